This is an optimization exercise on Yosys and OpenROAD, whose aim is small area, not a production implementation. Where RTL was checked, it was by simulation tests only, not by an equivalence proof against the original. Order is by start time. A run may have started before the one above it ended, and the first run may already hold edits. Not every run is shown, and edits may drop behaviour that the tests do not exercise. Only the layout flow was run in runs 1 and 2; the RTL was not checked for function there. In runs 9 to 14 the design's own scripts or RTL, not TritonCTS, make the clock network. The flow treats the clock pin as an ideal source. Dropping or thinning the clock tree relies on that and would not hold on a real chip.

**design.v**
```verilog
module firv2(
           o_data,
           i_data,
           i_enable,
           clock
           );
   parameter NB_DATA   = 8;
   parameter NBF_DATA  = 7;
   parameter NB_COEFF  = 8;
   parameter NBF_COEFF = 7;
   parameter N_COEFFS  = 15;
   localparam NB_DOT       = NB_DATA + NB_COEFF;
   localparam NBF_DOT      = NBF_DATA + NBF_COEFF;
   localparam NB_ADD       = NB_DOT + 4;
   localparam NBF_ADD      = NBF_DOT;
   localparam NB_DATA_OUT  = NB_DATA;
   localparam NBF_DATA_OUT = NBF_DATA;
   localparam NBI_ADD      = NB_ADD-NBF_ADD;
   localparam NBI_DATA_OUT = NB_DATA_OUT-NBF_DATA_OUT;
   localparam NB_SAT       = NBI_ADD-NBI_DATA_OUT;
   output reg signed [NB_DATA_OUT - 1 : 0] o_data;
   input [NB_DATA                 - 1 : 0] i_data;
   input                                   i_enable;
   input                                   clock;
   reg signed  [NB_DATA - 1 : 0] data_r;
   reg signed [NB_COEFF  - 1 : 0] coeff[N_COEFFS - 1 : 0];
   wire signed [NB_DATA  - 1 : 0] datam[N_COEFFS - 1 : 0];
      wire signed [NB_DOT   - 1 : 0] dots[N_COEFFS - 1 : 0];
   (* srl_style = "srl_register" *)reg [NB_DATA*N_COEFFS - 1 : 0] shift_data;
   reg signed [NB_ADD           - 1 : 0] tmp_add_data;
   wire signed [NB_DATA_OUT-1:0] add_trunc;
   integer                        ptr;
   always@(posedge clock) begin
     coeff[0]  <= 8'd0;
     coeff[1]  <= 8'd0;
     coeff[2]  <= 8'd1;
     coeff[3]  <= 8'd4;
     coeff[4]  <= 8'd10;
     coeff[5]  <= 8'd16;
     coeff[6]  <= 8'd21;
     coeff[7]  <= 8'd24;
     coeff[8]  <= 8'd21;
     coeff[9]  <= 8'd16;
     coeff[10]  <= 8'd10;
     coeff[11]  <= 8'd4;
     coeff[12]  <= 8'd1;
     coeff[13]  <= 8'd0;
     coeff[14]  <= 8'd0;
   end
   always@(posedge clock)
     data_r <= i_data;
   always@(posedge clock) begin
      if(i_enable)
        shift_data <= {{shift_data[(N_COEFFS-1)*NB_DATA - 1 -: (N_COEFFS-1)*NB_DATA]},data_r};
      else
        shift_data <= shift_data;
   end
   generate
      genvar                     ptr_dot;
      for(ptr_dot=0;ptr_dot<N_COEFFS;ptr_dot=ptr_dot+1) begin:dots_prod
         assign datam[ptr_dot] = shift_data[(ptr_dot+1)*NB_DATA - 1 -: NB_DATA];
            assign dots[ptr_dot]  = datam[ptr_dot]*coeff[ptr_dot];
      end
   endgenerate
   always@(*) begin
      tmp_add_data = $signed({NB_ADD{1'b0}});
      for(ptr=0;ptr<N_COEFFS;ptr=ptr+1) begin
         tmp_add_data = tmp_add_data + $signed({{NB_ADD-NB_DOT{dots[ptr][NB_DOT-1]}},dots[ptr]});
      end
   end
   assign add_trunc = (~|tmp_add_data[NB_ADD-1 -: NB_SAT+1] || &tmp_add_data[NB_ADD-1 -: NB_SAT+1]) ? 
                      tmp_add_data[NB_ADD-NB_SAT-1 -: NB_DATA_OUT] : (tmp_add_data[NB_ADD-1]) ? {{1'b1},{NB_DATA_OUT-1{1'b0}}}:{{1'b0},{NB_DATA_OUT-1{1'b1}}};
   always@(posedge clock) begin
      if(i_enable)      
        o_data <= add_trunc;
      else
        o_data <= o_data;
   end
endmodule  
```
**run.sh**
```bash
#!/bin/bash
# synth_recipe.tcl (not shown) runs the flow's synth.tcl, then flattens the netlist and writes it again
# the make line also repeats each setting of config.mk as NAME=value (left out here)
make -C /OpenROAD-flow-scripts/flow DESIGN_CONFIG=/design/flow/config.mk WORK_HOME=/design/flow/orfs CLKGATE_MAP_FILE= SYNTH_SCRIPT=/design/flow/synth_recipe.tcl finish
```
**config.mk**
```make
export PLATFORM = sky130hd
export DESIGN_NAME = firv2
export DESIGN_NICKNAME = firv2
export VERILOG_FILES = /design/flow/design.v
export SDC_FILE = /design/flow/constraint.sdc
export NUM_CORES = 4
export LEC_CHECK = 0
export CAP_MARGIN = 20
export CORE_MARGIN = 2
export CORE_UTILIZATION = 40
export SLEW_MARGIN = 20
```
**constraint.sdc**
```tcl
create_clock -name core_clock -period 10.0 [get_ports {clock}]
set_input_delay 2.0000 -clock core_clock [delete_from_list [all_inputs] [get_ports {clock}]]
set_output_delay 2.0000 -clock core_clock [all_outputs]
set_load 0.01 [all_outputs]
```
==> impl_metrics.py, run 1 <==
metrics = {
    "yosys": {
        "synth_top_family_by_area": "adder cells",
        "avgSynthCellArea_um2": 12.3,
        "synthFlopType": "edfxtp_1",
        "yosys.area_share.adder": 0.412,
        "synthCells": 774,
        "synth_async_sr_flop_share": 0,
        "synth_compound_area_frac": 0.0567,
        "yosysWarnings": 2,
        "synth_xor_area_frac": 0.0322,
        "ys_types": 39,
        "ys_seq_area_frac": 0.370,
        "synth_mux_area_frac": 0.00118,
        "yosys.area_share.simple": 0.0193,
        "synth_seq_cells": 120,
        "synth_edf_count": 112,
        "synth_area_um2": 9510,
        "syn_nets": 1019,
    },
    "die": {
        "ios": 18,
        "die_area_um2": 25000,
        "die_w_um": 158,
        "die_y_um": 158,
        "coreArea_um2": 23400,
        "rows": 56,
        "start_util": 0.407,
    },
    "clock_tree": {
        "root_buffer": "clkbuf_16",
        "cts_buffers": 17,
        "ctsHoldBuffers": 0,
        "cts.htree.levels": 4,
        "clkTransAtPathRegs_ns": 0.06,
        "post_cts_buffers": 0,
        "postCtsResizedCells": 0,
        "cts_tree": "yes",
        "clock_latency_ns": 0.42,
        "clock_path_buffers": 2,
        "cts.sinks": 120,
    },
    "min_path": {
        "holdPathEnd": "shift_data[7]$_DFFE_PP_",
        "hold_start": "data_r[7]$_DFF_P_",
        "hold_class": "reg -> reg",
        "hold_depth": 0,
    },
    "routing": {
        "ant_nets": 0,
        "route.detailed.drc": 0,
        "dr.pass1.iters": 4,
        "vias": 5083,
        "wl_per_cell_um": 14.7,
        "viasPerCell": 4.46,
        "first_iter_violations": 273,
        "routed_wl_um": 16800,
    },
    "worst_setup_path": {
        "max_stage_delay_ns": 0.56,
        "crit_top_cell": "fa_1",
        "path_max_fanout": 7,
        "critPathKind": "reg -> reg",
        "reg2reg_depth": 27,
        "critPathSlowestCell": "fa_1",
        "reg2reg_slack_ns": 2.11,
        "r2r_end": "o_data[4]$_DFFE_PP_",
        "cp.required_ns": 10.14,
        "crit_buf_inv": 4,
        "r2r-start": "shift_data[35]$_DFFE_PP_",
        "crit_family": "adder cells",
        "start_kind": "flip-flop",
        "endpoint_kind": "flip-flop",
        "worstPathArrival_ns": 8.03,
    },
    "grt": {
        "grt_pass1_vias": 5441,
        "grt_max_degree": 70,
        "track_usage": 0.152,
        "grt_pass1_wl_um": 28300,
        "overflow": 0,
        "grt_antenna_before_repair": 0,
    },
    "sta": {
        "fmax_mhz": 127,
        "finalSetupViolations": 0,
        "skew_ns": 0.00624,
        "hold_viol_final": 0,
        "relSlewSlack": 0.397,
        "rsz0062_at_grt": "false",
        "tightest_slew_ns": 0.904,
        "layout_min_cycle_time_ns": 7.89,
        "period_share": 0.789,
        "maxSlewViolCount": 0,
        "fin_ws_ns": 2.11,
        "final.setup.tns_ns": 0,
    },
    "place": {
        "place_congestion": 0.791,
        "place.port_buffers": 17,
        "post-place-ws_ns": 2.08,
        "hpwl_um": 13600,
        "dpl_cell_area_um2": 10100,
    },
    "layout": {
        "antennaDiodeCount": 0,
        "drive_above_1_share": 0.0487,
        "final_area_um2": 10700,
        "fin_util": 0.457,
        "syn2layout_area_growth_pct": 12.3,
        "nets": 1053,
    },
    "run_status": {
        "status": "no timing/DRC/antenna violations",
    },
    "job": {
        "max-cap-violations": 0,
    },
}
==> final cells by class <==
class	count	area [um2]
tap	319	399
fill	2151	12700
timing repair buffer	18	175
inverter	268	1010
multi-input combinational	383	4960
clock buffer	22	474
clock inverter	10	141
sequential	120	3520
==> placed cells by master, fill, tap and decap left out, types with 4 or more instances in the layout <==
cell	Yosys	routed
nand2_1	5	5
ha_1	104	104
a21oi_1	32	32
clkdlybuf4s50_1	0	16
fa_1	131	131
o21ai_0	13	13
edfxtp_1	112	112
o21bai_1	6	6
inv_1	268	268
nor3_1	4	4
nor2_1	4	4
a21o_1	14	14
clkbuf_16	0	17
dfxtp_1	8	8
xor2_1	12	12
xnor2_1	23	23
==> cell families (layout without fill, tap and decap cells) <==
group / after synthesis / after routing
buf+inv: 271 / 318
fa+ha+maj: 235 / 235
flops: 120 / 120
compound gates: 80 / 80
xor+xnor: 35 / 35
simple gates: 32 / 32
mux: 1 / 1
==> registers in the layout (all words and copies together) (netlist names) <==
register    flops
data_r          8
o_data          8
shift_data    104
==> through the flow <==
step	std cells	hold WS, ns
4_1_cts	1140	0.404
3_3_place_gp	1108	0.387
3_5_place_dp	1108	0.391
2_1_floorplan	774	0.386
5_1_grt	1140	0.409
6_report	1140	0.402
==> cell usage after synthesis (all sizes together), types with 3 or more instances <==
master,count,area share
a21o,14,0.011
a21oi,32,0.017
and2,3,0.0020
dfxtp,8,0.017
edfxtp,112,0.35
fa,131,0.28
ha,104,0.14
inv,268,0.11
nand2,5,0.0020
nand2b,3,0.0020
nand4,4,0.0033
nor2,4,0.0016
nor2b,3,0.0020
nor3,4,0.0021
o21a,3,0.0024
o21ai,15,0.0079
o21bai,6,0.0047
or3,3,0.0025
xnor2,23,0.021
xor2,12,0.011
==> per-layer routing <==
layer | track usage | routed length [um]
met1 | 0.218 | 8490
met3 | 0.0320 | 502
met4 | 0.0390 | 190
met5 | 0 | 0
met2 | 0.236 | 7590
==> how the worst max path moves through the flow <==
stage | from | end | slack [ns] | cells past startpoint
floorplan | shift_data[35]$_DFFE_PP_ | o_data[0]$_DFFE_PP_ | 2.57 | 31
global route | shift_data[83]$_DFFE_PP_ | o_data[1]$_DFFE_PP_ | 1.63 | 27
finish | shift_data[35]$_DFFE_PP_ | o_data[4]$_DFFE_PP_ | 2.11 | 27
CTS | shift_data[35]$_DFFE_PP_ | o_data[4]$_DFFE_PP_ | 2.08 | 27
global placement | shift_data[35]$_DFFE_PP_ | o_data[1]$_DFFE_PP_ | 2.24 | 29
detailed placement | shift_data[35]$_DFFE_PP_ | o_data[4]$_DFFE_PP_ | 2.08 | 27
Power of run 1 is left out: the tool's default activity adds up to more than one toggle a clock period on the data nets, which glitch-free logic cannot reach.
==> inputs of run 2 (changes only) <==
==> design.v (replaced) <==
module firv2(
           o_data,
           i_data,
           i_enable,
           clock
           );
   output reg [7:0] o_data;
   input      [7:0] i_data;
   input            i_enable;
   input            clock;
   reg [7:0] data_r;
   reg [7:0] tap0;
   reg [7:0] tap1;
   reg [7:0] tap2;
   reg [7:0] tap3;
   reg [7:0] tap4;
   reg [7:0] tap5;
   reg [7:0] tap6;
   reg [7:0] tap7;
   reg [7:0] tap8;
   reg [7:0] tap9;
   reg [7:0] tap10;
   reg [7:0] tap11;
   reg [7:0] tap12;
   always @(posedge clock)
     data_r <= {~i_data[7], i_data[6:0]};
   always @(posedge clock)
     if (i_enable) begin
        tap0 <= data_r;
        tap1 <= tap0;
        tap2 <= tap1;
        tap3 <= tap2;
        tap4 <= tap3;
        tap5 <= tap4;
        tap6 <= tap5;
        tap7 <= tap6;
        tap8 <= tap7;
        tap9 <= tap8;
        tap10 <= tap9;
        tap11 <= tap10;
        tap12 <= tap11;
     end
   wire s1 = tap6[0] ^ tap8[0];
   wire c2 = tap6[0] & tap8[0];
   wire s4 = tap6[1] ^ tap8[1] ^ c2;
   wire c3 = (tap6[1] & tap8[1]) | (tap6[1] & c2) | (tap8[1] & c2);
   wire s6 = tap6[2] ^ tap8[2] ^ c3;
   wire c5 = (tap6[2] & tap8[2]) | (tap6[2] & c3) | (tap8[2] & c3);
   wire s8 = tap6[3] ^ tap8[3] ^ c5;
   wire c7 = (tap6[3] & tap8[3]) | (tap6[3] & c5) | (tap8[3] & c5);
   wire s10 = tap6[4] ^ tap8[4] ^ c7;
   wire c9 = (tap6[4] & tap8[4]) | (tap6[4] & c7) | (tap8[4] & c7);
   wire s12 = tap6[5] ^ tap8[5] ^ c9;
   wire c11 = (tap6[5] & tap8[5]) | (tap6[5] & c9) | (tap8[5] & c9);
   wire s14 = tap6[6] ^ tap8[6] ^ c11;
   wire c13 = (tap6[6] & tap8[6]) | (tap6[6] & c11) | (tap8[6] & c11);
   wire s16 = tap6[7] ^ tap8[7] ^ c13;
   wire c15 = (tap6[7] & tap8[7]) | (tap6[7] & c13) | (tap8[7] & c13);
   wire s17 = tap4[0] ^ tap10[0];
   wire c18 = tap4[0] & tap10[0];
   wire s20 = tap4[1] ^ tap10[1] ^ c18;
   wire c19 = (tap4[1] & tap10[1]) | (tap4[1] & c18) | (tap10[1] & c18);
   wire s21 = s1 ^ s20;
   wire c22 = s1 & s20;
   wire s24 = tap4[2] ^ tap10[2] ^ c19;
   wire c23 = (tap4[2] & tap10[2]) | (tap4[2] & c19) | (tap10[2] & c19);
   wire s26 = s4 ^ c22 ^ s24;
   wire c25 = (s4 & c22) | (s4 & s24) | (c22 & s24);
   wire s28 = tap4[3] ^ tap10[3] ^ c23;
   wire c27 = (tap4[3] & tap10[3]) | (tap4[3] & c23) | (tap10[3] & c23);
   wire s30 = s6 ^ c25 ^ s28;
   wire c29 = (s6 & c25) | (s6 & s28) | (c25 & s28);
   wire s32 = tap4[4] ^ tap10[4] ^ c27;
   wire c31 = (tap4[4] & tap10[4]) | (tap4[4] & c27) | (tap10[4] & c27);
   wire s34 = s8 ^ c29 ^ s32;
   wire c33 = (s8 & c29) | (s8 & s32) | (c29 & s32);
   wire s36 = tap4[5] ^ tap10[5] ^ c31;
   wire c35 = (tap4[5] & tap10[5]) | (tap4[5] & c31) | (tap10[5] & c31);
   wire s38 = s10 ^ c33 ^ s36;
   wire c37 = (s10 & c33) | (s10 & s36) | (c33 & s36);
   wire s40 = tap4[6] ^ tap10[6] ^ c35;
   wire c39 = (tap4[6] & tap10[6]) | (tap4[6] & c35) | (tap10[6] & c35);
   wire s42 = s12 ^ c37 ^ s40;
   wire c41 = (s12 & c37) | (s12 & s40) | (c37 & s40);
   wire s44 = tap4[7] ^ tap10[7] ^ c39;
   wire c43 = (tap4[7] & tap10[7]) | (tap4[7] & c39) | (tap10[7] & c39);
   wire s46 = s14 ^ c41 ^ s44;
   wire c45 = (s14 & c41) | (s14 & s44) | (c41 & s44);
   wire s48 = c43 ^ s16 ^ c45;
   wire c47 = (c43 & s16) | (c43 & c45) | (s16 & c45);
   wire s49 = c15 ^ c47;
   wire c50 = c15 & c47;
   wire c51 = (tap2[0] & tap12[0]) | (tap2[0] & s1) | (tap12[0] & s1);
   wire s53 = tap2[1] ^ tap12[1] ^ s17;
   wire c52 = (tap2[1] & tap12[1]) | (tap2[1] & s17) | (tap12[1] & s17);
   wire c54 = (c51 & s4) | (c51 & s53) | (s4 & s53);
   wire s56 = tap2[2] ^ tap12[2] ^ tap3[0];
   wire c55 = (tap2[2] & tap12[2]) | (tap2[2] & tap3[0]) | (tap12[2] & tap3[0]);
   wire s58 = tap11[0] ^ s56 ^ c52;
   wire c57 = (tap11[0] & s56) | (tap11[0] & c52) | (s56 & c52);
   wire s60 = s21 ^ s6 ^ c54;
   wire c59 = (s21 & s6) | (s21 & c54) | (s6 & c54);
   wire c61 = s58 & s60;
   wire s63 = tap2[3] ^ tap12[3] ^ tap3[1];
   wire c62 = (tap2[3] & tap12[3]) | (tap2[3] & tap3[1]) | (tap12[3] & tap3[1]);
   wire s65 = tap11[1] ^ tap7[0] ^ s17;
   wire c64 = (tap11[1] & tap7[0]) | (tap11[1] & s17) | (tap7[0] & s17);
   wire s67 = c55 ^ s63 ^ s65;
   wire c66 = (c55 & s63) | (c55 & s65) | (s63 & s65);
   wire s69 = c57 ^ s67 ^ s8;
   wire c68 = (c57 & s67) | (c57 & s8) | (s67 & s8);
   wire s71 = c59 ^ s26 ^ c61;
   wire c70 = (c59 & s26) | (c59 & c61) | (s26 & c61);
   wire c72 = s69 & s71;
   wire s74 = tap2[4] ^ tap12[4] ^ tap3[2];
   wire c73 = (tap2[4] & tap12[4]) | (tap2[4] & tap3[2]) | (tap12[4] & tap3[2]);
   wire s76 = tap11[2] ^ tap7[1] ^ tap5[0];
   wire c75 = (tap11[2] & tap7[1]) | (tap11[2] & tap5[0]) | (tap7[1] & tap5[0]);
   wire s78 = tap9[0] ^ tap7[0] ^ c62;
   wire c77 = (tap9[0] & tap7[0]) | (tap9[0] & c62) | (tap7[0] & c62);
   wire s80 = s74 ^ s76 ^ c64;
   wire c79 = (s74 & s76) | (s74 & c64) | (s76 & c64);
   wire s82 = s78 ^ s21 ^ c66;
   wire c81 = (s78 & s21) | (s78 & c66) | (s21 & c66);
   wire s84 = s80 ^ s82 ^ s10;
   wire c83 = (s80 & s82) | (s80 & s10) | (s82 & s10);
   wire s86 = c68 ^ s30 ^ c70;
   wire c85 = (c68 & s30) | (c68 & c70) | (s30 & c70);
   wire c87 = (s84 & c72) | (s84 & s86) | (c72 & s86);
   wire s89 = tap2[5] ^ tap12[5] ^ tap3[3];
   wire c88 = (tap2[5] & tap12[5]) | (tap2[5] & tap3[3]) | (tap12[5] & tap3[3]);
   wire s91 = tap11[3] ^ tap7[2] ^ tap5[1];
   wire c90 = (tap11[3] & tap7[2]) | (tap11[3] & tap5[1]) | (tap7[2] & tap5[1]);
   wire s93 = tap9[1] ^ tap7[1] ^ c73;
   wire c92 = (tap9[1] & tap7[1]) | (tap9[1] & c73) | (tap7[1] & c73);
   wire s95 = c75 ^ s89 ^ s91;
   wire c94 = (c75 & s89) | (c75 & s91) | (s89 & s91);
   wire s97 = c77 ^ s93 ^ s95;
   wire c96 = (c77 & s93) | (c77 & s95) | (s93 & s95);
   wire s99 = c79 ^ s97 ^ c81;
   wire c98 = (c79 & s97) | (c79 & c81) | (s97 & c81);
   wire s101 = s26 ^ s99 ^ s12;
   wire c100 = (s26 & s99) | (s26 & s12) | (s99 & s12);
   wire s103 = c83 ^ s34 ^ c85;
   wire c102 = (c83 & s34) | (c83 & c85) | (s34 & c85);
   wire c104 = (s101 & c87) | (s101 & s103) | (c87 & s103);
   wire s106 = tap2[6] ^ tap12[6] ^ tap3[4];
   wire c105 = (tap2[6] & tap12[6]) | (tap2[6] & tap3[4]) | (tap12[6] & tap3[4]);
   wire s108 = tap11[4] ^ tap7[3] ^ tap5[2];
   wire c107 = (tap11[4] & tap7[3]) | (tap11[4] & tap5[2]) | (tap7[3] & tap5[2]);
   wire s110 = tap9[2] ^ tap7[2] ^ c88;
   wire c109 = (tap9[2] & tap7[2]) | (tap9[2] & c88) | (tap7[2] & c88);
   wire s112 = c90 ^ s106 ^ s108;
   wire c111 = (c90 & s106) | (c90 & s108) | (s106 & s108);
   wire s114 = c92 ^ c94 ^ s110;
   wire c113 = (c92 & c94) | (c92 & s110) | (c94 & s110);
   wire s116 = s112 ^ c96 ^ s114;
   wire c115 = (s112 & c96) | (s112 & s114) | (c96 & s114);
   wire s118 = s116 ^ c98 ^ s30;
   wire c117 = (s116 & c98) | (s116 & s30) | (c98 & s30);
   wire s120 = s118 ^ s14 ^ c100;
   wire c119 = (s118 & s14) | (s118 & c100) | (s14 & c100);
   wire s122 = s38 ^ c102 ^ s120;
   wire c121 = (s38 & c102) | (s38 & s120) | (c102 & s120);
   wire c123 = c104 & s122;
   wire s125 = tap2[7] ^ tap12[7] ^ tap3[5];
   wire c124 = (tap2[7] & tap12[7]) | (tap2[7] & tap3[5]) | (tap12[7] & tap3[5]);
   wire s127 = tap11[5] ^ tap7[4] ^ tap5[3];
   wire c126 = (tap11[5] & tap7[4]) | (tap11[5] & tap5[3]) | (tap7[4] & tap5[3]);
   wire s129 = tap9[3] ^ tap7[3] ^ c105;
   wire c128 = (tap9[3] & tap7[3]) | (tap9[3] & c105) | (tap7[3] & c105);
   wire s131 = c107 ^ s125 ^ s127;
   wire c130 = (c107 & s125) | (c107 & s127) | (s125 & s127);
   wire s133 = c109 ^ c111 ^ s129;
   wire c132 = (c109 & c111) | (c109 & s129) | (c111 & s129);
   wire s135 = s131 ^ c113 ^ s133;
   wire c134 = (s131 & c113) | (s131 & s133) | (c113 & s133);
   wire s137 = c115 ^ s135 ^ s34;
   wire c136 = (c115 & s135) | (c115 & s34) | (s135 & s34);
   wire s139 = c117 ^ s137 ^ s16;
   wire c138 = (c117 & s137) | (c117 & s16) | (s137 & s16);
   wire s141 = c119 ^ s42 ^ c121;
   wire c140 = (c119 & s42) | (c119 & c121) | (s42 & c121);
   wire s143 = s139 ^ c123 ^ s141;
   wire c142 = (s139 & c123) | (s139 & s141) | (c123 & s141);
   wire s145 = tap3[6] ^ tap11[6] ^ tap7[5];
   wire c144 = (tap3[6] & tap11[6]) | (tap3[6] & tap7[5]) | (tap11[6] & tap7[5]);
   wire s147 = tap5[4] ^ tap9[4] ^ tap7[4];
   wire c146 = (tap5[4] & tap9[4]) | (tap5[4] & tap7[4]) | (tap9[4] & tap7[4]);
   wire s149 = c124 ^ c126 ^ s145;
   wire c148 = (c124 & c126) | (c124 & s145) | (c126 & s145);
   wire s151 = s147 ^ c128 ^ c130;
   wire c150 = (s147 & c128) | (s147 & c130) | (c128 & c130);
   wire s153 = s149 ^ c132 ^ s151;
   wire c152 = (s149 & c132) | (s149 & s151) | (c132 & s151);
   wire s155 = c134 ^ s153 ^ s38;
   wire c154 = (c134 & s153) | (c134 & s38) | (s153 & s38);
   wire s157 = c136 ^ c15 ^ s155;
   wire c156 = (c136 & c15) | (c136 & s155) | (c15 & s155);
   wire s159 = c138 ^ s46 ^ s157;
   wire c158 = (c138 & s46) | (c138 & s157) | (s46 & s157);
   wire s161 = c140 ^ s159 ^ c142;
   wire c160 = (c140 & s159) | (c140 & c142) | (s159 & c142);
   wire s163 = tap3[7] ^ tap11[7] ^ tap7[6];
   wire c162 = (tap3[7] & tap11[7]) | (tap3[7] & tap7[6]) | (tap11[7] & tap7[6]);
   wire s165 = tap5[5] ^ tap9[5] ^ tap7[5];
   wire c164 = (tap5[5] & tap9[5]) | (tap5[5] & tap7[5]) | (tap9[5] & tap7[5]);
   wire s167 = c144 ^ c146 ^ s163;
   wire c166 = (c144 & c146) | (c144 & s163) | (c146 & s163);
   wire s169 = s165 ^ c148 ^ s167;
   wire c168 = (s165 & c148) | (s165 & s167) | (c148 & s167);
   wire s171 = c150 ^ s169 ^ c152;
   wire c170 = (c150 & s169) | (c150 & c152) | (s169 & c152);
   wire s173 = s171 ^ s42 ^ c154;
   wire c172 = (s171 & s42) | (s171 & c154) | (s42 & c154);
   wire s175 = c156 ^ s173 ^ s48;
   wire c174 = (c156 & s173) | (c156 & s48) | (s173 & s48);
   wire s177 = c158 ^ s175 ^ c160;
   wire c176 = (c158 & s175) | (c158 & c160) | (s175 & c160);
   wire s179 = tap7[7] ^ tap5[6] ^ tap9[6];
   wire c178 = (tap7[7] & tap5[6]) | (tap7[7] & tap9[6]) | (tap5[6] & tap9[6]);
   wire s181 = tap7[6] ^ c162 ^ c164;
   wire c180 = (tap7[6] & c162) | (tap7[6] & c164) | (c162 & c164);
   wire s183 = s179 ^ c166 ^ s181;
   wire c182 = (s179 & c166) | (s179 & s181) | (c166 & s181);
   wire s185 = c168 ^ s183 ^ c170;
   wire c184 = (c168 & s183) | (c168 & c170) | (s183 & c170);
   wire s187 = s185 ^ s46 ^ c172;
   wire c186 = (s185 & s46) | (s185 & c172) | (s46 & c172);
   wire s189 = s187 ^ s49 ^ c174;
   wire c188 = (s187 & s49) | (s187 & c174) | (s49 & c174);
   wire s190 = c176 ^ s189;
   wire c191 = c176 & s189;
   wire s193 = tap5[7] ^ tap9[7] ^ tap7[7];
   wire c192 = (tap5[7] & tap9[7]) | (tap5[7] & tap7[7]) | (tap9[7] & tap7[7]);
   wire s195 = c178 ^ s193 ^ c180;
   wire c194 = (c178 & s193) | (c178 & c180) | (s193 & c180);
   wire s197 = c182 ^ s195 ^ c184;
   wire c196 = (c182 & s195) | (c182 & c184) | (s195 & c184);
   wire s199 = s197 ^ s48 ^ c186;
   wire c198 = (s197 & s48) | (s197 & c186) | (s48 & c186);
   wire s201 = c50 ^ s199 ^ c188;
   wire c200 = (c50 & s199) | (c50 & c188) | (s199 & c188);
   wire s202 = c191 ^ s201;
   wire c203 = c191 & s201;
   wire s205 = c192 ^ c194 ^ c196;
   wire c204 = (c192 & c194) | (c192 & c196) | (c194 & c196);
   wire s207 = s205 ^ s49 ^ c198;
   wire c206 = (s205 & s49) | (s205 & c198) | (s49 & c198);
   wire s209 = s207 ^ c200 ^ c203;
   wire c208 = (s207 & c200) | (s207 & c203) | (c200 & c203);
   wire s211 = c204 ^ c50 ^ c206;
   wire c210 = (c204 & c50) | (c204 & c206) | (c50 & c206);
   wire s212 = c208 ^ s211;
   wire c213 = c208 & s211;
   wire s214 = c210 ^ c213;
   always @(posedge clock)
     if (i_enable)
       o_data <= {~s214, s212, s209, s202, s190, s177, s161, s143};
endmodule
==> run 2 against run 1 <==
  * Still clean
  * Setup slack better by 0.84 ns
  * Non-clock buffer count is the same
  * Sequential share of layout area is 17 points higher
  * Critical path type unchanged
==> impl_metrics.py, run 2 <==
metrics = {
    "yosys": {
        "ys_types": 12,
        "synth_area_leaders": "edfxtp_1 55%, fa_1 31%, inv_1 8.2%",
        "synthCells": 368,
        "synthFlopType": "edfxtp_1",
        "synth_seq_cells": 120,
        "yosysWarnings": 1,
        "syn_nets": 481,
        "ys_seq_area_frac": 0.577,
        "synth_async_sr_flop_share": 0,
        "synth_top_area_cell": "edfxtp_1",
        "synth_common_cells": "134 x inv_1, 112 x edfxtp_1, 96 x fa_1",
        "avgSynthCellArea_um2": 16.6,
        "yosysMostFrequentCell": "inv_1",
        "synth_edf_count": 112,
        "netlist.area_leader.share": 0.551,
        "synth_area_um2": 6100,
    },
    "routing": {
        "viasPerCell": 4.31,
        "ant_nets": 0,
        "wl_per_cell_um": 15.6,
        "dr.pass1.iters": 4,
        "vias": 2609,
        "route.detailed.drc": 0,
        "routed_wl_um": 9460,
        "first_iter_violations": 144,
    },
    "clock_tree": {
        "cts_buffers": 17,
        "clock_path_buffers": 2,
        "postCtsResizedCells": 0,
        "cts.sinks": 120,
        "ctsHoldBuffers": 0,
        "clkTransAtPathRegs_ns": 0.06,
        "post_cts_buffers": 0,
        "root_buffer": "clkbuf_16",
        "cts.htree.levels": 4,
        "cts_tree": "yes",
        "clock_latency_ns": 0.41,
    },
    "worst_setup_path": {
        "worstPathArrival_ns": 7.21,
        "critPathKind": "reg -> reg",
        "reg2reg_slack_ns": 2.95,
        "path_max_fanout": 2,
        "startpoint": "tap4[0]$_DFFE_PP_",
        "start_kind": "flip-flop",
        "r2r-start": "tap4[0]$_DFFE_PP_",
        "endpoint_kind": "flip-flop",
        "r2r_end": "o_data[6]$_DFFE_PP_",
        "setup.worst_path.end": "o_data[6]$_DFFE_PP_",
        "reg2reg_depth": 20,
        "cp.required_ns": 10.16,
    },
    "layout": {
        "nets": 518,
        "mostFrequentLayoutCells": "134 x inv_1, 112 x edfxtp_1, 96 x fa_1",
        "syn2layout_area_growth_pct": 16.6,
        "drive_above_1_share": 0.0861,
        "antennaDiodeCount": 0,
        "final_common_cell": "inv_1",
    },
    "min_path": {
        "hold_class": "reg -> reg",
    },
    "sta": {
        "period_share": 0.705,
        "fmax_mhz": 142,
        "skew_ns": 0.00651,
        "rsz0062_at_grt": "false",
        "relSlewSlack": 0.341,
        "final.setup.tns_ns": 0,
        "finalSetupViolations": 0,
        "maxSlewViolCount": 0,
        "hold_viol_final": 0,
        "layout_min_cycle_time_ns": 7.05,
        "tightest_slew_ns": 0.989,
    },
    "die": {
        "die_w_um": 128,
        "coreArea_um2": 15000,
        "die_area_um2": 16300,
        "rows": 45,
        "start_util": 0.406,
        "die_y_um": 128,
        "ios": 18,
    },
    "grt": {
        "grt_pass1_wl_um": 16000,
        "grt_pass1_vias": 3058,
        "overflow": 0,
        "grt_max_degree": 82,
        "use_met3": 0.0503,
        "track_usage": 0.137,
        "grt_util_met2": 0.214,
        "grt_use_met1": 0.177,
        "grt_antenna_before_repair": 0,
        "busiest_layer": "met2",
    },
    "run_status": {
        "status": "no timing/DRC/antenna violations",
    },
    "place": {
        "hpwl_um": 6920,
        "place_congestion": 0.784,
        "place.port_buffers": 17,
    },
    "job": {
        "max-cap-violations": 0,
    },
}
run 2: cell families after synthesis:
| logic type | count (synthesis) | share of synthesized area |
|---|---|---|
| XOR/XNOR | 1 | 0.00144 |
| buffers and inverters | 134 | 0.0824 |
| AND/OR/NAND/NOR | 5 | 0.00349 |
| adder cells (fa/ha/maj) | 105 | 0.333 |
| flip-flops | 120 | 0.577 |
| AO/OA/AOI/OAI | 3 | 0.00246 |
run 2: final cells by class:
class                   instances  area (um2)
well taps                     188         235
clock buffers                  18         439
clock inverters                14         165
multi-input cells             114        2080
inverters                     134         503
fillers                      1295        7920
flip-flops and latches        120        3520
repair buffers                 18         175
run 2: how the worst min path moves through the flow:
stage | end | depth (start not counted) | start | slack [ns]
finish | tap0[5]$_DFFE_PP_ | 0 | data_r[5]$_DFF_P_ | 0.40
global route | tap0[3]$_DFFE_PP_ | 0 | data_r[3]$_DFF_P_ | 0.41
CTS | tap0[5]$_DFFE_PP_ | 0 | data_r[5]$_DFF_P_ | 0.40
detailed placement | tap0[5]$_DFFE_PP_ | 0 | data_r[5]$_DFF_P_ | 0.39
global placement | tap0[4]$_DFFE_PP_ | 0 | data_r[4]$_DFF_P_ | 0.39
floorplan | tap0[0]$_DFFE_PP_ | 0 | data_r[0]$_DFF_P_ | 0.39
run 2: critical path, cell delays in order (launching register included):
cell	delay, ns
edfxtp_1	0.36
ha_1	0.16
inv_1	0.05
fa_1	0.37
fa_1	0.38
fa_1	0.38
fa_1	0.38
fa_1	0.48
inv_1	0.05
fa_1	0.44
fa_1	0.44
fa_1	0.45
fa_1	0.54
fa_1	0.42
fa_1	0.46
fa_1	0.54
ha_1	0.14
inv_1	0.05
fa_1	0.40
inv_1	0.07
ha_1	0.22
run 2: per-layer routing:
metal,part of all wire,vias up,wire [um]
met5,0,-,0
met4,0.017,0,161
met3,0.037,13,354
met2,0.50,43,4700
met1,0.45,1368,4250
li1,-,1185,-
run 2: metrics by stage:
stage / worst slack (ns) / cell area [um2] / utilization / hold slack [ns] / cells
final: 2.95 / 7120 / 0.473 / 0.402 / 606
after CTS: 2.89 / 7120 / 0.473 / 0.403 / 606
after global routing: 2.62 / 7120 / 0.473 / 0.412 / 606
after global placement: 3.01 / 6510 / 0.433 / 0.389 / 574
after detailed placement: 2.91 / 6510 / 0.433 / 0.389 / 574
after floorplan: 3.18 / 6100 / - / 0.386 / 368
Power of run 2 is not shown: the default activity estimate is doubtful for this run.
==> inputs of run 3 (changes only) <==
==> design.v (replaced) <==
module firv2(
           o_data,
           i_data,
           i_enable,
           clock
           );
   output reg [7:0] o_data;
   input      [7:0] i_data;
   input            i_enable;
   input            clock;
   reg [7:0] data_r;
   reg [7:0] tap0;
   reg [7:0] tap1;
   reg [7:0] tap2;
   reg [7:0] tap3;
   reg [7:0] tap4;
   reg [7:0] tap5;
   reg [7:0] tap6;
   reg [7:0] tap7;
   reg [7:0] tap8;
   reg [7:0] tap9;
   reg [7:0] tap10;
   reg [7:0] tap11;
   reg [7:0] tap12;
   always @(posedge clock)
     data_r <= {~i_data[7], i_data[6:0]};
   always @(posedge clock)
     if (i_enable) begin
        tap0 <= data_r;
        tap1 <= tap0;
        tap2 <= tap1;
        tap3 <= tap2;
        tap4 <= tap3;
        tap5 <= tap4;
        tap6 <= tap5;
        tap7 <= tap6;
        tap8 <= tap7;
        tap9 <= tap8;
        tap10 <= tap9;
        tap11 <= tap10;
        tap12 <= tap11;
     end
   wire s1, c2;
   fir_ha u_s1 (.a(tap6[0]), .b(tap8[0]), .s(s1), .co(c2));
   wire s4, c3;
   fir_fa u_s4 (.a(tap6[1]), .b(tap8[1]), .c(c2), .s(s4), .co(c3));
   wire s6, c5;
   fir_fa u_s6 (.a(tap6[2]), .b(tap8[2]), .c(c3), .s(s6), .co(c5));
   wire s8, c7;
   fir_fa u_s8 (.a(tap6[3]), .b(tap8[3]), .c(c5), .s(s8), .co(c7));
   wire s10, c9;
   fir_fa u_s10 (.a(tap6[4]), .b(tap8[4]), .c(c7), .s(s10), .co(c9));
   wire s12, c11;
   fir_fa u_s12 (.a(tap6[5]), .b(tap8[5]), .c(c9), .s(s12), .co(c11));
   wire s14, c13;
   fir_fa u_s14 (.a(tap6[6]), .b(tap8[6]), .c(c11), .s(s14), .co(c13));
   wire s16, c15;
   fir_fa u_s16 (.a(tap6[7]), .b(tap8[7]), .c(c13), .s(s16), .co(c15));
   wire s17, c18;
   fir_ha u_s17 (.a(tap4[0]), .b(tap10[0]), .s(s17), .co(c18));
   wire s20, c19;
   fir_fa u_s20 (.a(tap4[1]), .b(tap10[1]), .c(c18), .s(s20), .co(c19));
   wire s21, c22;
   fir_ha u_s21 (.a(s1), .b(s20), .s(s21), .co(c22));
   wire s24, c23;
   fir_fa u_s24 (.a(tap4[2]), .b(tap10[2]), .c(c19), .s(s24), .co(c23));
   wire s26, c25;
   fir_fa u_s26 (.a(s4), .b(c22), .c(s24), .s(s26), .co(c25));
   wire s28, c27;
   fir_fa u_s28 (.a(tap4[3]), .b(tap10[3]), .c(c23), .s(s28), .co(c27));
   wire s30, c29;
   fir_fa u_s30 (.a(s6), .b(c25), .c(s28), .s(s30), .co(c29));
   wire s32, c31;
   fir_fa u_s32 (.a(tap4[4]), .b(tap10[4]), .c(c27), .s(s32), .co(c31));
   wire s34, c33;
   fir_fa u_s34 (.a(s8), .b(c29), .c(s32), .s(s34), .co(c33));
   wire s36, c35;
   fir_fa u_s36 (.a(tap4[5]), .b(tap10[5]), .c(c31), .s(s36), .co(c35));
   wire s38, c37;
   fir_fa u_s38 (.a(s10), .b(c33), .c(s36), .s(s38), .co(c37));
   wire s40, c39;
   fir_fa u_s40 (.a(tap4[6]), .b(tap10[6]), .c(c35), .s(s40), .co(c39));
   wire s42, c41;
   fir_fa u_s42 (.a(s12), .b(c37), .c(s40), .s(s42), .co(c41));
   wire s44, c43;
   fir_fa u_s44 (.a(tap4[7]), .b(tap10[7]), .c(c39), .s(s44), .co(c43));
   wire s46, c45;
   fir_fa u_s46 (.a(s14), .b(c41), .c(s44), .s(s46), .co(c45));
   wire s48, c47;
   fir_fa u_s48 (.a(c43), .b(s16), .c(c45), .s(s48), .co(c47));
   wire s49, c50;
   fir_ha u_s49 (.a(c15), .b(c47), .s(s49), .co(c50));
   wire c51 = (tap2[0] & tap12[0]) | (tap2[0] & s1) | (tap12[0] & s1);
   wire s53, c52;
   fir_fa u_s53 (.a(tap2[1]), .b(tap12[1]), .c(s17), .s(s53), .co(c52));
   wire c54 = (c51 & s4) | (c51 & s53) | (s4 & s53);
   wire s56, c55;
   fir_fa u_s56 (.a(tap2[2]), .b(tap12[2]), .c(tap3[0]), .s(s56), .co(c55));
   wire s58, c57;
   fir_fa u_s58 (.a(tap11[0]), .b(s56), .c(c52), .s(s58), .co(c57));
   wire s60, c59;
   fir_fa u_s60 (.a(s21), .b(s6), .c(c54), .s(s60), .co(c59));
   wire c61 = s58 & s60;
   wire s63, c62;
   fir_fa u_s63 (.a(tap2[3]), .b(tap12[3]), .c(tap3[1]), .s(s63), .co(c62));
   wire s65, c64;
   fir_fa u_s65 (.a(tap11[1]), .b(tap7[0]), .c(s17), .s(s65), .co(c64));
   wire s67, c66;
   fir_fa u_s67 (.a(c55), .b(s63), .c(s65), .s(s67), .co(c66));
   wire s69, c68;
   fir_fa u_s69 (.a(c57), .b(s67), .c(s8), .s(s69), .co(c68));
   wire s71, c70;
   fir_fa u_s71 (.a(c59), .b(s26), .c(c61), .s(s71), .co(c70));
   wire c72 = s69 & s71;
   wire s74, c73;
   fir_fa u_s74 (.a(tap2[4]), .b(tap12[4]), .c(tap3[2]), .s(s74), .co(c73));
   wire s76, c75;
   fir_fa u_s76 (.a(tap11[2]), .b(tap7[1]), .c(tap5[0]), .s(s76), .co(c75));
   wire s78, c77;
   fir_fa u_s78 (.a(tap9[0]), .b(tap7[0]), .c(c62), .s(s78), .co(c77));
   wire s80, c79;
   fir_fa u_s80 (.a(s74), .b(s76), .c(c64), .s(s80), .co(c79));
   wire s82, c81;
   fir_fa u_s82 (.a(s78), .b(s21), .c(c66), .s(s82), .co(c81));
   wire s84, c83;
   fir_fa u_s84 (.a(s80), .b(s82), .c(s10), .s(s84), .co(c83));
   wire s86, c85;
   fir_fa u_s86 (.a(c68), .b(s30), .c(c70), .s(s86), .co(c85));
   wire c87 = (s84 & c72) | (s84 & s86) | (c72 & s86);
   wire s89, c88;
   fir_fa u_s89 (.a(tap2[5]), .b(tap12[5]), .c(tap3[3]), .s(s89), .co(c88));
   wire s91, c90;
   fir_fa u_s91 (.a(tap11[3]), .b(tap7[2]), .c(tap5[1]), .s(s91), .co(c90));
   wire s93, c92;
   fir_fa u_s93 (.a(tap9[1]), .b(tap7[1]), .c(c73), .s(s93), .co(c92));
   wire s95, c94;
   fir_fa u_s95 (.a(c75), .b(s89), .c(s91), .s(s95), .co(c94));
   wire s97, c96;
   fir_fa u_s97 (.a(c77), .b(s93), .c(s95), .s(s97), .co(c96));
   wire s99, c98;
   fir_fa u_s99 (.a(c79), .b(s97), .c(c81), .s(s99), .co(c98));
   wire s101, c100;
   fir_fa u_s101 (.a(s26), .b(s99), .c(s12), .s(s101), .co(c100));
   wire s103, c102;
   fir_fa u_s103 (.a(c83), .b(s34), .c(c85), .s(s103), .co(c102));
   wire c104 = (s101 & c87) | (s101 & s103) | (c87 & s103);
   wire s106, c105;
   fir_fa u_s106 (.a(tap2[6]), .b(tap12[6]), .c(tap3[4]), .s(s106), .co(c105));
   wire s108, c107;
   fir_fa u_s108 (.a(tap11[4]), .b(tap7[3]), .c(tap5[2]), .s(s108), .co(c107));
   wire s110, c109;
   fir_fa u_s110 (.a(tap9[2]), .b(tap7[2]), .c(c88), .s(s110), .co(c109));
   wire s112, c111;
   fir_fa u_s112 (.a(c90), .b(s106), .c(s108), .s(s112), .co(c111));
   wire s114, c113;
   fir_fa u_s114 (.a(c92), .b(c94), .c(s110), .s(s114), .co(c113));
   wire s116, c115;
   fir_fa u_s116 (.a(s112), .b(c96), .c(s114), .s(s116), .co(c115));
   wire s118, c117;
   fir_fa u_s118 (.a(s116), .b(c98), .c(s30), .s(s118), .co(c117));
   wire s120, c119;
   fir_fa u_s120 (.a(s118), .b(s14), .c(c100), .s(s120), .co(c119));
   wire s122, c121;
   fir_fa u_s122 (.a(s38), .b(c102), .c(s120), .s(s122), .co(c121));
   wire c123 = c104 & s122;
   wire s125, c124;
   fir_fa u_s125 (.a(tap2[7]), .b(tap12[7]), .c(tap3[5]), .s(s125), .co(c124));
   wire s127, c126;
   fir_fa u_s127 (.a(tap11[5]), .b(tap7[4]), .c(tap5[3]), .s(s127), .co(c126));
   wire s129, c128;
   fir_fa u_s129 (.a(tap9[3]), .b(tap7[3]), .c(c105), .s(s129), .co(c128));
   wire s131, c130;
   fir_fa u_s131 (.a(c107), .b(s125), .c(s127), .s(s131), .co(c130));
   wire s133, c132;
   fir_fa u_s133 (.a(c109), .b(c111), .c(s129), .s(s133), .co(c132));
   wire s135, c134;
   fir_fa u_s135 (.a(s131), .b(c113), .c(s133), .s(s135), .co(c134));
   wire s137, c136;
   fir_fa u_s137 (.a(c115), .b(s135), .c(s34), .s(s137), .co(c136));
   wire s139, c138;
   fir_fa u_s139 (.a(c117), .b(s137), .c(s16), .s(s139), .co(c138));
   wire s141, c140;
   fir_fa u_s141 (.a(c119), .b(s42), .c(c121), .s(s141), .co(c140));
   wire s143, c142;
   fir_fa u_s143 (.a(s139), .b(c123), .c(s141), .s(s143), .co(c142));
   wire s145, c144;
   fir_fa u_s145 (.a(tap3[6]), .b(tap11[6]), .c(tap7[5]), .s(s145), .co(c144));
   wire s147, c146;
   fir_fa u_s147 (.a(tap5[4]), .b(tap9[4]), .c(tap7[4]), .s(s147), .co(c146));
   wire s149, c148;
   fir_fa u_s149 (.a(c124), .b(c126), .c(s145), .s(s149), .co(c148));
   wire s151, c150;
   fir_fa u_s151 (.a(s147), .b(c128), .c(c130), .s(s151), .co(c150));
   wire s153, c152;
   fir_fa u_s153 (.a(s149), .b(c132), .c(s151), .s(s153), .co(c152));
   wire s155, c154;
   fir_fa u_s155 (.a(c134), .b(s153), .c(s38), .s(s155), .co(c154));
   wire s157, c156;
   fir_fa u_s157 (.a(c136), .b(c15), .c(s155), .s(s157), .co(c156));
   wire s159, c158;
   fir_fa u_s159 (.a(c138), .b(s46), .c(s157), .s(s159), .co(c158));
   wire s161, c160;
   fir_fa u_s161 (.a(c140), .b(s159), .c(c142), .s(s161), .co(c160));
   wire s163, c162;
   fir_fa u_s163 (.a(tap3[7]), .b(tap11[7]), .c(tap7[6]), .s(s163), .co(c162));
   wire s165, c164;
   fir_fa u_s165 (.a(tap5[5]), .b(tap9[5]), .c(tap7[5]), .s(s165), .co(c164));
   wire s167, c166;
   fir_fa u_s167 (.a(c144), .b(c146), .c(s163), .s(s167), .co(c166));
   wire s169, c168;
   fir_fa u_s169 (.a(s165), .b(c148), .c(s167), .s(s169), .co(c168));
   wire s171, c170;
   fir_fa u_s171 (.a(c150), .b(s169), .c(c152), .s(s171), .co(c170));
   wire s173, c172;
   fir_fa u_s173 (.a(s171), .b(s42), .c(c154), .s(s173), .co(c172));
   wire s175, c174;
   fir_fa u_s175 (.a(c156), .b(s173), .c(s48), .s(s175), .co(c174));
   wire s177, c176;
   fir_fa u_s177 (.a(c158), .b(s175), .c(c160), .s(s177), .co(c176));
   wire s179, c178;
   fir_fa u_s179 (.a(tap7[7]), .b(tap5[6]), .c(tap9[6]), .s(s179), .co(c178));
   wire s181, c180;
   fir_fa u_s181 (.a(tap7[6]), .b(c162), .c(c164), .s(s181), .co(c180));
   wire s183, c182;
   fir_fa u_s183 (.a(s179), .b(c166), .c(s181), .s(s183), .co(c182));
   wire s185, c184;
   fir_fa u_s185 (.a(c168), .b(s183), .c(c170), .s(s185), .co(c184));
   wire s187, c186;
   fir_fa u_s187 (.a(s185), .b(s46), .c(c172), .s(s187), .co(c186));
   wire s189, c188;
   fir_fa u_s189 (.a(s187), .b(s49), .c(c174), .s(s189), .co(c188));
   wire s190, c191;
   fir_ha u_s190 (.a(c176), .b(s189), .s(s190), .co(c191));
   wire s193, c192;
   fir_fa u_s193 (.a(tap5[7]), .b(tap9[7]), .c(tap7[7]), .s(s193), .co(c192));
   wire s195, c194;
   fir_fa u_s195 (.a(c178), .b(s193), .c(c180), .s(s195), .co(c194));
   wire s197, c196;
   fir_fa u_s197 (.a(c182), .b(s195), .c(c184), .s(s197), .co(c196));
   wire s199, c198;
   fir_fa u_s199 (.a(s197), .b(s48), .c(c186), .s(s199), .co(c198));
   wire s201, c200;
   fir_fa u_s201 (.a(c50), .b(s199), .c(c188), .s(s201), .co(c200));
   wire s202, c203;
   fir_ha u_s202 (.a(c191), .b(s201), .s(s202), .co(c203));
   wire s205, c204;
   fir_fa u_s205 (.a(c192), .b(c194), .c(c196), .s(s205), .co(c204));
   wire s207, c206;
   fir_fa u_s207 (.a(s205), .b(s49), .c(c198), .s(s207), .co(c206));
   wire s209, c208;
   fir_fa u_s209 (.a(s207), .b(c200), .c(c203), .s(s209), .co(c208));
   wire s211, c210;
   fir_fa u_s211 (.a(c204), .b(c50), .c(c206), .s(s211), .co(c210));
   wire s212, c213;
   fir_ha u_s212 (.a(c208), .b(s211), .s(s212), .co(c213));
   wire s214 = c210 ^ c213;
   always @(posedge clock)
     if (i_enable)
       o_data <= {~s214, s212, s209, s202, s190, s177, s161, s143};
endmodule
module fir_fa(a, b, c, s, co);
   input  a, b, c;
   output s, co;
   assign s  = a ^ b ^ c;
   assign co = (a & b) | (a & c) | (b & c);
endmodule
module fir_ha(a, b, s, co);
   input  a, b;
   output s, co;
   assign s  = a ^ b;
   assign co = a & b;
endmodule
--- a/config.mk
+++ b/config.mk
@@ -9,3 +9,4 @@
 export CORE_MARGIN = 2
 export CORE_UTILIZATION = 40
 export SLEW_MARGIN = 20
+export SYNTH_HIERARCHICAL = 1
==> run 3 against run 2 <==
  * Setup slack worse by 0.18 ns
  * Cell area down 8.2%
  * Global-route usage up 0.41 points
  * First-iteration DRC count up 74%
  * Die area down 8.0%
  * Via count down 18%
  * Sequential share of layout area up 4.4 points
  * Count of clock-buffer cells in the layout up 10
  * Critical path depth down 2
  * Worst hold slack about the same
  * Non-clock buffer count unchanged
  * Register-to-register slack worse by 0.18 ns
  * Largest cell class unchanged
==> impl_metrics.py, run 3 <==
metrics = {
    "yosys": {
        "yosysWarnings": 7,
        "synth_common_cells": "112 x edfxtp_1, 96 x fa_1, 8 x dfxtp_1",
        "synth_area_um2": 5600,
        "avgSynthCellArea_um2": 24.0,
        "synth_async_sr_flop_share": 0,
        "ys_seq_area_frac": 0.629,
        "synth_top_area_cell": "edfxtp_1",
        "yosysMostFrequentCell": "edfxtp_1",
        "synth_area_leaders": "edfxtp_1 60%, fa_1 34%, dfxtp_1 2.9%",
        "synth_seq_cells": 120,
        "synthCells": 233,
        "synthFlopType": "edfxtp_1",
        "syn_nets": 346,
        "netlist.area_leader.share": 0.600,
        "synth_edf_count": 112,
        "ys_types": 11,
    },
    "min_path": {
        "hold_start": "data_r[3]$_DFF_P_",
        "hold_depth": 0,
        "hold_class": "reg -> reg",
    },
    "clock_tree": {
        "clock_path_buffers": 2,
        "clock_latency_ns": 0.41,
        "post_cts_buffers": 0,
        "cts.htree.levels": 4,
        "postCtsResizedCells": 0,
        "root_buffer": "clkbuf_16",
        "clkTransAtPathRegs_ns": 0.05,
        "cts.sinks": 120,
        "cts_buffers": 17,
        "ctsHoldBuffers": 0,
        "cts_tree": "yes",
    },
    "grt": {
        "grt_use_met1": 0.186,
        "grt_antenna_before_repair": 0,
        "busiest_layer": "met2",
        "grt_util_met2": 0.213,
        "grt_pass1_vias": 2524,
        "use_met3": 0.0516,
        "grt_pass1_wl_um": 14600,
        "track_usage": 0.141,
        "overflow": 0,
        "grt_max_degree": 75,
    },
    "sta": {
        "period_share": 0.723,
        "skew_ns": 0.00718,
        "relSlewSlack": 0.379,
        "hold_viol_final": 0,
        "finalSetupViolations": 0,
        "rsz0062_at_grt": "false",
        "tightest_slew_ns": 0.931,
        "final.setup.tns_ns": 0,
        "maxSlewViolCount": 0,
        "layout_min_cycle_time_ns": 7.23,
        "fmax_mhz": 138,
    },
    "worst_setup_path": {
        "r2r-start": "tap6[0]$_DFFE_PP_",
        "path_max_fanout": 2,
        "start_kind": "flip-flop",
        "endpoint_kind": "flip-flop",
        "startpoint": "tap6[0]$_DFFE_PP_",
        "cp.required_ns": 10.16,
        "crit_top_cell": "fa_1",
        "critPathSlowestCell": "fa_1",
        "critPathKind": "reg -> reg",
        "max_stage_delay_ns": 0.66,
        "crit_chain": "ha_1 > fa_1 > fa_1 > fa_1 > fa_1 > fa_1 > fa_1 > fa_1 > fa_1 > fa_1 > fa_1 > fa_1 > fa_1 > ha_1 > ha_1 > fa_1 > ha_1 > xnor2_1",
        "reg2reg_depth": 18,
        "worstPathArrival_ns": 7.40,
    },
    "die": {
        "die_area_um2": 15000,
        "die_w_um": 122,
        "die_y_um": 122,
        "start_util": 0.407,
        "coreArea_um2": 13800,
        "ios": 18,
        "rows": 43,
    },
    "layout": {
        "seq_area_um2": 3520,
        "antennaDiodeCount": 0,
        "drive_above_1_share": 0.102,
        "nets": 383,
        "final_common_cell": "edfxtp_1",
        "mostFrequentLayoutCells": "112 x edfxtp_1, 96 x fa_1, 17 x clkbuf_16",
        "multi_input_area_um2": 2080,
        "fillers": 1144,
        "syn2layout_area_growth_pct": 16.6,
    },
    "routing": {
        "vias": 2134,
        "routed_wl_um": 8740,
        "first_iter_violations": 251,
        "wl_per_cell_um": 18.9,
        "ant_nets": 0,
        "viasPerCell": 4.61,
        "dr.pass1.iters": 4,
        "route.detailed.drc": 0,
    },
    "place": {
        "hpwl_um": 6400,
        "place_congestion": 0.738,
        "place.port_buffers": 17,
    },
    "job": {
        "max-cap-violations": 0,
    },
    "run_status": {
        "status": "no timing/DRC/antenna violations",
    },
}
[run 3: cell count changes after synthesis]
cell and delta:
and2_1 +1, nor2_1 -2, nand2_1 -2, inv_1 -133
a22oi_1 +1
[run 3: final cells by class]
type,instances,area share
inverter,1,0.000575
sequential,120,0.539
clock inverter,4,0.00345
tap,180,0.0345
multi-input combinational,112,0.318
timing repair buffer,18,0.0268
clock buffer,28,0.0776
[run 3: layer usage]
metal	routed length [um]	part of all wire	up-vias
met5	0	0	-
met4	159	0.018	0
met3	278	0.032	13
met2	4440	0.51	31
met1	3860	0.44	1179
li1	-	-	911
[run 3: modules after synthesis, one instance, submodules excluded]
module / copies in the design / flip-flops and latches / cell area, um2 / cells
firv2: 1 / 120 / 3590 / 130
fir_fa: 96 / 0 / 20.0 / 1
fir_ha: 7 / 0 / 12.5 / 1
[run 3: kinds of logic after synthesis]
family                     after synthesis  synth area share
adders and majority gates              105             0.363
xor gates and xnor gates                 1           0.00156
and+or+nand+nor                          2           0.00223
AOI/OAI and AO/OA                        4           0.00402
buffers and inverters                    1          0.000669
DFF                                    120             0.629
[run 3: metrics by stage]
stage | area [um2] | hold slack (ns) | utilization | instances | setup WS (ns)
floorplan | 5600 | 0.386 | - | 233 | 3.25
global placement | 6000 | 0.387 | 0.436 | 431 | 2.75
detailed placement | 6000 | 0.389 | 0.436 | 431 | 2.68
CTS | 6530 | 0.402 | 0.474 | 463 | 2.66
global route | 6530 | 0.407 | 0.474 | 463 | 2.46
finish | 6530 | 0.402 | 0.474 | 463 | 2.77
[run 3: path summary, 6_finish.rpt]
check                                      endpoint  slack (ns)
worst min register to register    tap0[3]$_DFFE_PP_        0.40
worst max-delay path            o_data[7]$_DFFE_PP_        2.77
worst max register to register  o_data[7]$_DFFE_PP_        2.77
worst min-delay path              tap0[3]$_DFFE_PP_        0.40
[run 3: worst max-delay path: cells and delay by family, from the launching register on]
kind	cells	cell delay [ns]
xor+xnor	1	0.12
fa+ha+maj	17	6.49
flops	1	0.38
Power of run 3 is not shown: the default activity estimate is doubtful for this run.
==> inputs of run 4 (changes only) <==
--- a/config.mk
+++ b/config.mk
@@ -8,5 +8,8 @@
 export CAP_MARGIN = 20
 export CORE_MARGIN = 2
 export CORE_UTILIZATION = 40
+export CTS_BUF_LIST = sky130_fd_sc_hd__clkbuf_8
+export CTS_CLUSTER_DIAMETER = 100
+export CTS_CLUSTER_SIZE = 30
 export SLEW_MARGIN = 20
 export SYNTH_HIERARCHICAL = 1
==> run 4 against run 3 <==
  * Still clean
  * Final cell count stayed put
  * Maximum frequency is 0.53% higher
  * Sequential cell count stayed put
  * Sequential share of layout area is 1.6 points higher
  * Non-clock buffer count stayed put
  * Critical endpoint unchanged
==> impl_metrics.py, run 4 <==
metrics = {
    "routing": {
        "routed_wl_um": 8500,
        "vias": 2132,
        "viasPerCell": 4.60,
        "dr.pass1.iters": 4,
        "route.detailed.drc": 0,
        "wl_per_cell_um": 18.4,
        "ant_nets": 0,
        "first_iter_violations": 225,
    },
    "worst_setup_path": {
        "cp.required_ns": 10.19,
        "path_max_fanout": 2,
        "critPathKind": "reg -> reg",
        "critPathSlowestCell": "fa_1",
        "reg2reg_slack_ns": 2.80,
        "crit_top_cell": "fa_1",
        "r2r_end": "o_data[7]$_DFFE_PP_",
        "start_kind": "flip-flop",
        "endpoint_kind": "flip-flop",
        "crit_chain": "ha_1 > fa_1 > fa_1 > fa_1 > fa_1 > fa_1 > fa_1 > fa_1 > fa_1 > fa_1 > fa_1 > fa_1 > fa_1 > ha_1 > ha_1 > fa_1 > ha_1 > xnor2_1",
        "worstPathArrival_ns": 7.38,
        "reg2reg_depth": 18,
        "max_stage_delay_ns": 0.63,
        "r2r-start": "tap6[0]$_DFFE_PP_",
    },
    "clock_tree": {
        "cts.sinks": 120,
        "cts.htree.levels": 4,
        "cts_buffers": 17,
        "clock_latency_ns": 0.43,
        "clkTransAtPathRegs_ns": 0.07,
        "post_cts_buffers": 0,
        "root_buffer": "clkbuf_8",
        "clock_path_buffers": 2,
        "ctsHoldBuffers": 0,
        "postCtsResizedCells": 0,
        "cts_tree": "yes",
    },
    "die": {
        "start_util": 0.407,
        "rows": 43,
        "die_w_um": 122,
        "die_area_um2": 15000,
        "ios": 18,
        "die_y_um": 122,
        "coreArea_um2": 13800,
    },
    "yosys": {
        "yosysMostFrequentCell": "edfxtp_1",
        "synth_area_um2": 5600,
        "avgSynthCellArea_um2": 24.0,
        "synthCells": 233,
        "yosysWarnings": 7,
        "syn_nets": 346,
        "ys_seq_area_frac": 0.629,
        "synth_top_area_cell": "edfxtp_1",
        "synth_seq_cells": 120,
        "synth_area_leaders": "edfxtp_1 60%, fa_1 34%, dfxtp_1 2.9%",
        "synth_common_cells": "112 x edfxtp_1, 96 x fa_1, 8 x dfxtp_1",
        "synthFlopType": "edfxtp_1",
        "synth_async_sr_flop_share": 0,
        "ys_types": 11,
        "synth_edf_count": 112,
        "netlist.area_leader.share": 0.600,
    },
    "sta": {
        "skew_ns": 0.00786,
        "final.setup.tns_ns": 0,
        "tightest_slew_ns": 0.935,
        "worst_hold_slack_ns": 0.405,
        "finalSetupViolations": 0,
        "layout_min_cycle_time_ns": 7.20,
        "relSlewSlack": 0.376,
        "hold_viol_final": 0,
        "rsz0062_at_grt": "false",
        "period_share": 0.720,
        "maxSlewViolCount": 0,
        "fmax_mhz": 139,
    },
    "min_path": {
        "hold_depth": 0,
        "hold_start": "data_r[3]$_DFF_P_",
        "holdPathEnd": "tap0[3]$_DFFE_PP_",
        "hold_class": "reg -> reg",
    },
    "layout": {
        "nets": 383,
        "drive_above_1_share": 0.102,
        "syn2layout_area_growth_pct": 13.2,
        "final_cells": 463,
        "antennaDiodeCount": 0,
        "final_common_cell": "edfxtp_1",
        "mostFrequentLayoutCells": "112 x edfxtp_1, 96 x fa_1, 21 x clkbuf_8",
    },
    "run_status": {
        "status": "no timing/DRC/antenna violations",
    },
    "place": {
        "placed_cells": 431,
        "hpwl_um": 6400,
        "place_congestion": 0.738,
        "place.port_buffers": 17,
    },
    "grt": {
        "grt_max_degree": 75,
        "track_usage": 0.138,
        "grt_pass1_wl_um": 14200,
        "overflow": 0,
        "grt_pass1_vias": 2520,
        "grt_antenna_before_repair": 0,
    },
    "job": {
        "max-cap-violations": 0,
    },
}
-- run 4: cell counts after synthesis --
Identical to the previous run, type by type.
-- run 4: worst max-delay path, delay by kind of cell (launching register included) --
kind	cells	cell delay [ns]
flops	1	0.39
xor+xnor	1	0.12
fa+ha+maj	17	6.44
-- run 4: layout make-up --
cell class / count / area (um2)
tap: 180 / 225
multi-input combinational: 112 / 2080
clock buffer: 21 / 289
fill: 1160 / 7430
timing repair buffer: 18 / 175
sequential: 120 / 3520
inverter: 1 / 3.75
clock inverter: 11 / 48.8
-- run 4: per-stage QoR --
step                instance area (um2)   util  setup WS (ns)
floorplan                          5600      -           3.25
global placement                   6000  0.436           2.75
detailed placement                 6000  0.436           2.68
CTS                                6340  0.460           2.68
global route                       6340  0.460           2.47
finish                             6340  0.460           2.80
-- run 4: logic make-up (layout without fill, tap and decap cells) --
group | count (synthesis) | in the layout | share of synthesized area
AND/OR/NAND/NOR | 2 | 2 | 0.00223
adder cells (fa/ha/maj) | 105 | 105 | 0.363
AO/OA/AOI/OAI | 4 | 4 | 0.00402
XOR/XNOR | 1 | 1 | 0.00156
flip-flops | 120 | 120 | 0.629
buffers and inverters | 1 | 51 | 0.000669
-- run 4: Yosys stat by module, one instance, submodules excluded --
module | cells | times used | flops+latches | area [um2]
fir_fa | 1 | 96 | 0 | 20.0
fir_ha | 1 | 7 | 0 | 12.5
firv2 | 130 | 1 | 120 | 3590
-- run 4: worst max-delay path by stage --
stage / from / to / slack [ns]
floorplan: tap6[0]$_DFFE_PP_ / o_data[7]$_DFFE_PP_ / 3.25
global placement: tap6[0]$_DFFE_PP_ / o_data[7]$_DFFE_PP_ / 2.75
detailed placement: tap6[0]$_DFFE_PP_ / o_data[7]$_DFFE_PP_ / 2.68
CTS: tap6[0]$_DFFE_PP_ / o_data[7]$_DFFE_PP_ / 2.68
global route: tap6[0]$_DFFE_PP_ / o_data[7]$_DFFE_PP_ / 2.47
finish: tap6[0]$_DFFE_PP_ / o_data[7]$_DFFE_PP_ / 2.80
-- run 4: routing by layer --
layer	share of wire	track usage
met5	0	0
met4	0.015	0.0560
met3	0.032	0.0516
met2	0.51	0.209
met1	0.44	0.181
Power of run 4 is not shown: the default activity estimate is doubtful for this run.
==> inputs of run 5 (changes only) <==
==> flow/run.sh (new file) <==
#!/bin/bash
# Own flow: the standard layout (standard.sh), with plain buf_1 port
# buffers and a clock tree of small buffers without dummy loads.
export BUFFER_PORTS_ARGS="-buffer_cell sky130_fd_sc_hd__buf_1"
export CTS_ARGS="-sink_clustering_enable -repair_clock_nets -dont_use_dummy_load -buf_list sky130_fd_sc_hd__clkbuf_4"
bash standard.sh > standard.log 2>&1
==> standard.sh (new file) <==
#!/bin/bash
# synth_recipe.tcl (not shown) runs the flow's synth.tcl, then flattens the netlist and writes it again
# the make line also repeats each setting of config.mk as NAME=value (left out here)
make -C /OpenROAD-flow-scripts/flow DESIGN_CONFIG=/design/flow/config.mk WORK_HOME=/design/flow/orfs CLKGATE_MAP_FILE= SYNTH_SCRIPT=/design/flow/synth_recipe.tcl "${@:-finish}"
==> config.mk (replaced) <==
export PLATFORM = sky130hd
export DESIGN_NAME = firv2
export DESIGN_NICKNAME = firv2
export VERILOG_FILES = /design/flow/design.v
export SDC_FILE = /design/flow/constraint.sdc
export NUM_CORES = 4
export LEC_CHECK = 0
export CAP_MARGIN = 20
export CORE_MARGIN = 2
export CORE_UTILIZATION = 75
export PLACE_DENSITY = 0.85
export SLEW_MARGIN = 20
export SYNTH_HIERARCHICAL = 1
removed: run.sh
==> run 5 against run 4 <==
  * Register-to-register slack better by 0.06 ns
  * Via count down 0.14%
  * Final cell count down 21%
  * Setup slack better by 0.060 ns
  * Global-route usage up 10 points
  * Die area down 45%
  * Cell area down 6.4%
  * Worst hold slack worse by 0.0060 ns
  * Sequential share of layout area up 3.8 points
  * Utilization up 36 points
==> impl_metrics.py, run 5 <==
metrics = {
    "routing": {
        "route.detailed.drc": 0,
        "wl_per_cell_um": 21.6,
        "viasPerCell": 5.80,
        "first_iter_violations": 133,
        "routed_wl_um": 7940,
        "ant_nets": 0,
        "vias": 2129,
        "dr.pass1.iters": 4,
    },
    "die": {
        "die_y_um": 90.4,
        "coreArea_um2": 7250,
        "rows": 31,
        "die_area_um2": 8180,
        "ios": 18,
        "start_util": 0.772,
        "die_w_um": 90.4,
    },
    "worst_setup_path": {
        "critPathSlowestCell": "fa_1",
        "cp.required_ns": 10.24,
        "critPathKind": "reg -> reg",
        "crit_chain": "ha_1 > fa_1 > fa_1 > fa_1 > fa_1 > fa_1 > fa_1 > fa_1 > fa_1 > fa_1 > fa_1 > fa_1 > fa_1 > ha_1 > ha_1 > fa_1 > ha_1 > xnor2_1",
        "crit_top_cell": "fa_1",
        "endpoint_kind": "flip-flop",
        "max_stage_delay_ns": 0.60,
        "path_max_fanout": 2,
        "worstPathArrival_ns": 7.38,
        "start_kind": "flip-flop",
    },
    "run_status": {
        "status": "no timing/DRC/antenna violations",
    },
    "clock_tree": {
        "cts_buffers": 17,
        "clock_path_buffers": 2,
        "cts.sinks": 120,
        "clkTransAtPathRegs_ns": 0.08,
        "ctsHoldBuffers": 0,
        "root_buffer": "clkbuf_4",
        "cts.htree.levels": 4,
        "cts_tree": "yes",
        "postCtsResizedCells": 0,
        "clock_latency_ns": 0.52,
        "post_cts_buffers": 0,
    },
    "sta": {
        "maxSlewViolCount": 0,
        "tightest_slew_ns": 0.905,
        "hold_viol_final": 0,
        "finalSetupViolations": 0,
        "relSlewSlack": 0.397,
        "period_share": 0.714,
        "rsz0062_at_grt": "false",
        "final.setup.tns_ns": 0,
        "fmax_mhz": 140,
        "layout_min_cycle_time_ns": 7.14,
        "skew_ns": 0.0477,
    },
    "yosys": {
        "ys_seq_area_frac": 0.629,
        "yosys.area_share.simple": 0.00223,
        "synth_mux_area_frac": 0,
        "synthCells": 233,
        "synth_seq_cells": 120,
        "synth_area_leaders": "edfxtp_1 60%, fa_1 34%, dfxtp_1 2.9%",
        "synthFlopType": "edfxtp_1",
        "synth_compound_area_frac": 0.00402,
        "yosys.area_share.adder": 0.363,
        "netlist.area_leader.share": 0.600,
        "synth_edf_count": 112,
        "synth_common_cells": "112 x edfxtp_1, 96 x fa_1, 8 x dfxtp_1",
        "yosysWarnings": 7,
        "synth_top_family_by_area": "adder cells",
        "synth_area_um2": 5600,
        "yosysMostFrequentCell": "edfxtp_1",
        "ys_types": 11,
        "synth_async_sr_flop_share": 0,
        "synth_xor_area_frac": 0.00156,
        "syn_nets": 346,
        "synth_top_area_cell": "edfxtp_1",
        "avgSynthCellArea_um2": 24.0,
    },
    "grt": {
        "grt_max_degree": 103,
        "grt_antenna_before_repair": 0,
        "grt_pass1_vias": 2515,
        "overflow": 0,
        "track_usage": 0.237,
        "grt_pass1_wl_um": 13400,
    },
    "layout": {
        "drive_above_1_share": 0.0784,
        "final_cells": 367,
        "seq_area_um2": 3520,
        "final_area_um2": 5930,
        "mostFrequentLayoutCells": "112 x edfxtp_1, 96 x fa_1, 18 x clkbuf_4",
        "multi_input_area_um2": 2080,
        "fillers": 359,
        "nets": 383,
        "antennaDiodeCount": 0,
        "final_common_cell": "edfxtp_1",
        "syn2layout_area_growth_pct": 5.90,
    },
    "place": {
        "hpwl_um": 6080,
        "place.port_buffers": 17,
        "dpl_cell_area_um2": 5800,
        "placed_cells": 350,
        "place_congestion": 0.879,
    },
    "job": {
        "max-cap-violations": 0,
    },
    "min_path": {
        "hold_class": "reg -> reg",
    },
}
-- run 5: worst paths after layout --
check | from | endpoint | slack (ns) | cells past startpoint
setup / recovery | tap6[0]$_DFFE_PP_ | o_data[7]$_DFFE_PP_ | 2.86 | 18
setup reg to reg | tap6[0]$_DFFE_PP_ | o_data[7]$_DFFE_PP_ | 2.86 | 18
hold / removal | tap1[1]$_DFFE_PP_ | tap2[1]$_DFFE_PP_ | 0.40 | 0
hold reg to reg | tap1[1]$_DFFE_PP_ | tap2[1]$_DFFE_PP_ | 0.40 | 0
-- run 5: modules after synthesis (local to each module, per instance) --
| module | cells inside | cell area, um2 |
|---|---|---|
| firv2 | 130 | 3590 |
| fir_fa | 1 | 20.0 |
| fir_ha | 1 | 12.5 |
-- run 5: kinds of logic (layout without fill, tap and decap cells) --
logic type / after synthesis / in the layout
flip-flops: 120 / 120
adder cells (fa/ha/maj): 105 / 105
AO/OA/AOI/OAI: 4 / 4
AND/OR/NAND/NOR: 2 / 2
XOR/XNOR: 1 / 1
buffers and inverters: 1 / 36
-- run 5: area by class of cell --
cell class	instances	share of cell area
Multi-Input combinational cell	112	0.350
Sequential cell	120	0.594
Clock buffer	17	0.0215
Timing Repair Buffer	18	0.0133
Tap cell	99	0.0209
Inverter	1	0.000633
-- run 5: layer usage --
layer / track usage / wire length [um]
met3: 0.0718 / 294
met1: 0.317 / 3070
met2: 0.381 / 4480
met5: 0 / 0
met4: 0.0910 / 97
-- run 5: critical path: cells and delay by family, from the launching register on --
kind | cells | cell delay (ns)
xor+xnor | 1 | 0.12
fa+ha+maj | 17 | 6.37
flops | 1 | 0.40
-- run 5: per-stage QoR --
step	setup WS, ns	hold slack [ns]	utilization
3_3_place_gp	2.91	0.387	0.800
5_1_grt	2.61	0.416	0.818
4_1_cts	2.80	0.395	0.817
6_report	2.86	0.399	0.818
3_5_place_dp	2.82	0.396	0.800
2_1_floorplan	3.25	0.386	-
Power of run 5 is not shown: the default activity estimate is doubtful for this run.
==> inputs of run 6 (changes only) <==
==> flow/run.sh (replaced) <==
#!/bin/bash
# Own flow: the standard layout (standard.sh), with plain buf_1 port
# buffers and a clock tree of small buffers without dummy loads.
export BUFFER_PORTS_ARGS="-buffer_cell sky130_fd_sc_hd__buf_1"
export CTS_ARGS="-sink_clustering_enable -repair_clock_nets -dont_use_dummy_load -buf_list sky130_fd_sc_hd__clkbuf_8"
bash standard.sh > standard.log 2>&1
==> run 6 against run 5 <==
  * First-iteration DRC count down 14%
  * Clock skew shrank 0.020 ns
  * Die area unchanged
  * Synthesized area did not move
  * Cell area increased by 1.8%
  * Sequential cell count unchanged
  * Synthesized cell count unchanged
  * Register-to-register slack about the same
  * Maximum frequency decreased by 0.11%
  * Worst hold slack improved by 0.0025 ns
  * Largest cell class unchanged
==> impl_metrics.py, run 6 <==
metrics = {
    "run_status": {
        "status": "no timing/DRC/antenna violations",
    },
    "routing": {
        "route.detailed.drc": 0,
        "first_iter_violations": 114,
        "dr.pass1.iters": 4,
        "routed_wl_um": 7940,
        "vias": 2123,
        "viasPerCell": 5.78,
        "ant_nets": 0,
        "wl_per_cell_um": 21.6,
    },
    "layout": {
        "drive_above_1_share": 0.0784,
        "nets": 383,
        "final_area_um2": 6040,
        "antennaDiodeCount": 0,
        "multi_input_area_um2": 2080,
        "syn2layout_area_growth_pct": 7.79,
        "seq_area_um2": 3520,
        "fillers": 339,
        "fin_util": 0.833,
        "final_common_cell": "edfxtp_1",
        "mostFrequentLayoutCells": "112 x edfxtp_1, 96 x fa_1, 17 x clkbuf_8",
    },
    "worst_setup_path": {
        "endpoint_kind": "flip-flop",
        "start_kind": "flip-flop",
        "path_max_fanout": 2,
        "critPathKind": "reg -> reg",
        "cp.required_ns": 10.16,
        "reg2reg_depth": 18,
        "worstPathArrival_ns": 7.30,
    },
    "place": {
        "hpwl_um": 6080,
        "place_congestion": 0.879,
        "dpl_cell_area_um2": 5800,
        "place.port_buffers": 17,
    },
    "clock_tree": {
        "clock_path_buffers": 2,
        "clkTransAtPathRegs_ns": 0.06,
        "root_buffer": "clkbuf_8",
        "ctsHoldBuffers": 0,
        "post_cts_buffers": 0,
        "cts.htree.levels": 4,
        "cts.sinks": 120,
        "clock_latency_ns": 0.42,
        "cts_buffers": 17,
        "postCtsResizedCells": 0,
        "cts_tree": "yes",
    },
    "sta": {
        "hold_viol_final": 0,
        "skew_ns": 0.0279,
        "final.setup.tns_ns": 0,
        "maxSlewViolCount": 0,
        "period_share": 0.714,
        "tightest_slew_ns": 0.881,
        "layout_min_cycle_time_ns": 7.14,
        "rsz0062_at_grt": "false",
        "relSlewSlack": 0.412,
        "fmax_mhz": 140,
        "finalSetupViolations": 0,
    },
    "die": {
        "ios": 18,
        "die_area_um2": 8180,
        "coreArea_um2": 7250,
        "die_w_um": 90.4,
        "rows": 31,
        "die_y_um": 90.4,
        "start_util": 0.772,
    },
    "grt": {
        "grt_pass1_vias": 2515,
        "grt_max_degree": 103,
        "track_usage": 0.236,
        "grt_antenna_before_repair": 0,
        "grt_pass1_wl_um": 13400,
        "overflow": 0,
    },
    "yosys": {
        "syn_nets": 346,
        "ys_seq_area_frac": 0.629,
        "synth_async_sr_flop_share": 0,
        "synth_top_area_cell": "edfxtp_1",
        "yosysWarnings": 7,
        "avgSynthCellArea_um2": 24.0,
        "synth_edf_count": 112,
        "synthCells": 233,
        "synth_area_leaders": "edfxtp_1 60%, fa_1 34%, dfxtp_1 2.9%",
        "synth_area_um2": 5600,
        "yosysMostFrequentCell": "edfxtp_1",
        "synthFlopType": "edfxtp_1",
        "synth_common_cells": "112 x edfxtp_1, 96 x fa_1, 8 x dfxtp_1",
        "ys_types": 11,
        "netlist.area_leader.share": 0.600,
        "synth_seq_cells": 120,
    },
    "job": {
        "max-cap-violations": 0,
    },
    "min_path": {
        "hold_class": "reg -> reg",
        "hold_depth": 0,
    },
}
[run 6: kinds of logic after synthesis]
group,synth area share
flip-flops,0.629
AND/OR/NAND/NOR,0.00223
adder cells (fa/ha/maj),0.363
XOR/XNOR,0.00156
AO/OA/AOI/OAI,0.00402
buffers and inverters,0.000669
[run 6: worst paths after layout]
kind / start / endpoint / slack, ns
max reg2reg: tap6[0]$_DFFE_PP_ / o_data[7]$_DFFE_PP_ / 2.86
max: tap6[0]$_DFFE_PP_ / o_data[7]$_DFFE_PP_ / 2.86
min reg2reg: data_r[1]$_DFF_P_ / tap0[1]$_DFFE_PP_ / 0.40
min: data_r[1]$_DFF_P_ / tap0[1]$_DFFE_PP_ / 0.40
[run 6: worst max-delay path, stage by stage, from the launching register on]
cell and delay (ns):
edfxtp_1 0.39, ha_1 0.25, fa_1 0.39, fa_1 0.41, fa_1 0.41, fa_1 0.42, fa_1 0.40, fa_1 0.61
fa_1 0.47, fa_1 0.39, fa_1 0.47, fa_1 0.39, fa_1 0.38, fa_1 0.38, ha_1 0.21, ha_1 0.20
fa_1 0.37, ha_1 0.23, xnor2_1 0.12
[run 6: Yosys stat by module, one instance, submodules excluded]
module  times used  flip-flops and latches  cell area, um2  cells inside
fir_ha           7                       0            12.5             1
fir_fa          96                       0            20.0             1
firv2            1                     120            3590           130
[run 6: per-stage QoR]
| stage | hold slack, ns | worst slack [ns] | instances |
|---|---|---|---|
| 5_1_grt | 0.412 | 2.61 | 367 |
| 6_report | 0.401 | 2.86 | 367 |
| 2_1_floorplan | 0.386 | 3.25 | 233 |
| 4_1_cts | 0.405 | 2.79 | 367 |
| 3_5_place_dp | 0.396 | 2.82 | 350 |
| 3_3_place_gp | 0.387 | 2.91 | 350 |
[run 6: final cells by class]
type | count | share of cell area
sequential | 120 | 0.583
multi-input combinational | 112 | 0.344
clock buffer | 17 | 0.0387
tap | 99 | 0.0205
timing repair buffer | 18 | 0.0131
inverter | 1 | 0.000622
[run 6: layer usage]
| metal | GRT usage | vias to the layer above | share of wire |
|---|---|---|---|
| met5 | 0 | - | 0 |
| met4 | 0.0859 | 0 | 0.021 |
| met3 | 0.0676 | 15 | 0.032 |
| met2 | 0.378 | 47 | 0.56 |
| met1 | 0.321 | 1161 | 0.39 |
| li1 | - | 900 | - |
Power of run 6 is not shown: the default activity estimate is doubtful for this run.
==> inputs of run 7 (changes only) <==
--- a/design.v
+++ b/design.v
@@ -8,6 +8,8 @@
    input      [7:0] i_data;
    input            i_enable;
    input            clock;
+   wire       en   = i_enable;
+   wire       en_n = ~i_enable;
    reg [7:0] data_r;
    reg [7:0] tap0;
    reg [7:0] tap1;
@@ -24,22 +26,58 @@
    reg [7:0] tap12;
    always @(posedge clock)
      data_r <= {~i_data[7], i_data[6:0]};
-   always @(posedge clock)
-     if (i_enable) begin
-        tap0 <= data_r;
-        tap1 <= tap0;
-        tap2 <= tap1;
-        tap3 <= tap2;
-        tap4 <= tap3;
-        tap5 <= tap4;
-        tap6 <= tap5;
-        tap7 <= tap6;
-        tap8 <= tap7;
-        tap9 <= tap8;
-        tap10 <= tap9;
-        tap11 <= tap10;
-        tap12 <= tap11;
-     end
+   wire [7:0] tap0_next;
+   fir_hold8 u_hold_0 (.en(en), .en_n(en_n), .d(data_r), .q(tap0), .y(tap0_next));
+   always @(posedge clock)
+     tap0 <= tap0_next;
+   wire [7:0] tap1_next;
+   fir_hold8 u_hold_1 (.en(en), .en_n(en_n), .d(tap0), .q(tap1), .y(tap1_next));
+   always @(posedge clock)
+     tap1 <= tap1_next;
+   wire [7:0] tap2_next;
+   fir_hold8 u_hold_2 (.en(en), .en_n(en_n), .d(tap1), .q(tap2), .y(tap2_next));
+   always @(posedge clock)
+     tap2 <= tap2_next;
+   wire [7:0] tap3_next;
+   fir_hold8 u_hold_3 (.en(en), .en_n(en_n), .d(tap2), .q(tap3), .y(tap3_next));
+   always @(posedge clock)
+     tap3 <= tap3_next;
+   wire [7:0] tap4_next;
+   fir_hold8 u_hold_4 (.en(en), .en_n(en_n), .d(tap3), .q(tap4), .y(tap4_next));
+   always @(posedge clock)
+     tap4 <= tap4_next;
+   wire [7:0] tap5_next;
+   fir_hold8 u_hold_5 (.en(en), .en_n(en_n), .d(tap4), .q(tap5), .y(tap5_next));
+   always @(posedge clock)
+     tap5 <= tap5_next;
+   wire [7:0] tap6_next;
+   fir_hold8 u_hold_6 (.en(en), .en_n(en_n), .d(tap5), .q(tap6), .y(tap6_next));
+   always @(posedge clock)
+     tap6 <= tap6_next;
+   wire [7:0] tap7_next;
+   fir_hold8 u_hold_7 (.en(en), .en_n(en_n), .d(tap6), .q(tap7), .y(tap7_next));
+   always @(posedge clock)
+     tap7 <= tap7_next;
+   wire [7:0] tap8_next;
+   fir_hold8 u_hold_8 (.en(en), .en_n(en_n), .d(tap7), .q(tap8), .y(tap8_next));
+   always @(posedge clock)
+     tap8 <= tap8_next;
+   wire [7:0] tap9_next;
+   fir_hold8 u_hold_9 (.en(en), .en_n(en_n), .d(tap8), .q(tap9), .y(tap9_next));
+   always @(posedge clock)
+     tap9 <= tap9_next;
+   wire [7:0] tap10_next;
+   fir_hold8 u_hold_10 (.en(en), .en_n(en_n), .d(tap9), .q(tap10), .y(tap10_next));
+   always @(posedge clock)
+     tap10 <= tap10_next;
+   wire [7:0] tap11_next;
+   fir_hold8 u_hold_11 (.en(en), .en_n(en_n), .d(tap10), .q(tap11), .y(tap11_next));
+   always @(posedge clock)
+     tap11 <= tap11_next;
+   wire [7:0] tap12_next;
+   fir_hold8 u_hold_12 (.en(en), .en_n(en_n), .d(tap11), .q(tap12), .y(tap12_next));
+   always @(posedge clock)
+     tap12 <= tap12_next;
    wire s1, c2;
    fir_ha u_s1 (.a(tap6[0]), .b(tap8[0]), .s(s1), .co(c2));
    wire s4, c3;
@@ -254,9 +292,16 @@
    wire s212, c213;
    fir_ha u_s212 (.a(c208), .b(s211), .s(s212), .co(c213));
    wire s214 = c210 ^ c213;
-   always @(posedge clock)
-     if (i_enable)
-       o_data <= {~s214, s212, s209, s202, s190, s177, s161, s143};
+   wire [7:0] o_next;
+   fir_hold8 u_hold_o (.en(en), .en_n(en_n), .d({~s214, s212, s209, s202, s190, s177, s161, s143}), .q(o_data), .y(o_next));
+   always @(posedge clock)
+     o_data <= o_next;
+endmodule
+module fir_hold8(en, en_n, d, q, y);
+   input        en, en_n;
+   input  [7:0] d, q;
+   output [7:0] y;
+   assign y = (d & {8{en}}) | (q & {8{en_n}});
 endmodule
 module fir_fa(a, b, c, s, co);
    input  a, b, c;
--- a/config.mk
+++ b/config.mk
@@ -5,6 +5,7 @@
 export SDC_FILE = /design/flow/constraint.sdc
 export NUM_CORES = 4
 export LEC_CHECK = 0
+export ABC_AREA = 1
 export CAP_MARGIN = 20
 export CORE_MARGIN = 2
 export CORE_UTILIZATION = 75
==> run 7 against run 6 <==
  * Highest routed layer unchanged
  * Maximum frequency grew 1.3%
  * Clock skew shrank 0.0066 ns
  * Synthesized cell count grew to 2.6 times the previous value
  * Count of clock-buffer cells in the layout is the same
  * First-iteration DRC count grew 53%
  * Utilization shrank 2.2 points
  * Die area grew 5.5%
  * Critical path depth grew 2
  * Via count grew 81%
==> impl_metrics.py, run 7 <==
metrics = {
    "die": {
        "die_area_um2": 8630,
        "start_util": 0.771,
        "rows": 32,
        "coreArea_um2": 7690,
        "ios": 18,
        "die_w_um": 92.9,
        "die_y_um": 92.9,
    },
    "run_status": {
        "status": "no timing/DRC/antenna violations",
    },
    "layout": {
        "drive_above_1_share": 0.0371,
        "mostFrequentLayoutCells": "346 x nand2_1, 120 x dfxtp_1, 96 x fa_1",
        "syn2layout_area_growth_pct": 5.13,
        "nets": 735,
        "antennaDiodeCount": 0,
        "final_common_cell": "nand2_1",
    },
    "yosys": {
        "synth_async_sr_flop_share": 0,
        "synthFlopType": "dfxtp_1",
        "synth_top_family_by_area": "adder cells",
        "synthCells": 612,
        "ys_types": 13,
        "yosys.area_share.adder": 0.339,
        "netlist.area_leader.share": 0.405,
        "synth_area_leaders": "dfxtp_1 41%, fa_1 32%, nand2_1 22%",
        "avgSynthCellArea_um2": 9.68,
        "yosysWarnings": 7,
        "synth_edf_count": 0,
        "synth_seq_cells": 120,
        "synth_mux_area_frac": 0,
        "synth_xor_area_frac": 0.00148,
        "yosys.area_share.simple": 0.221,
        "synth_top_area_cell": "dfxtp_1",
        "ys_seq_area_frac": 0.405,
        "syn_nets": 725,
        "synth_compound_area_frac": 0.00317,
        "synth_common_cells": "346 x nand2_1, 120 x dfxtp_1, 96 x fa_1",
        "yosysMostFrequentCell": "nand2_1",
        "synth_area_um2": 5930,
    },
    "sta": {
        "skew_ns": 0.0213,
        "final.setup.tns_ns": 0,
        "rsz0062_at_grt": "false",
        "finalSetupViolations": 0,
        "relSlewSlack": 0.277,
        "hold_viol_final": 0,
        "tightest_slew_ns": 1.08,
        "period_share": 0.705,
        "layout_min_cycle_time_ns": 7.05,
        "fmax_mhz": 142,
        "maxSlewViolCount": 0,
    },
    "min_path": {
        "hold_depth": 2,
        "hold_class": "reg -> reg",
    },
    "worst_setup_path": {
        "reg2reg_depth": 20,
        "max_stage_delay_ns": 0.57,
        "endpoint_kind": "flip-flop",
        "crit_top_cell": "fa_1",
        "cp.required_ns": 10.38,
        "crit_chain": "ha_1 > fa_1 > fa_1 > fa_1 > fa_1 > fa_1 > fa_1 > fa_1 > fa_1 > fa_1 > fa_1 > fa_1 > fa_1 > ha_1 > ha_1 > fa_1 > ha_1 > xnor2_1 > nand2_1 > nand2_1",
        "critPathKind": "reg -> reg",
        "start_kind": "flip-flop",
        "worstPathArrival_ns": 7.44,
        "critPathSlowestCell": "fa_1",
        "path_max_fanout": 3,
    },
    "clock_tree": {
        "root_buffer": "clkbuf_8",
        "clock_latency_ns": 0.45,
        "clock_path_buffers": 2,
        "postCtsResizedCells": 0,
        "cts_tree": "yes",
        "cts_buffers": 17,
        "post_cts_buffers": 0,
        "cts.sinks": 120,
        "clkTransAtPathRegs_ns": 0.08,
        "ctsHoldBuffers": 0,
        "cts.htree.levels": 4,
    },
    "routing": {
        "routed_wl_um": 11300,
        "wl_per_cell_um": 15.6,
        "route.detailed.drc": 0,
        "dr.pass1.iters": 4,
        "first_iter_violations": 174,
        "viasPerCell": 5.31,
        "vias": 3835,
        "ant_nets": 0,
    },
    "grt": {
        "track_usage": 0.305,
        "grt_antenna_before_repair": 0,
        "overflow": 0,
        "grt_pass1_vias": 4060,
        "grt_pass1_wl_um": 19300,
        "grt_max_degree": 114,
    },
    "place": {
        "place.port_buffers": 17,
        "place_congestion": 0.921,
        "hpwl_um": 8350,
    },
    "job": {
        "max-cap-violations": 0,
    },
}
## run 7: cell count changes in the layout (fill, tap and decap cells not counted), moves of 2 or more
cell	change
maj3_2	-2
and2_1	-2
dfxtp_1	+112
buf_4	+2
edfxtp_1	-112
inv_1	+7
nand2_1	+346
## run 7: cells by family after synthesis
kind of cell / count (synthesis)
AND/OR/NAND/NOR: 348
AO/OA/AOI/OAI: 3
adder cells (fa/ha/maj): 103
XOR/XNOR: 1
buffers and inverters: 37
flip-flops: 120
## run 7: area by class of cell
class                           instances  area, um2
Inverter                                9       33.8
Timing Repair Buffer                   19       82.6
Clock buffer                           17        234
Multi-Input combinational cell        455       3350
Tap cell                              102        128
Sequential cell                       120       2400
Fill cell                             472       1460
## run 7: layer usage
layer | global-route usage | routed length, um | up-vias
met5 | 0 | 0 | -
met4 | 0.157 | 493 | 0
met3 | 0.0789 | 411 | 33
met2 | 0.527 | 6040 | 97
met1 | 0.349 | 4300 | 1870
li1 | - | - | 1835
## run 7: worst paths after layout
path	slack [ns]	endpoint	start
hold reg to reg	0.43	tap0[5]$_DFF_P_	data_r[5]$_DFF_P_
hold / removal	0.43	tap0[5]$_DFF_P_	data_r[5]$_DFF_P_
setup / recovery	2.95	o_data[7]$_DFF_P_	tap6[0]$_DFF_P_
setup reg to reg	2.95	o_data[7]$_DFF_P_	tap6[0]$_DFF_P_
## run 7: Yosys stat by module, one instance, submodules excluded
module,copies in the design,cells,cell area [um2],flip-flops and latches
fir_ha,7,1,12.5,0
fir_hold8,14,26,100,0
firv2,1,145,2510,120
fir_fa,96,1,20.0,0
## run 7: through the flow
step	worst slack [ns]	hold slack [ns]	std cells	utilization	instance area, um2
2_1_floorplan	3.37	0.403	612	-	5930
4_1_cts	2.92	0.434	722	0.810	6230
5_1_grt	2.75	0.459	722	0.810	6230
6_report	2.95	0.433	722	0.810	6230
3_3_place_gp	3.20	0.408	705	0.780	6000
3_5_place_dp	2.93	0.413	705	0.780	6000
## run 7: worst max-delay path, delay by kind of cell (launching register included)
family	cells	cell delay, ns
fa+ha+maj	17	6.37
xor+xnor	1	0.15
simple gates	2	0.16
flops	1	0.32
Power of run 7 is left out: the tool's default activity adds up to more than one toggle a clock period on the data nets, which glitch-free logic cannot reach.
==> inputs of run 8 (changes only) <==
--- a/config.mk
+++ b/config.mk
@@ -5,7 +5,6 @@
 export SDC_FILE = /design/flow/constraint.sdc
 export NUM_CORES = 4
 export LEC_CHECK = 0
-export ABC_AREA = 1
 export CAP_MARGIN = 20
 export CORE_MARGIN = 2
 export CORE_UTILIZATION = 75
==> run 8 against run 7 <==
  * Count of clock-buffer cells in the layout unchanged
  * Final cell count shrank 33%
  * Die area decreased by 2.3%
  * Largest cell class unchanged
  * Highest routed layer unchanged
==> impl_metrics.py, run 8 <==
metrics = {
    "yosys": {
        "ys_seq_area_frac": 0.415,
        "synthFlopType": "dfxtp_1",
        "avgSynthCellArea_um2": 15.5,
        "synth_edf_count": 0,
        "synth_seq_cells": 120,
        "synth_top_area_cell": "dfxtp_1",
        "synth_common_cells": "120 x dfxtp_1, 112 x a22o_1, 96 x fa_1",
        "ys_types": 12,
        "netlist.area_leader.share": 0.415,
        "yosysWarnings": 7,
        "syn_nets": 487,
        "synth_async_sr_flop_share": 0,
        "yosysMostFrequentCell": "dfxtp_1",
        "synthCells": 374,
        "synth_area_leaders": "dfxtp_1 42%, fa_1 33%, a22o_1 17%",
        "synth_area_um2": 5780,
    },
    "layout": {
        "nets": 497,
        "drive_above_1_share": 0.0602,
        "antennaDiodeCount": 0,
        "syn2layout_area_growth_pct": 2.23,
        "mostFrequentLayoutCells": "120 x dfxtp_1, 112 x a22o_1, 96 x fa_1",
        "final_common_cell": "dfxtp_1",
    },
    "worst_setup_path": {
        "start_kind": "flip-flop",
        "crit_top_cell": "fa_1",
        "crit_buf_inv": 0,
        "critPathKind": "reg -> reg",
        "worstPathArrival_ns": 7.28,
        "max_stage_delay_ns": 0.59,
        "crit_family": "adder cells",
        "critPathSlowestCell": "fa_1",
        "crit_chain": "ha_1 > fa_1 > fa_1 > fa_1 > fa_1 > fa_1 > fa_1 > fa_1 > fa_1 > fa_1 > fa_1 > fa_1 > fa_1 > ha_1 > ha_1 > fa_1 > ha_1 > xnor2_1 > a22o_1",
        "endpoint_kind": "flip-flop",
        "cp.required_ns": 10.30,
        "path_max_fanout": 3,
    },
    "sta": {
        "relSlewSlack": 0.272,
        "rsz0062_at_grt": "false",
        "final.setup.tns_ns": 0,
        "fmax_mhz": 143,
        "maxSlewViolCount": 0,
        "finalSetupViolations": 0,
        "hold_viol_final": 0,
        "skew_ns": 0.0228,
        "period_share": 0.698,
        "layout_min_cycle_time_ns": 6.98,
        "tightest_slew_ns": 1.09,
    },
    "die": {
        "die_y_um": 91.8,
        "ios": 18,
        "die_area_um2": 8430,
        "rows": 32,
        "die_w_um": 91.8,
        "start_util": 0.760,
        "coreArea_um2": 7610,
    },
    "clock_tree": {
        "clock_latency_ns": 0.42,
        "cts.sinks": 120,
        "cts.htree.levels": 4,
        "clkTransAtPathRegs_ns": 0.07,
        "cts_buffers": 17,
        "post_cts_buffers": 0,
        "postCtsResizedCells": 0,
        "clock_path_buffers": 2,
        "ctsHoldBuffers": 0,
        "cts_tree": "yes",
        "root_buffer": "clkbuf_8",
    },
    "place": {
        "hpwl_um": 7170,
        "place.port_buffers": 17,
        "place_congestion": 0.836,
    },
    "grt": {
        "grt_antenna_before_repair": 0,
        "grt_pass1_wl_um": 16700,
        "overflow": 0,
        "track_usage": 0.263,
        "grt_max_degree": 114,
        "grt_pass1_vias": 3304,
    },
    "routing": {
        "dr.pass1.iters": 4,
        "wl_per_cell_um": 20.2,
        "viasPerCell": 6.29,
        "first_iter_violations": 162,
        "vias": 3044,
        "route.detailed.drc": 0,
        "ant_nets": 0,
        "routed_wl_um": 9780,
    },
    "job": {
        "max-cap-violations": 0,
    },
    "run_status": {
        "status": "no timing/DRC/antenna violations",
    },
    "min_path": {
        "hold_class": "reg -> reg",
    },
}
run 8: cell count changes after synthesis, sizes merged, moves of 2 or more:
cell,delta
nand2,-346
a22o,+112
buf,+14
clkbuf,-14
inv,-7
and2,+2
maj3,+2
run 8: cells by family after synthesis:
logic type / share of synthesized area
adders and majority gates: 0.351
xor gates and xnor gates: 0.00152
DFF: 0.415
buffers and inverters: 0.0558
AOI/OAI and AO/OA: 0.174
and+or+nand+nor: 0.00216
run 8: worst register-to-register path, stage by stage, from the launching register on:
cell	delay, ns
dfxtp_1	0.33
ha_1	0.22
fa_1	0.38
fa_1	0.40
fa_1	0.39
fa_1	0.39
fa_1	0.40
fa_1	0.59
fa_1	0.46
fa_1	0.39
fa_1	0.45
fa_1	0.38
fa_1	0.38
fa_1	0.37
ha_1	0.21
ha_1	0.21
fa_1	0.37
ha_1	0.22
xnor2_1	0.13
a22o_1	0.22
run 8: per-layer routing:
metal	GRT usage	routed length, um
met1	0.350	4110
met2	0.420	5080
met3	0.0624	318
met4	0.112	266
met5	0	0
run 8: through the flow:
step / utilization / setup slack (ns) / std cells / instance area [um2] / hold WS (ns)
after floorplan: - / 3.25 / 374 / 5780 / 0.433
after global routing: 0.777 / 2.78 / 484 / 5910 / 0.472
after detailed placement: 0.746 / 2.96 / 467 / 5680 / 0.442
final: 0.777 / 3.02 / 484 / 5910 / 0.453
after global placement: 0.746 / 3.13 / 467 / 5680 / 0.438
after CTS: 0.777 / 2.96 / 484 / 5910 / 0.451
run 8: area by class of cell:
class                           count  area, um2
Multi-Input combinational cell    224       3060
Sequential cell                   120       2400
Fill cell                         450       1700
Clock buffer                       17        234
Tap cell                          102        128
Timing Repair Buffer               19       82.6
Inverter                            2       7.51
run 8: worst paths after layout:
check / from / to / slack [ns] / depth (start not counted)
worst min-delay path: data_r[5]$_DFF_P_ / tap0[5]$_DFF_P_ / 0.45 / 1
worst max register to register: tap6[0]$_DFF_P_ / o_data[7]$_DFF_P_ / 3.02 / 19
worst max-delay path: tap6[0]$_DFF_P_ / o_data[7]$_DFF_P_ / 3.02 / 19
worst min register to register: data_r[5]$_DFF_P_ / tap0[5]$_DFF_P_ / 0.45 / 1
run 8: modules after synthesis (local to each module, per instance):
module / area (um2) / times used / cells
fir_hold8: 92.6 / 14 / 10
firv2: 2480 / 1 / 131
fir_ha: 12.5 / 7 / 1
fir_fa: 20.0 / 96 / 1
Power of run 8 is left out for the same reason.
==> inputs of run 9 (changes only) <==
==> flow/run.sh (replaced) <==
#!/bin/bash
# Own flow: the standard layout (standard.sh) with two changes:
#  - the ports are buffered with buf_1 cells (BUFFER_PORTS_ARGS);
#  - after the cts step, post_cts.tcl replaces the clock tree with a flat one:
#    the clock port drives 4 clkbuf_16, each driving a quarter of the flip-flops.
# Each step's log is under orfs/logs/; make's output goes to standard.log.
here=$(cd "$(dirname "$0")" && pwd)
export BUFFER_PORTS_ARGS="-buffer_cell sky130_fd_sc_hd__buf_1"
export CTS_ARGS="-sink_clustering_enable -repair_clock_nets -dont_use_dummy_load -buf_list sky130_fd_sc_hd__clkbuf_8"
export POST_CTS_TCL="$here/post_cts.tcl"
export CLK_NB=4
export CLK_BUF=sky130_fd_sc_hd__clkbuf_16
bash standard.sh > standard.log 2>&1
==> flow/post_cts.tcl (new file) <==
# Runs at the end of ORFS's cts step (POST_CTS_TCL).
# Replaces the H-tree that clock_tree_synthesis built with a flat tree: the clock
# port drives CLK_NB buffers of type CLK_BUF, and each drives the flip-flops of one
# region of the core (regions split by x, then y, with equal flip-flop counts).
# Every flip-flop is one buffer from the port, so the clock arrives at all of them
# at about the same time.
set block [ord::get_db_block]
set clk [$block findNet clock]

# 1. take out the buffers clock_tree_synthesis inserted
set cts_bufs {}
foreach inst [$block getInsts] {
  set m [[$inst getMaster] getName]
  if {[string match "clkbuf_*" [$inst getName]] && [string match "*__clkbuf_*" $m]} {
    lappend cts_bufs $inst
  }
}
set cts_nets {}
foreach b $cts_bufs {
  set onet [[$b findITerm X] getNet]
  lappend cts_nets $onet
  foreach it [$onet getITerms] {
    if {[$it getInst] ne $b} {
      $it disconnect
      $it connect $clk
    }
  }
}
foreach b $cts_bufs { odb::dbInst_destroy $b }
foreach n $cts_nets { odb::dbNet_destroy $n }
puts "post_cts: removed [llength $cts_bufs] clock tree buffers"

# 2. flat tree
set sinks {}
foreach it [$clk getITerms] {
  set inst [$it getInst]
  lassign [$inst getLocation] x y
  lappend sinks [list $it $x $y]
}
set nb $::env(CLK_NB)
set ncol [expr {int(ceil(sqrt($nb)))}]
set nrow [expr {int(ceil(double($nb) / $ncol))}]
set sx [lsort -integer -index 1 $sinks]
set n [llength $sx]
set groups {}
for {set c 0} {$c < $ncol} {incr c} {
  set lo [expr {$c * $n / $ncol}]
  set hi [expr {($c + 1) * $n / $ncol - 1}]
  set col [lsort -integer -index 2 [lrange $sx $lo $hi]]
  set m [llength $col]
  set nr [expr {min($nrow, $nb - $c * $nrow)}]
  for {set r 0} {$r < $nr} {incr r} {
    set l2 [expr {$r * $m / $nr}]
    set h2 [expr {($r + 1) * $m / $nr - 1}]
    lappend groups [lrange $col $l2 $h2]
  }
}
set master [[ord::get_db] findMaster $::env(CLK_BUF)]
set i 0
foreach g $groups {
  set sxx 0
  set syy 0
  foreach s $g {
    incr sxx [lindex $s 1]
    incr syy [lindex $s 2]
  }
  set cx [expr {$sxx / [llength $g]}]
  set cy [expr {$syy / [llength $g]}]
  set inst [odb::dbInst_create $block $master "clkbuf_flat_$i"]
  set net [odb::dbNet_create $block "clknet_flat_$i"]
  $net setSigType CLOCK
  foreach s $g {
    set it [lindex $s 0]
    $it disconnect
    $it connect $net
  }
  [$inst findITerm A] connect $clk
  [$inst findITerm X] connect $net
  $inst setLocation $cx $cy
  $inst setPlacementStatus PLACED
  puts "post_cts: clkbuf_flat_$i drives [llength $g] flip-flops"
  incr i
}

detailed_placement
check_placement -verbose
estimate_parasitics -placement
report_clock_skew
report_clock_min_period
report_worst_slack -max
report_worst_slack -min
==> run 9 against run 8 <==
  * Sequential share of layout area increased by 0.80 points
  * Still clean
  * Maximum frequency is 0.27% lower
  * Routed wire length grew 0.43%
  * Worst hold slack better by 0.014 ns
  * Setup slack lost 0.019 ns
  * Critical path depth unchanged
  * Synthesized area is the same
  * Critical endpoint unchanged
  * Clock skew is 0.011 ns lower
  * Die area unchanged
==> impl_metrics.py, run 9 <==
metrics = {
    "sta": {
        "relSlewSlack": 0.483,
        "layout_min_cycle_time_ns": 7.00,
        "fmax_mhz": 143,
        "hold_viol_final": 0,
        "skew_ns": 0.0114,
        "maxSlewViolCount": 0,
        "finalSetupViolations": 0,
        "final.setup.tns_ns": 0,
        "rsz0062_at_grt": "false",
        "tightest_slew_ns": 0.775,
        "period_share": 0.700,
    },
    "worst_setup_path": {
        "crit_buf_inv": 0,
        "reg2reg_depth": 19,
        "crit_top_cell": "fa_1",
        "start_kind": "flip-flop",
        "path_max_fanout": 3,
        "crit_family": "adder cells",
        "cp.required_ns": 10.08,
        "reg2reg_slack_ns": 3.00,
        "max_stage_delay_ns": 0.59,
        "critPathKind": "reg -> reg",
        "r2r_end": "o_data[7]$_DFF_P_",
        "endpoint_kind": "flip-flop",
        "crit_chain": "ha_1 > fa_1 > fa_1 > fa_1 > fa_1 > fa_1 > fa_1 > fa_1 > fa_1 > fa_1 > fa_1 > fa_1 > fa_1 > ha_1 > ha_1 > fa_1 > ha_1 > xnor2_1 > a22o_1",
        "worstPathArrival_ns": 7.08,
        "r2r-start": "tap6[0]$_DFF_P_",
        "critPathSlowestCell": "fa_1",
    },
    "yosys": {
        "yosysWarnings": 7,
        "synth_edf_count": 0,
        "synth_common_cells": "120 x dfxtp_1, 112 x a22o_1, 96 x fa_1",
        "ys_seq_area_frac": 0.415,
        "synthFlopType": "dfxtp_1",
        "syn_nets": 487,
        "ys_types": 12,
        "synthCells": 374,
        "netlist.area_leader.share": 0.415,
        "synth_area_um2": 5780,
        "yosysMostFrequentCell": "dfxtp_1",
        "synth_area_leaders": "dfxtp_1 42%, fa_1 33%, a22o_1 17%",
        "synth_seq_cells": 120,
        "synth_async_sr_flop_share": 0,
        "avgSynthCellArea_um2": 15.5,
        "synth_top_area_cell": "dfxtp_1",
    },
    "routing": {
        "routed_wl_um": 9820,
        "first_iter_violations": 107,
        "viasPerCell": 6.28,
        "dr.pass1.iters": 4,
        "vias": 2964,
        "wl_per_cell_um": 20.8,
        "ant_nets": 0,
        "route.detailed.drc": 0,
    },
    "grt": {
        "grt_antenna_before_repair": 0,
        "track_usage": 0.256,
        "grt_max_degree": 114,
        "overflow": 0,
        "grt_pass1_wl_um": 16600,
        "grt_pass1_vias": 3191,
    },
    "place": {
        "hpwl_um": 7170,
        "place.port_buffers": 17,
        "place_congestion": 0.836,
        "dpl_cell_area_um2": 5680,
    },
    "die": {
        "start_util": 0.760,
        "die_y_um": 91.8,
        "coreArea_um2": 7610,
        "ios": 18,
        "rows": 32,
        "die_area_um2": 8430,
        "die_w_um": 91.8,
    },
    "min_path": {
        "holdPathEnd": "tap0[0]$_DFF_P_",
        "hold_depth": 1,
        "hold_class": "reg -> reg",
        "hold_start": "data_r[0]$_DFF_P_",
    },
    "clock_tree": {
        "clock_latency_ns": 0.17,
        "clkTransAtPathRegs_ns": 0.11,
        "cts.sinks": 120,
    },
    "layout": {
        "nets": 485,
        "antennaDiodeCount": 0,
        "final_area_um2": 5800,
        "fillers": 462,
        "syn2layout_area_growth_pct": 0.260,
        "final_common_cell": "dfxtp_1",
        "drive_above_1_share": 0.0297,
        "mostFrequentLayoutCells": "120 x dfxtp_1, 112 x a22o_1, 96 x fa_1",
    },
    "run_status": {
        "status": "no timing/DRC/antenna violations",
    },
    "job": {
        "max-cap-violations": 0,
    },
}
==> run 9: cell types whose count changed in the layout (fill, tap and decap cells not counted), sizes merged <==
cell | previous run | this run
buf | 18 | 19
clkbuf | 18 | 5
==> run 9: logic make-up after synthesis <==
family	after synthesis	share of synthesized area
DFF	120	0.415
AOI/OAI and AO/OA	116	0.174
adders and majority gates	105	0.351
buffers and inverters	30	0.0558
and+or+nand+nor	2	0.00216
xor gates and xnor gates	1	0.00152
==> run 9: worst register-to-register path, cell delays in order, from the launching register on <==
cell and delay (ns):
dfxtp_1 0.35, ha_1 0.22, fa_1 0.38, fa_1 0.40, fa_1 0.39, fa_1 0.38
fa_1 0.40, fa_1 0.59, fa_1 0.46, fa_1 0.39, fa_1 0.46, fa_1 0.39
fa_1 0.38, fa_1 0.37, ha_1 0.21, ha_1 0.21, fa_1 0.36, ha_1 0.22
xnor2_1 0.13, a22o_1 0.22
==> run 9: metal layers <==
layer / share of wire / wire [um] / track usage
met1: 0.42 / 4100 / 0.353
met2: 0.54 / 5310 / 0.442
met3: 0.020 / 193 / 0.0247
met4: 0.022 / 216 / 0.0759
met5: 0 / 0 / 0
==> run 9: how the worst max path moves through the flow <==
stage                         start  slack, ns  cells after the start           endpoint
global route        tap6[0]$_DFF_P_       2.76                     19  o_data[7]$_DFF_P_
floorplan           tap6[0]$_DFF_P_       3.25                     19  o_data[7]$_DFF_P_
finish              tap6[0]$_DFF_P_       3.00                     19  o_data[7]$_DFF_P_
detailed placement  tap6[0]$_DFF_P_       2.96                     19  o_data[7]$_DFF_P_
global placement    tap6[0]$_DFF_P_       3.13                     19  o_data[7]$_DFF_P_
==> run 9: metrics by stage <==
stage	setup WS [ns]	cells	hold WS [ns]	util
2_1_floorplan	3.25	374	0.433	-
3_3_place_gp	3.13	467	0.438	0.746
3_5_place_dp	2.96	467	0.442	0.746
5_1_grt	2.76	472	0.482	0.762
6_report	3.00	472	0.466	0.762
==> run 9: area by class of cell <==
type                       count  area [um2]  area share
buffer                         4         100      0.0173
inverter                       2        7.51     0.00130
multi-input combinational    224        3060       0.527
sequential                   120        2400       0.414
tap                          102         128      0.0220
timing repair buffer          20         103      0.0177
==> run 9: per-module statistics from Yosys, one instance, submodules excluded <==
module,cells,times used,cell area (um2)
fir_hold8,10,14,92.6
firv2,131,1,2480
fir_ha,1,7,12.5
fir_fa,1,96,20.0
Power of run 9 is left out for the same reason.
==> inputs of run 10 (changes only) <==
--- a/config.mk
+++ b/config.mk
@@ -7,7 +7,7 @@
 export LEC_CHECK = 0
 export CAP_MARGIN = 20
 export CORE_MARGIN = 2
-export CORE_UTILIZATION = 75
-export PLACE_DENSITY = 0.85
+export CORE_UTILIZATION = 90
+export PLACE_DENSITY = 0.95
 export SLEW_MARGIN = 20
 export SYNTH_HIERARCHICAL = 1
==> run 10 against run 9 <==
  * Setup slack got worse by 0.41 ns
  * Worst hold slack improved by 0.010 ns
  * First-iteration DRC count grew to 2.9 times the previous value
  * Die area down 16%
  * Routed wire length rose by 53%
  * Critical path depth is the same
  * Cell area decreased by 1.0%
  * Clock skew is 0.0018 ns higher
  * Global-route usage up 19 points
  * Via count increased by 21%
  * Register-to-register slack worse by 0.41 ns
  * Final cell count is 5.7% lower
==> impl_metrics.py, run 10 <==
metrics = {
    "clock_tree": {
        "clock_latency_ns": 0.17,
        "cts.sinks": 120,
        "clkTransAtPathRegs_ns": 0.12,
    },
    "die": {
        "rows": 29,
        "die_y_um": 84.2,
        "start_util": 0.921,
        "die_w_um": 84.2,
        "ios": 18,
        "coreArea_um2": 6280,
        "die_area_um2": 7080,
    },
    "routing": {
        "viasPerCell": 8.06,
        "wl_per_cell_um": 33.7,
        "vias": 3588,
        "route.detailed.drc": 0,
        "ant_nets": 0,
        "routed_wl_um": 15000,
        "first_iter_violations": 314,
        "dr.pass1.iters": 5,
    },
    "sta": {
        "final.setup.tns_ns": 0,
        "layout_min_cycle_time_ns": 7.40,
        "fmax_mhz": 135,
        "period_share": 0.740,
        "tightest_slew_ns": 1.14,
        "skew_ns": 0.0132,
        "hold_viol_final": 0,
        "rsz0062_at_grt": "false",
        "relSlewSlack": 0.240,
        "fin_ws_ns": 2.60,
        "maxSlewViolCount": 0,
        "finalSetupViolations": 0,
    },
    "worst_setup_path": {
        "critPathKind": "reg -> reg",
        "crit_family": "adder cells",
        "cp.required_ns": 10.08,
        "start_kind": "flip-flop",
        "crit_top_cell": "fa_1",
        "endpoint_kind": "flip-flop",
        "critPathSlowestCell": "fa_1",
        "crit_buf_inv": 0,
        "startpoint": "tap8[0]$_DFF_P_",
        "max_stage_delay_ns": 0.62,
        "worstPathArrival_ns": 7.48,
        "crit_chain": "ha_1 > fa_1 > fa_1 > fa_1 > fa_1 > fa_1 > fa_1 > fa_1 > fa_1 > fa_1 > fa_1 > fa_1 > fa_1 > ha_1 > ha_1 > fa_1 > ha_1 > xnor2_1 > a22o_1",
        "path_max_fanout": 3,
        "r2r-start": "tap8[0]$_DFF_P_",
    },
    "yosys": {
        "synthCells": 374,
        "synth_async_sr_flop_share": 0,
        "synth_area_leaders": "dfxtp_1 42%, fa_1 33%, a22o_1 17%",
        "synthFlopType": "dfxtp_1",
        "synth_seq_cells": 120,
        "synth_common_cells": "120 x dfxtp_1, 112 x a22o_1, 96 x fa_1",
        "synth_area_um2": 5780,
        "synth_edf_count": 0,
        "ys_types": 12,
        "netlist.area_leader.share": 0.415,
        "avgSynthCellArea_um2": 15.5,
        "ys_seq_area_frac": 0.415,
        "syn_nets": 487,
        "yosysWarnings": 7,
        "yosysMostFrequentCell": "dfxtp_1",
        "synth_top_area_cell": "dfxtp_1",
    },
    "layout": {
        "final_common_cell": "dfxtp_1",
        "antennaDiodeCount": 0,
        "nets": 483,
        "drive_above_1_share": 0.0245,
        "mostFrequentLayoutCells": "120 x dfxtp_1, 112 x a22o_1, 96 x fa_1",
        "syn2layout_area_growth_pct": -0.757,
        "fin_util": 0.914,
        "final_cells": 445,
    },
    "min_path": {
        "hold_start": "data_r[7]$_DFF_P_",
        "hold_class": "reg -> reg",
    },
    "place": {
        "hpwl_um": 8700,
        "place_congestion": 0.910,
        "placed_cells": 441,
        "post-place-ws_ns": 2.88,
        "place.port_buffers": 17,
    },
    "grt": {
        "grt_pass1_vias": 3879,
        "grt_antenna_before_repair": 0,
        "grt_pass1_wl_um": 22900,
        "grt_util_met2": 0.749,
        "grt_use_met1": 0.515,
        "busiest_layer": "met2",
        "grt_max_degree": 114,
        "use_met3": 0.0777,
        "track_usage": 0.449,
        "overflow": 0,
    },
    "run_status": {
        "status": "no timing/DRC/antenna violations",
    },
    "job": {
        "max-cap-violations": 0,
    },
}
## run 10: cell type report
cell class / count / area [um2]
tap: 77 / 96.3
multi-input combinational: 224 / 3060
timing repair buffer: 18 / 75.1
buffer: 4 / 100
inverter: 2 / 7.51
fill: 171 / 539
sequential: 120 / 2400
## run 10: worst reg2reg max path, delay by kind of cell, from the launching register on
kind,cells,cell delay [ns]
compound gates,1,0.24
xor+xnor,1,0.16
flops,1,0.38
fa+ha+maj,17,6.54
## run 10: path summary, 6_finish.rpt
check                            to  slack (ns)  cells past startpoint
hold / removal      tap0[7]$_DFF_P_        0.48                      1
hold reg to reg     tap0[7]$_DFF_P_        0.48                      1
setup / recovery  o_data[7]$_DFF_P_        2.60                     19
setup reg to reg  o_data[7]$_DFF_P_        2.60                     19
## run 10: per-module statistics from Yosys, one instance, submodules excluded
module | cells | flops+latches | cell area (um2)
fir_hold8 | 10 | 0 | 92.6
fir_fa | 1 | 0 | 20.0
firv2 | 131 | 120 | 2480
fir_ha | 1 | 0 | 12.5
## run 10: cells by family after synthesis
family          count (synthesis)  share of synthesized area
flops                         120                      0.415
compound gates                116                      0.174
fa+ha+maj                     105                      0.351
buf+inv                        30                     0.0558
simple gates                    2                    0.00216
xor+xnor                        1                    0.00152
## run 10: stage by stage
step                      hold slack, ns  instance area, um2
final                              0.477                5740
after global routing               0.480                5740
after detailed placement           0.443                5640
after global placement             0.439                5640
after floorplan                    0.433                5780
## run 10: routing by layer
layer  part of all wire  wire (um)
met5                  0          0
met4               0.10       1530
met3              0.078       1180
met2               0.50       7540
met1               0.32       4760
Power of run 10 is left out for the same reason.
==> inputs of run 11 (changes only) <==
--- a/flow/run.sh
+++ b/flow/run.sh
@@ -9,5 +9,5 @@
 export CTS_ARGS="-sink_clustering_enable -repair_clock_nets -dont_use_dummy_load -buf_list sky130_fd_sc_hd__clkbuf_8"
 export POST_CTS_TCL="$here/post_cts.tcl"
 export CLK_NB=4
-export CLK_BUF=sky130_fd_sc_hd__clkbuf_16
+export CLK_BUF=sky130_fd_sc_hd__buf_12
 bash standard.sh > standard.log 2>&1
==> run 11 against run 10 <==
  * Worst hold slack better by 0.015 ns
  * Final cell count is 0.22% higher
  * Routed wire length is 1.3% higher
  * Cell area is 0.13% higher
  * Highest routed layer unchanged
  * Maximum frequency is 0.32% higher
  * Synthesized cell count stayed put
  * Via count is 0.22% lower
  * First-iteration DRC count is 5.1% higher
==> impl_metrics.py, run 11 <==
metrics = {
    "run_status": {
        "status": "no timing/DRC/antenna violations",
    },
    "yosys": {
        "synth_async_sr_flop_share": 0,
        "yosysMostFrequentCell": "dfxtp_1",
        "synth_area_leaders": "dfxtp_1 42%, fa_1 33%, a22o_1 17%",
        "netlist.area_leader.share": 0.415,
        "synth_top_area_cell": "dfxtp_1",
        "synthCells": 374,
        "ys_types": 12,
        "synthFlopType": "dfxtp_1",
        "synth_common_cells": "120 x dfxtp_1, 112 x a22o_1, 96 x fa_1",
        "synth_edf_count": 0,
        "synth_area_um2": 5780,
        "syn_nets": 487,
        "ys_seq_area_frac": 0.415,
        "yosysWarnings": 7,
        "avgSynthCellArea_um2": 15.5,
        "synth_seq_cells": 120,
    },
    "sta": {
        "fin_ws_ns": 2.62,
        "rsz0062_at_grt": "false",
        "tightest_slew_ns": 0.981,
        "final.setup.tns_ns": 0,
        "fmax_mhz": 135,
        "layout_min_cycle_time_ns": 7.38,
        "skew_ns": 0.0104,
        "period_share": 0.738,
        "relSlewSlack": 0.345,
        "maxSlewViolCount": 0,
        "finalSetupViolations": 0,
        "hold_viol_final": 0,
    },
    "worst_setup_path": {
        "start_kind": "flip-flop",
        "worstPathArrival_ns": 7.43,
        "endpoint_kind": "flip-flop",
        "cp.required_ns": 10.05,
        "reg2reg_slack_ns": 2.62,
        "critPathKind": "reg -> reg",
        "path_max_fanout": 3,
    },
    "place": {
        "place_congestion": 0.910,
        "hpwl_um": 8700,
        "placed_cells": 441,
        "place.port_buffers": 17,
        "post-place-ws_ns": 2.88,
    },
    "layout": {
        "drive_above_1_share": 0.0271,
        "antennaDiodeCount": 0,
        "final_cells": 446,
        "mostFrequentLayoutCells": "120 x dfxtp_1, 112 x a22o_1, 96 x fa_1",
        "final_common_cell": "dfxtp_1",
        "fin_util": 0.915,
        "syn2layout_area_growth_pct": -0.628,
        "nets": 484,
    },
    "clock_tree": {
        "cts.sinks": 120,
        "clock_latency_ns": 0.15,
        "clkTransAtPathRegs_ns": 0.12,
    },
    "routing": {
        "topRoutingLayerUsed": "met4",
        "dr.pass1.iters": 6,
        "route.detailed.drc": 0,
        "wl_per_cell_um": 34.1,
        "met3_length_um": 1230,
        "ant_nets": 0,
        "first_iter_violations": 330,
        "routed_wl_um": 15200,
        "viasPerCell": 8.03,
        "route.met2.wl_um": 7800,
        "vias": 3580,
        "wirelength_met1_um": 4780,
    },
    "die": {
        "rows": 29,
        "start_util": 0.921,
        "die_area_um2": 7080,
        "die_y_um": 84.2,
        "ios": 18,
        "die_w_um": 84.2,
        "coreArea_um2": 6280,
    },
    "min_path": {
        "hold_class": "reg -> reg",
    },
    "grt": {
        "grt_max_degree": 114,
        "track_usage": 0.456,
        "grt_pass1_wl_um": 23100,
        "grt_pass1_vias": 3863,
        "overflow": 0,
        "grt_antenna_before_repair": 0,
    },
    "job": {
        "max-cap-violations": 0,
    },
}
## run 11: kinds of logic (layout without fill, tap and decap cells)
kind of cell | after synthesis | count (layout) | synth area share
flip-flops | 120 | 120 | 0.415
AO/OA/AOI/OAI | 116 | 116 | 0.174
adder cells (fa/ha/maj) | 105 | 105 | 0.351
buffers and inverters | 30 | 25 | 0.0558
AND/OR/NAND/NOR | 2 | 2 | 0.00216
XOR/XNOR | 1 | 1 | 0.00152
## run 11: final cells by class
type / count / area, um2
plain buffers: 4 / 80.1
fillers: 176 / 532
inverters: 2 / 7.51
multi-input cells: 224 / 3060
flip-flops and latches: 120 / 2400
well taps: 77 / 96.3
repair buffers: 19 / 103
## run 11: through the flow
step                      instance area [um2]  hold slack [ns]
after floorplan                          5780            0.433
after global placement                   5640            0.439
after detailed placement                 5640            0.443
after global routing                     5750            0.505
final                                    5750            0.492
## run 11: modules after synthesis (local to each module, per instance)
| module | cells | flops+latches |
|---|---|---|
| fir_hold8 | 10 | 0 |
| firv2 | 131 | 120 |
| fir_ha | 1 | 0 |
| fir_fa | 1 | 0 |
## run 11: critical path: stages, from the launching register on
cell and delay, ns:
dfxtp_1 0.38, ha_1 0.23, fa_1 0.38, fa_1 0.40, fa_1 0.44, fa_1 0.43, fa_1 0.46, fa_1 0.62
fa_1 0.49, fa_1 0.41, fa_1 0.46, fa_1 0.39, fa_1 0.39, fa_1 0.39, ha_1 0.23, ha_1 0.21
fa_1 0.38, ha_1 0.23, xnor2_1 0.13, a22o_1 0.24
## run 11: per-layer routing
| layer | up-vias | track usage |
|---|---|---|
| li1 | 1342 | - |
| met1 | 1789 | 0.525 |
| met2 | 323 | 0.768 |
| met3 | 126 | 0.0993 |
| met4 | 0 | 0.311 |
| met5 | - | 0 |
## run 11: final timing paths
check | start | to | depth (start not counted)
setup / recovery | tap8[0]$_DFF_P_ | o_data[7]$_DFF_P_ | 19
hold reg to reg | data_r[7]$_DFF_P_ | tap0[7]$_DFF_P_ | 1
hold / removal | data_r[7]$_DFF_P_ | tap0[7]$_DFF_P_ | 1
setup reg to reg | tap8[0]$_DFF_P_ | o_data[7]$_DFF_P_ | 19
Power of run 11 is left out for the same reason.
==> inputs of run 12 (changes only) <==
--- a/flow/run.sh
+++ b/flow/run.sh
@@ -9,5 +9,5 @@
 export CTS_ARGS="-sink_clustering_enable -repair_clock_nets -dont_use_dummy_load -buf_list sky130_fd_sc_hd__clkbuf_8"
 export POST_CTS_TCL="$here/post_cts.tcl"
 export CLK_NB=4
-export CLK_BUF=sky130_fd_sc_hd__buf_12
+export CLK_BUF=sky130_fd_sc_hd__clkbuf_16
 bash standard.sh > standard.log 2>&1
--- a/config.mk
+++ b/config.mk
@@ -7,7 +7,7 @@
 export LEC_CHECK = 0
 export CAP_MARGIN = 20
 export CORE_MARGIN = 2
-export CORE_UTILIZATION = 90
+export CORE_UTILIZATION = 85
 export PLACE_DENSITY = 0.95
 export SLEW_MARGIN = 20
 export SYNTH_HIERARCHICAL = 1
==> run 12 against run 11 <==
  * Still clean
  * Utilization fell by 5.6 points
  * Worst hold slack got worse by 0.018 ns
  * Maximum frequency rose by 2.1%
  * Final cell count rose by 0.45%
  * First-iteration DRC count fell by 32%
  * Sequential share of layout area barely moved
  * Register-to-register slack improved by 0.15 ns
  * Critical path depth did not move
  * Synthesized cell count did not move
  * Critical endpoint unchanged
==> impl_metrics.py, run 12 <==
metrics = {
    "worst_setup_path": {
        "cp.required_ns": 10.06,
        "path_max_fanout": 3,
        "reg2reg_depth": 19,
        "worstPathArrival_ns": 7.29,
        "endpoint_kind": "flip-flop",
        "start_kind": "flip-flop",
        "critPathKind": "reg -> reg",
    },
    "yosys": {
        "synth_xor_area_frac": 0.00151,
        "synth_seq_cells": 120,
        "synthCells": 374,
        "ys_seq_area_frac": 0.415,
        "synth_edf_count": 0,
        "synth_area_um2": 5780,
        "avgSynthCellArea_um2": 15.5,
        "synth_top_area_cell": "dfxtp_1",
        "yosysWarnings": 7,
        "synth_common_cells": "120 x dfxtp_1, 112 x a22o_1, 96 x fa_1",
        "synthFlopType": "dfxtp_1",
        "yosys.area_share.adder": 0.351,
        "synth_mux_area_frac": 0,
        "synth_async_sr_flop_share": 0,
        "ys_types": 12,
        "yosys.area_share.simple": 0.00216,
        "netlist.area_leader.share": 0.415,
        "synth_top_family_by_area": "adder cells",
        "yosysMostFrequentCell": "dfxtp_1",
        "synth_area_leaders": "dfxtp_1 42%, fa_1 33%, a22o_1 17%",
        "synth_compound_area_frac": 0.174,
        "syn_nets": 487,
    },
    "sta": {
        "final.setup.tns_ns": 0,
        "layout_min_cycle_time_ns": 7.23,
        "maxSlewViolCount": 0,
        "hold_viol_final": 0,
        "fmax_mhz": 138,
        "period_share": 0.723,
        "rsz0062_at_grt": "false",
        "fin_ws_ns": 2.77,
        "finalSetupViolations": 0,
        "relSlewSlack": 0.275,
        "skew_ns": 0.00851,
        "tightest_slew_ns": 1.09,
    },
    "grt": {
        "overflow": 0,
        "grt_pass1_wl_um": 19100,
        "grt_max_degree": 114,
        "track_usage": 0.345,
        "grt_antenna_before_repair": 0,
        "grt_pass1_vias": 3510,
    },
    "place": {
        "post-place-ws_ns": 2.88,
        "place.port_buffers": 17,
        "place_congestion": 0.943,
        "placed_cells": 444,
        "hpwl_um": 8220,
    },
    "die": {
        "die_area_um2": 7480,
        "die_w_um": 86.5,
        "coreArea_um2": 6680,
        "die_y_um": 86.5,
        "start_util": 0.865,
        "rows": 30,
        "ios": 18,
    },
    "routing": {
        "vias": 3167,
        "route.detailed.drc": 0,
        "routed_wl_um": 11700,
        "ant_nets": 0,
        "wl_per_cell_um": 26.2,
        "dr.pass1.iters": 4,
        "first_iter_violations": 223,
        "viasPerCell": 7.07,
    },
    "clock_tree": {
        "cts.sinks": 120,
        "clock_latency_ns": 0.17,
        "clkTransAtPathRegs_ns": 0.11,
    },
    "layout": {
        "drive_above_1_share": 0.0245,
        "final_common_cell": "dfxtp_1",
        "nets": 483,
        "mostFrequentLayoutCells": "120 x dfxtp_1, 112 x a22o_1, 96 x fa_1",
        "antennaDiodeCount": 0,
        "final_cells": 448,
        "syn2layout_area_growth_pct": -0.692,
    },
    "run_status": {
        "status": "no timing/DRC/antenna violations",
    },
    "min_path": {
        "hold_class": "reg -> reg",
        "hold_depth": 1,
    },
    "job": {
        "max-cap-violations": 0,
    },
}
-- run 12: layout make-up --
cell class / instances / area, um2
inverters: 2 / 7.51
repair buffers: 18 / 75.1
fillers: 290 / 940
multi-input cells: 224 / 3060
plain buffers: 4 / 100
well taps: 80 / 100
flip-flops and latches: 120 / 2400
-- run 12: kinds of logic after synthesis --
group / after synthesis
XOR/XNOR: 1
AO/OA/AOI/OAI: 116
buffers and inverters: 30
AND/OR/NAND/NOR: 2
flip-flops: 120
adder cells (fa/ha/maj): 105
-- run 12: worst paths after layout --
check	start	slack [ns]	endpoint
max	tap6[0]$_DFF_P_	2.77	o_data[7]$_DFF_P_
min	data_r[7]$_DFF_P_	0.47	tap0[7]$_DFF_P_
max reg2reg	tap6[0]$_DFF_P_	2.77	o_data[7]$_DFF_P_
min reg2reg	data_r[7]$_DFF_P_	0.47	tap0[7]$_DFF_P_
-- run 12: per-layer routing --
layer  vias to the layer above  track usage  wire [um]
met1                      1663        0.452       4360
met3                        39       0.0448        524
li1                       1335            -          -
met2                       130        0.593       6390
met4                         0        0.141        444
met5                         -            0          0
-- run 12: Yosys stat by module, one instance, submodules excluded --
module | flip-flops and latches | copies in the design | cells inside
fir_hold8 | 0 | 14 | 10
fir_fa | 0 | 96 | 1
fir_ha | 0 | 7 | 1
firv2 | 120 | 1 | 131
-- run 12: stage by stage --
stage / area [um2] / utilization / hold WS, ns
2_1_floorplan: 5780 / - / 0.433
3_3_place_gp: 5640 / 0.844 / 0.436
3_5_place_dp: 5640 / 0.844 / 0.448
5_1_grt: 5740 / 0.859 / 0.496
6_report: 5740 / 0.859 / 0.474
-- run 12: critical path, cell delays in order (launching register included) --
cell and delay, ns:
dfxtp_1 0.35, ha_1 0.22, fa_1 0.38, fa_1 0.40, fa_1 0.40, fa_1 0.40, fa_1 0.41, fa_1 0.60
fa_1 0.47, fa_1 0.39, fa_1 0.48, fa_1 0.41, fa_1 0.39, fa_1 0.38, ha_1 0.22, ha_1 0.22
fa_1 0.37, ha_1 0.23, xnor2_1 0.14, a22o_1 0.25
Power of run 12 is left out for the same reason.
==> inputs of run 13 (changes only) <==
--- a/config.mk
+++ b/config.mk
@@ -8,6 +8,8 @@
 export CAP_MARGIN = 20
 export CORE_MARGIN = 2
 export CORE_UTILIZATION = 85
+export GPL_ROUTABILITY_DRIVEN = 0
+export GPL_TIMING_DRIVEN = 0
 export PLACE_DENSITY = 0.95
 export SLEW_MARGIN = 20
 export SYNTH_HIERARCHICAL = 1
==> run 13 against run 12 <==
  * Register-to-register slack got worse by 0.15 ns
  * Maximum frequency shrank 2.0%
  * Still clean
  * Synthesized area did not move
==> impl_metrics.py, run 13 <==
metrics = {
    "layout": {
        "antennaDiodeCount": 0,
        "drive_above_1_share": 0.0861,
        "fillers": 205,
        "syn2layout_area_growth_pct": 4.57,
        "final_common_cell": "dfxtp_1",
        "mostFrequentLayoutCells": "120 x dfxtp_1, 112 x a22o_1, 96 x fa_1",
        "nets": 510,
    },
    "yosys": {
        "yosysWarnings": 7,
        "netlist.area_leader.share": 0.415,
        "synthCells": 374,
        "synth_common_cells": "120 x dfxtp_1, 112 x a22o_1, 96 x fa_1",
        "synth_async_sr_flop_share": 0,
        "synth_top_area_cell": "dfxtp_1",
        "syn_nets": 487,
        "ys_types": 12,
        "ys_seq_area_frac": 0.415,
        "synthFlopType": "dfxtp_1",
        "synth_area_um2": 5780,
        "synth_seq_cells": 120,
        "synth_area_leaders": "dfxtp_1 42%, fa_1 33%, a22o_1 17%",
        "yosysMostFrequentCell": "dfxtp_1",
        "avgSynthCellArea_um2": 15.5,
        "synth_edf_count": 0,
    },
    "sta": {
        "layout_min_cycle_time_ns": 7.38,
        "skew_ns": 0.0126,
        "final.setup.tns_ns": 0,
        "finalSetupViolations": 0,
        "maxSlewViolCount": 0,
        "relSlewSlack": 0.295,
        "rsz0062_at_grt": "false",
        "fin_ws_ns": 2.62,
        "fmax_mhz": 136,
        "hold_viol_final": 0,
        "tightest_slew_ns": 1.06,
        "period_share": 0.738,
    },
    "worst_setup_path": {
        "reg2reg_depth": 19,
        "endpoint_kind": "flip-flop",
        "start_kind": "flip-flop",
        "critPathKind": "reg -> reg",
        "worstPathArrival_ns": 7.46,
        "setup.worst_path.end": "o_data[7]$_DFF_P_",
        "cp.required_ns": 10.08,
        "r2r_end": "o_data[7]$_DFF_P_",
        "reg2reg_slack_ns": 2.62,
        "r2r-start": "tap8[0]$_DFF_P_",
        "path_max_fanout": 3,
        "startpoint": "tap8[0]$_DFF_P_",
    },
    "routing": {
        "ant_nets": 0,
        "vias": 3824,
        "routed_wl_um": 16400,
        "viasPerCell": 8.05,
        "route.detailed.drc": 0,
        "first_iter_violations": 366,
        "dr.pass1.iters": 5,
        "wl_per_cell_um": 34.6,
    },
    "grt": {
        "overflow": 0,
        "grt_antenna_before_repair": 0,
        "grt_pass1_wl_um": 24600,
        "grt_max_degree": 31,
        "grt_pass1_vias": 4086,
        "track_usage": 0.467,
    },
    "job": {
        "max-cap-violations": 0,
    },
    "place": {
        "place.port_buffers": 17,
        "hpwl_um": 9980,
        "post-place-ws_ns": 2.77,
    },
    "die": {
        "die_area_um2": 7480,
        "die_w_um": 86.5,
        "ios": 18,
        "rows": 30,
        "die_y_um": 86.5,
        "start_util": 0.865,
        "coreArea_um2": 6680,
    },
    "clock_tree": {
        "cts.sinks": 120,
        "clock_latency_ns": 0.17,
        "clkTransAtPathRegs_ns": 0.12,
    },
    "min_path": {
        "hold_class": "reg -> reg",
    },
    "run_status": {
        "status": "no timing/DRC/antenna violations",
    },
}
## run 13: through the flow
stage | instance area (um2) | hold WS, ns | cells | utilization
detailed placement | 5950 | 0.442 | 471 | 0.890
floorplan | 5780 | 0.433 | 374 | -
finish | 6050 | 0.490 | 475 | 0.905
global route | 6050 | 0.496 | 475 | 0.905
global placement | 5950 | 0.437 | 471 | 0.890
## run 13: how the worst min path moves through the flow
stage / start / end / slack (ns) / cells past startpoint
after floorplan: data_r[0]$_DFF_P_ / tap0[0]$_DFF_P_ / 0.43 / 1
final: tap1[1]$_DFF_P_ / tap1[1]$_DFF_P_ / 0.49 / 1
after detailed placement: data_r[2]$_DFF_P_ / tap0[2]$_DFF_P_ / 0.44 / 1
after global routing: data_r[5]$_DFF_P_ / tap0[5]$_DFF_P_ / 0.50 / 1
after global placement: data_r[7]$_DFF_P_ / tap0[7]$_DFF_P_ / 0.44 / 1
## run 13: critical path: stages (launching register included)
cell and delay [ns]:
dfxtp_1 0.37, ha_1 0.22, fa_1 0.40, fa_1 0.39, fa_1 0.40, fa_1 0.42
fa_1 0.40, fa_1 0.67, fa_1 0.49, fa_1 0.41, fa_1 0.47, fa_1 0.40
fa_1 0.41, fa_1 0.39, ha_1 0.23, ha_1 0.24, fa_1 0.38, ha_1 0.22
xnor2_1 0.13, a22o_1 0.23
## run 13: kinds of logic (layout without fill, tap and decap cells)
logic type      after synthesis  in the layout  share of synthesized area
compound gates              116            116                      0.174
xor+xnor                      1              1                    0.00152
fa+ha+maj                   105            105                      0.351
buf+inv                      30             51                     0.0558
flops                       120            120                      0.415
simple gates                  2              2                    0.00216
## run 13: routing by layer
layer / vias up / global-route usage / share of wire
met5: - / 0 / 0
met4: 0 / 0.214 / 0.068
met3: 107 / 0.0952 / 0.10
met2: 381 / 0.753 / 0.49
met1: 1949 / 0.621 / 0.34
li1: 1387 / - / -
## run 13: layout make-up
class	count	area, um2	area share
multi-input combinational	224	3060	0.506
timing repair buffer	17	63.8	0.0106
buffer	32	415	0.0687
inverter	2	7.51	0.00124
sequential	120	2400	0.397
tap	80	100	0.0166
## run 13: modules after synthesis (local to each module, per instance)
module	cell area, um2	flip-flops and latches	cells inside
fir_hold8	92.6	0	10
fir_fa	20.0	0	1
firv2	2480	120	131
fir_ha	12.5	0	1
Power of run 13 is left out for the same reason.
==> inputs of run 14 (changes only) <==
==> config.mk (replaced) <==
export PLATFORM = sky130hd
export DESIGN_NAME = firv2
export DESIGN_NICKNAME = firv2
export VERILOG_FILES = /design/flow/design.v
export SDC_FILE = /design/flow/constraint.sdc
export NUM_CORES = 4
export LEC_CHECK = 0
export CAP_MARGIN = 0
export CORE_MARGIN = 2
export CORE_UTILIZATION = 85
export PLACE_DENSITY = 0.95
export SLEW_MARGIN = 0
export SYNTH_HIERARCHICAL = 1
==> run 14 against run 13 <==
  * Still clean
  * Highest routed layer unchanged
  * Worst hold slack worse by 0.016 ns
  * Sequential share of layout area grew 2.1 points
  * Maximum frequency increased by 2.1%
  * Largest cell class unchanged
==> impl_metrics.py, run 14 <==
metrics = {
    "yosys": {
        "synthFlopType": "dfxtp_1",
        "yosysWarnings": 7,
        "yosys.area_share.simple": 0.00216,
        "synth_area_leaders": "dfxtp_1 42%, fa_1 33%, a22o_1 17%",
        "ys_types": 12,
        "synth_area_um2": 5780,
        "netlist.area_leader.share": 0.415,
        "synthCells": 374,
        "yosys.area_share.adder": 0.351,
        "avgSynthCellArea_um2": 15.5,
        "synth_compound_area_frac": 0.174,
        "syn_nets": 487,
        "synth_mux_area_frac": 0,
        "synth_async_sr_flop_share": 0,
        "synth_xor_area_frac": 0.00151,
        "synth_top_area_cell": "dfxtp_1",
        "synth_top_family_by_area": "adder cells",
        "yosysMostFrequentCell": "dfxtp_1",
        "ys_seq_area_frac": 0.415,
        "synth_seq_cells": 120,
        "synth_edf_count": 0,
        "synth_common_cells": "120 x dfxtp_1, 112 x a22o_1, 96 x fa_1",
    },
    "die": {
        "start_util": 0.865,
        "rows": 30,
        "ios": 18,
        "die_y_um": 86.5,
        "coreArea_um2": 6680,
        "die_area_um2": 7480,
        "die_w_um": 86.5,
    },
    "layout": {
        "antennaDiodeCount": 0,
        "final_area_um2": 5740,
        "drive_above_1_share": 0.0245,
        "mostFrequentLayoutCells": "120 x dfxtp_1, 112 x a22o_1, 96 x fa_1",
        "fillers": 290,
        "final_common_cell": "dfxtp_1",
        "fin_util": 0.859,
        "syn2layout_area_growth_pct": -0.692,
        "nets": 483,
    },
    "min_path": {
        "hold_depth": 1,
        "hold_start": "data_r[7]$_DFF_P_",
        "holdPathEnd": "tap0[7]$_DFF_P_",
        "hold_class": "reg -> reg",
    },
    "routing": {
        "first_iter_violations": 223,
        "route.detailed.drc": 0,
        "wl_per_cell_um": 26.1,
        "vias": 3162,
        "viasPerCell": 7.06,
        "ant_nets": 0,
        "routed_wl_um": 11700,
        "dr.pass1.iters": 4,
    },
    "sta": {
        "final.setup.tns_ns": 0,
        "hold_viol_final": 0,
        "maxSlewViolCount": 0,
        "finalSetupViolations": 0,
        "tightest_slew_ns": 1.18,
        "fin_ws_ns": 2.77,
        "period_share": 0.723,
        "rsz0062_at_grt": "false",
        "skew_ns": 0.00882,
        "relSlewSlack": 0.212,
        "layout_min_cycle_time_ns": 7.23,
        "fmax_mhz": 138,
    },
    "place": {
        "hpwl_um": 8220,
        "place_congestion": 0.943,
        "post-place-ws_ns": 2.88,
        "dpl_cell_area_um2": 5640,
        "place.port_buffers": 17,
    },
    "grt": {
        "grt_pass1_wl_um": 19100,
        "grt_pass1_vias": 3510,
        "grt_antenna_before_repair": 0,
        "grt_max_degree": 114,
        "overflow": 0,
        "track_usage": 0.345,
    },
    "worst_setup_path": {
        "worstPathArrival_ns": 7.29,
        "endpoint_kind": "flip-flop",
        "critPathKind": "reg -> reg",
        "critPathSlowestCell": "fa_1",
        "cp.required_ns": 10.06,
        "crit_family": "adder cells",
        "crit_chain": "ha_1 > fa_1 > fa_1 > fa_1 > fa_1 > fa_1 > fa_1 > fa_1 > fa_1 > fa_1 > fa_1 > fa_1 > fa_1 > ha_1 > ha_1 > fa_1 > ha_1 > xnor2_1 > a22o_1",
        "path_max_fanout": 3,
        "reg2reg_depth": 19,
        "r2r-start": "tap6[0]$_DFF_P_",
        "crit_top_cell": "fa_1",
        "reg2reg_slack_ns": 2.77,
        "crit_buf_inv": 0,
        "start_kind": "flip-flop",
        "max_stage_delay_ns": 0.60,
        "r2r_end": "o_data[7]$_DFF_P_",
    },
    "clock_tree": {
        "clock_latency_ns": 0.17,
        "clkTransAtPathRegs_ns": 0.11,
        "cts.sinks": 120,
    },
    "run_status": {
        "status": "no timing/DRC/antenna violations",
    },
    "job": {
        "max-cap-violations": 0,
    },
}
run 14: layout make-up:
| class | instances | area, um2 | share of cell area |
|---|---|---|---|
| Sequential cell | 120 | 2400 | 0.418 |
| Buffer | 4 | 100 | 0.0174 |
| Inverter | 2 | 7.51 | 0.00131 |
| Tap cell | 80 | 100 | 0.0174 |
| Multi-Input combinational cell | 224 | 3060 | 0.532 |
| Timing Repair Buffer | 18 | 75.1 | 0.0131 |
run 14: how the worst max path moves through the flow:
stage / from / to / slack (ns) / depth (start not counted)
6_report: tap6[0]$_DFF_P_ / o_data[7]$_DFF_P_ / 2.77 / 19
5_1_grt: tap6[0]$_DFF_P_ / o_data[7]$_DFF_P_ / 2.62 / 19
3_5_place_dp: tap6[0]$_DFF_P_ / o_data[7]$_DFF_P_ / 2.88 / 19
3_3_place_gp: tap6[0]$_DFF_P_ / o_data[7]$_DFF_P_ / 3.13 / 19
2_1_floorplan: tap6[0]$_DFF_P_ / o_data[7]$_DFF_P_ / 3.25 / 19
run 14: kinds of logic (layout without fill, tap and decap cells):
kind of cell	Yosys count	in the layout
buf+inv	30	24
compound gates	116	116
simple gates	2	2
fa+ha+maj	105	105
flops	120	120
xor+xnor	1	1
run 14: Yosys stat by module, one instance, submodules excluded:
module	flip-flops and latches	cell area, um2	cells inside
fir_hold8	0	92.6	10
firv2	120	2480	131
fir_fa	0	20.0	1
fir_ha	0	12.5	1
run 14: through the flow:
| step | std cells | hold WS [ns] |
|---|---|---|
| 6_report | 448 | 0.474 |
| 5_1_grt | 448 | 0.496 |
| 3_5_place_dp | 444 | 0.448 |
| 3_3_place_gp | 444 | 0.436 |
| 2_1_floorplan | 374 | 0.433 |
run 14: per-layer routing:
metal	GRT usage	vias up	wire length, um	part of all wire
met5	0	-	0	0
met4	0.141	0	453	0.039
met3	0.0448	39	527	0.045
met2	0.593	129	6360	0.54
met1	0.452	1658	4360	0.37
li1	-	1336	-	-
Power of run 14 is left out for the same reason.

separate check: timing with driven ports:
No port has a modelled driver above. Below, the same layouts with a new extraction and two added sets of constraints.
Step 1 sets driving cells, clkbuf_16 on the clock port and buf_2 on the other inputs (assumed; they add their load-dependent delay and slew).
Step 2 moves the port delays by t, midway between the first and last clock arrival at a register: inputs arrive t later, outputs are due t later. That takes back most of the time a late clock gives input paths.
Slacks: ideal ports / drivers / drivers and shift; pairs: ideal ports / drivers.
run | shift t [ns] | setup slack, ns | hold slack, ns | clock arrival spread, ns | slew at the worst register clock pin (ns)
run 1 | 0.457 | 2.105 / 2.105 / 2.105 | 0.402 / 0.402 / 0.402 | 0.007 / 0.007 | 0.06 / 0.06
run 2 | 0.453 | 2.949 / 2.949 / 2.949 | 0.402 / 0.402 / 0.402 | 0.007 / 0.007 | 0.06 / 0.06
run 3 | 0.445 | 2.767 / 2.767 / 2.767 | 0.402 / 0.402 / 0.402 | 0.008 / 0.008 | 0.05 / 0.05
run 4 | 0.461 | 2.805 / 2.805 / 2.805 | 0.405 / 0.405 / 0.405 | 0.010 / 0.010 | 0.07 / 0.07
run 5 | 0.522 | 2.864 / 2.864 / 2.864 | 0.399 / 0.399 / 0.399 | 0.057 / 0.057 | 0.12 / 0.12
run 6 | 0.442 | 2.857 / 2.857 / 2.857 | 0.401 / 0.401 / 0.401 | 0.029 / 0.029 | 0.08 / 0.08
run 7 | 0.468 | 2.946 / 2.946 / 2.946 | 0.433 / 0.433 / 0.433 | 0.030 / 0.030 | 0.08 / 0.08
run 8 | 0.436 | 3.021 / 3.021 / 3.021 | 0.453 / 0.453 / 0.453 | 0.028 / 0.029 | 0.07 / 0.07
run 9 | 0.245 | 3.002 / 3.002 / 3.002 | 0.466 / 0.466 / 0.466 | 0.013 / 0.014 | 0.11 / 0.11
run 10 | 0.248 | 2.596 / 2.596 / 2.596 | 0.477 / 0.477 / 0.477 | 0.016 / 0.016 | 0.12 / 0.12
run 11 | 0.230 | 2.619 / 2.619 / 2.619 | 0.492 / 0.492 / 0.492 | 0.014 / 0.014 | 0.12 / 0.12
run 12 | 0.242 | 2.773 / 2.773 / 2.773 | 0.474 / 0.474 / 0.474 | 0.012 / 0.012 | 0.11 / 0.11
run 13 | 0.250 | 2.624 / 2.624 / 2.624 | 0.490 / 0.490 / 0.490 | 0.014 / 0.014 | 0.12 / 0.12
run 14 | 0.241 | 2.773 / 2.773 / 2.773 | 0.474 / 0.474 / 0.474 | 0.011 / 0.011 | 0.11 / 0.11
After both steps setup and hold are still met in every run listed.
